Context: an optimization exercise on an open-source flow, tuned for small area. The choices shown serve that exercise and are no tape-out recipe.
The RTL was checked by simulation tests, not by an equivalence proof against the original design.
Order is by start time. A run may have started before the one above it ended, and the first run may already hold edits.
Some runs may be left out. An edit can pass the tests and still lose a function that they never use.

==> design.v <==
module KeyPress(
	CLK,
	nRST,
	KEY_IN,
	KEY_FLAG,
	KEY_STATE
);
	input CLK;
	input nRST;
	input KEY_IN;
	output reg KEY_FLAG;			 
	output reg KEY_STATE;		 
	reg key_a, key_b;
	reg en_cnt, cnt_full;
	reg [3:0]state;
	reg [19:0]cnt;
	wire flag_H2L, flag_L2H;
	localparam
		Key_up			=	4'b0001,
		Filter_Up2Down	=	4'b0010,
		Key_down			=	4'b0100,
		Filter_Down2Up	=	4'b1000;
	always @(posedge CLK or negedge nRST)
		if(!nRST)
			begin
				key_a <= 1'b0;
				key_b <= 1'b0;
			end
		else
			begin
				key_a <= KEY_IN;
				key_b <= key_a;
			end
	assign flag_H2L = key_b && (!key_a);
	assign flag_L2H = (!key_b) && key_a;
	always @(posedge CLK or negedge nRST)
		if(!nRST)
			cnt <= 1'b0;
		else if(en_cnt)
			cnt <= cnt + 1'b1;
		else
			cnt <= 1'b0;
	always @(posedge CLK or negedge nRST)
		if(!nRST)
			cnt_full <= 1'b0;
		else if(cnt == 20'd39)
			cnt_full <= 1'b1;
		else
			cnt_full <= 1'b0;
	always @(posedge CLK or negedge nRST)
		if(!nRST)
			begin
				en_cnt <= 1'b0;
				state <= Key_up;
				KEY_FLAG <= 1'b0;
				KEY_STATE <= 1'b1;
			end
		else
			case(state)
				Key_up: begin
					KEY_FLAG <= 1'b0;
					if(flag_H2L) begin
						state <= Filter_Up2Down;
						en_cnt <= 1'b1;
					end
					else
						state <= Key_up;
				end
				Filter_Up2Down: begin
					if(cnt_full) begin
						en_cnt <= 1'b0;
						state <= Key_down;
						KEY_STATE <= 1'b0;
						KEY_FLAG <= 1'b1;
					end
					else if(flag_L2H) begin
						en_cnt <= 1'b0;
						state <= Key_up;
					end
					else
						state <= Filter_Up2Down;
				end
				Key_down: begin
					KEY_FLAG <= 1'b0;
					if(flag_L2H) begin
						state <= Filter_Down2Up;
						en_cnt <= 1'b1;
					end
					else
						state <= Key_down;
				end
				Filter_Down2Up: begin
					if(cnt_full) begin
						en_cnt <= 1'b0;
						state <= Key_up;
						KEY_FLAG <= 1'b1;
						KEY_STATE <= 1'b1;
					end
					else if(flag_H2L) begin
						en_cnt <= 1'b0;
						state <= Key_down;
					end
					else
						state <= Filter_Down2Up;
				end
				default: begin
					en_cnt <= 1'b0;
					state <= Key_up;
					KEY_FLAG <= 1'b0;
					KEY_STATE <= 1'b1;
				end
			endcase
endmodule
module KeyValue(
	CLK,
	nRST,
	KEY_ROW,
	KEY_COL,
	KEY_Value,
    KEY_Value1,
	Value_en
);
	input CLK;
	input nRST;
	input [3:0]KEY_COL;				 
	output reg Value_en;
	output reg [3:0]KEY_ROW;		 
	output reg [3:0]KEY_Value;		 
    output reg [3:0]KEY_Value1;		 
	wire [3:0]key_flag;
	wire [3:0]key_state;
	reg [4:0]state;
	reg row_flag;						 
	reg [1:0]rowIndex;
	reg [1:0]colIndex;
	wire [3:0]key_index;
	localparam
		NO_KEY		=	5'b00001,
		ROW_ONE		=	5'b00010,
		ROW_TWO		=	5'b00100,
		ROW_THREE	=	5'b01000,
		ROW_FOUR	=	5'b10000;
	KeyPress u0(
		.CLK(CLK),
		.nRST(nRST),
		.KEY_IN(KEY_COL[0]),
		.KEY_FLAG(key_flag[0]),
		.KEY_STATE(key_state[0])
	);
	KeyPress u1(
		.CLK(CLK),
		.nRST(nRST),
		.KEY_IN(KEY_COL[1]),
		.KEY_FLAG(key_flag[1]),
		.KEY_STATE(key_state[1])
	);
	KeyPress u2(
		.CLK(CLK),
		.nRST(nRST),
		.KEY_IN(KEY_COL[2]),
		.KEY_FLAG(key_flag[2]),
		.KEY_STATE(key_state[2])
	);
	KeyPress u3(
		.CLK(CLK),
		.nRST(nRST),
		.KEY_IN(KEY_COL[3]),
		.KEY_FLAG(key_flag[3]),
		.KEY_STATE(key_state[3])
	);
	always @(posedge CLK or negedge nRST)
		if(!nRST)
			begin
				state <= NO_KEY;
				row_flag <= 1'b0;
				KEY_ROW <= 4'b0000;
				rowIndex <= 2'd0;
			end
		else
			case(state)
				NO_KEY: begin
					row_flag <= 1'b0;
					KEY_ROW <= 4'b0000;
					if(key_flag != 4'b0000) begin
						state <= ROW_ONE;
						KEY_ROW <= 4'b1110;
					end
					else
						state <= NO_KEY;
				end
				ROW_ONE: begin
					if(KEY_COL != 4'b1111) begin
						state <= NO_KEY;
						rowIndex <= 2'd0;
						row_flag <= 1'b1;
					end
					else begin
						state <= ROW_TWO;
						KEY_ROW <= 4'b1101;
					end
				end
				ROW_TWO: begin
					if(KEY_COL != 4'b1111) begin
						state <= NO_KEY;
						rowIndex <= 2'd1;
						row_flag <= 1'b1;
					end
					else begin
						state <= ROW_THREE;
						KEY_ROW <= 4'b1011;
					end
				end
				ROW_THREE: begin
					if(KEY_COL != 4'b1111) begin
						state <= NO_KEY;
						rowIndex <= 2'd2;
						row_flag <= 1'b1;
					end
					else begin
						state <= ROW_FOUR;
						KEY_ROW <= 4'b0111;
					end
				end
				ROW_FOUR: begin
					if(KEY_COL != 4'b1111) begin
						rowIndex <= 2'd3;
						row_flag <= 1'b1;
					end
					state <= NO_KEY;
				end
			endcase
	always @(posedge CLK or negedge nRST)
		if(!nRST)
			colIndex <= 2'd0;
		else if(key_state != 4'b1111)
			case(key_state)
				4'b1110: colIndex <= 2'd0;
				4'b1101: colIndex <= 2'd1;
				4'b1011: colIndex <= 2'd2;
				4'b0111: colIndex <= 2'd3;
			endcase
	assign key_index = {rowIndex, colIndex};
	always @(posedge CLK or negedge nRST)
		if(!nRST)
			begin
				Value_en <= 1'b0;
				KEY_Value <= 4'h0;
				KEY_Value1 <= 4'h0;
			end
		else if(row_flag)
			begin
				Value_en <= 1'b1;
				KEY_Value1 <= key_index;
				case(key_index)
					4'd0:  KEY_Value <= 4'h1;
					4'd1:  KEY_Value <= 4'h2;
					4'd2:  KEY_Value <= 4'h3;
					4'd3:  KEY_Value <= 4'ha;
					4'd4:  KEY_Value <= 4'h4;
					4'd5:  KEY_Value <= 4'h5;
					4'd6:  KEY_Value <= 4'h6;
					4'd7:  KEY_Value <= 4'hb;
					4'd8:  KEY_Value <= 4'h7;
					4'd9:  KEY_Value <= 4'h8;
					4'd10: KEY_Value <= 4'h9;
					4'd11: KEY_Value <= 4'hc;
					4'd12: KEY_Value <= 4'he;
					4'd13: KEY_Value <= 4'h0;
					4'd14: KEY_Value <= 4'hf;
					default: KEY_Value <= 4'hd;
				endcase
			end
		else
			Value_en <= 1'b0;
endmodule
module smg_display(
    input wire clk,            
    input wire rst_n,          
    input wire [31:0] number,  
    output reg [7:0] seg,      
    output reg [2:0] sel       
);
reg [7:0] div_cnt;
wire scan_tick;
reg [3:0] display_data [7:0];
reg [2:0] scan_cnt;
always @(posedge clk or negedge rst_n) begin
    if (!rst_n)
        div_cnt <= 8'd0;
    else
        div_cnt <= div_cnt + 8'd1;
end
assign scan_tick = (div_cnt[4:0] == 5'b01111);
always @(posedge clk or negedge rst_n) begin
    if (!rst_n)
        scan_cnt <= 3'd0;
    else if (scan_tick)
        scan_cnt <= scan_cnt + 3'd1;
end
always @(posedge clk or negedge rst_n) begin
    if (!rst_n)
        sel <= 3'd1;
    else if (scan_tick)
        sel <= 3'd1 + scan_cnt;
end
always @(posedge clk or negedge rst_n) begin
    if (!rst_n) begin
        display_data[0] <= 4'hf;
        display_data[1] <= 4'hf;
        display_data[2] <= 4'hf;
        display_data[3] <= 4'hf;
        display_data[4] <= 4'hf;
        display_data[5] <= 4'hf;
        display_data[6] <= 4'hf;
        display_data[7] <= 4'hf;
    end else begin
        if (number == 32'hFFFFFFFF) begin
            display_data[0] <= 4'hf;
            display_data[1] <= 4'hf;
            display_data[2] <= 4'hf;
            display_data[3] <= 4'hf;
            display_data[4] <= 4'hf;
            display_data[5] <= 4'hf;
            display_data[6] <= 4'hf;
            display_data[7] <= 4'hf;
        end else begin
            display_data[0] <= number[31:28];
            display_data[1] <= number[27:24];
            display_data[2] <= number[23:20];
            display_data[3] <= number[19:16];
            display_data[4] <= number[15:12];
            display_data[5] <= number[11:8];
            display_data[6] <= number[7:4];
            display_data[7] <= number[3:0];
        end
    end
end
always @(*) begin
    case(display_data[scan_cnt])
        4'h0: seg = 8'b00111111;   
        4'h1: seg = 8'b00000110;   
        4'h2: seg = 8'b01011011;   
        4'h3: seg = 8'b01001111;   
        4'h4: seg = 8'b01100110;   
        4'h5: seg = 8'b01101101;   
        4'h6: seg = 8'b01111101;   
        4'h7: seg = 8'b00000111;   
        4'h8: seg = 8'b01111111;   
        4'h9: seg = 8'b01101111;   
        4'hf: seg = 8'b01000000;   
        default: seg = 8'b00000000;
    endcase
end
endmodule
module mm_lock(
    input wire clk,            
    input wire rst_n,          
    input wire [3:0] key_value,   
    input wire key_valid,      
    output reg [31:0] display_num,     
    output wire led1,          
    output wire led2,          
    output reg led3,           
    output reg [31:0] error_count,    
    output wire start_count4,  
    output wire start_count5   
);
    reg [3:0] input_count;           
    reg current_state;
    localparam LOCKED = 1'b0;
    localparam UNLOCKED = 1'b1;
    reg count5__begin;               
    reg [31:0] password;
    reg change_password_mode;
    reg [31:0] temp_password;        
    reg password_success;
    reg [24:0] flash_counter;
    wire led3_flash;
    reg [26:0] success_timer;
    reg [28:0] idle_timer;
    wire idle_timeout;
    localparam IDLE_TIMEOUT = 20_000 - 1;
    always @(posedge clk or negedge rst_n) begin
        if(!rst_n) begin
            display_num <= 32'hFFFFFFFF;
            input_count <= 0;
            current_state <= LOCKED;
            change_password_mode <= 0;
            error_count <= 0;
            temp_password <= 0;
            password_success <= 0;
            success_timer <= 0;
            idle_timer <= 0;
            count5__begin <= 0;
            password <= 32'h12345678;
        end else begin
            if(!key_valid) begin
                if(current_state == UNLOCKED) begin
                    idle_timer <= (idle_timer >= IDLE_TIMEOUT) ? 0 : idle_timer + 1;
                end else begin
                    idle_timer <= 0;
                end
                if(idle_timeout) begin
                    current_state <= LOCKED;
                    display_num <= 32'hFFFFFFFF;
                    input_count <= 0;
                    change_password_mode <= 0;
                    temp_password <= 0;
                    count5__begin <= 0;
                end
                if(password_success) begin
                    if(success_timer < 27'd2_000) begin
                        success_timer <= success_timer + 1;
                    end else begin
                        password_success <= 0;
                        success_timer <= 0;
                    end
                end
            end
            if(key_valid) begin
                idle_timer <= 0;
                case(key_value)
                    4'h0, 4'h1, 4'h2, 4'h3, 4'h4, 4'h5, 4'h6, 4'h7, 4'h8, 4'h9: begin
                        count5__begin <= 1;
                        if(input_count < 8) begin
                            display_num <= {display_num[27:0], key_value};
                            input_count <= input_count + 1;
                        end
                    end
                    4'hA: begin  
                        if(current_state == LOCKED) begin
                            if(display_num == password) begin
                                current_state <= UNLOCKED;
                                display_num <= 32'hFFFFFFFF;
                                error_count <= 0;
                            end else begin  
                                input_count <= 0;
                                error_count <= error_count + 1;
                                display_num <= error_count + 1;
                            end
                        end else if(change_password_mode) begin
                            if(temp_password == 0) begin  
                                temp_password <= display_num;
                                display_num <= 32'hFFFFFFFF;
                                input_count <= 0;
                            end else begin  
                                if(display_num == temp_password) begin
                                    password <= display_num;
                                    password_success <= 1;
                                end
                                change_password_mode <= 0;
                                temp_password <= 0;
                                display_num <= 32'hFFFFFFFF;
                                input_count <= 0;
                            end
                        end
                    end
                    4'hB: begin  
                        current_state <= LOCKED;
                        display_num <= 32'hFFFFFFFF;
                        input_count <= 0;
                        change_password_mode <= 0;
                        temp_password <= 0;
                        count5__begin <= 0;
                    end
                    4'hC: begin  
                        display_num <= 32'hFFFFFFFF;
                        input_count <= 0;
                    end
                    4'hD: begin  
                        if(current_state == UNLOCKED) begin
                            change_password_mode <= ~change_password_mode;
                            input_count <= 0;
                            display_num <= 32'hFFFFFFFF;
                            temp_password <= 0;
                        end
                    end
                    4'hE: begin  
                        if(current_state == UNLOCKED) begin
                            input_count <= 0;
                            display_num <= password;
                        end
                    end
                    default: ;
                endcase
            end
        end
    end
    always @(posedge clk or negedge rst_n) begin
        if(!rst_n) begin
            flash_counter <= 0;
        end else begin
            flash_counter <= (flash_counter == 25'd250) ? 0 : flash_counter + 1;
        end
    end
    assign led3_flash = (flash_counter < 25'd125);
    always @(*) begin
        if(password_success) begin
            led3 = led3_flash;
        end else begin
            led3 = change_password_mode;
        end
    end
    assign start_count4 = (current_state == LOCKED) && (error_count >= 1);
    assign start_count5 = (current_state == LOCKED) && (count5__begin > 0);
    assign led1 = (current_state == UNLOCKED);
    assign led2 = (current_state == LOCKED);
    assign idle_timeout = (idle_timer == IDLE_TIMEOUT);
endmodule
module warning(
    input wire clk,
    input wire rst_n,
    input wire [31:0] error_count,
    input wire start_count4,
    input wire start_count5,
    output reg led4,
    output reg led5
);
    parameter COUNT_1S = 2_000 - 1;
    parameter COUNT_5S = 5 * (COUNT_1S + 1) - 1;
    parameter COUNT_30S = 30 * (COUNT_1S + 1) - 1;
    parameter FLASH_PERIOD = (COUNT_1S + 1) / 8 -1;
    reg [31:0] counter4;
    reg [31:0] prev_error_count;
    reg counter4_reset_flag;
     always @(posedge clk or negedge rst_n) begin
        if (!rst_n) begin
            counter4 <= 0;
            led4 <= 0;
            prev_error_count <= 0;
            counter4_reset_flag <= 0;
        end else begin
            if (error_count != prev_error_count) begin
                counter4 <= 0;
                prev_error_count <= error_count;
                counter4_reset_flag <= 1;
            end else begin
                counter4_reset_flag <= 0;
            end
            if (start_count4) begin
                if (counter4_reset_flag) begin
                    counter4 <= 0;
                end
                case (error_count)
                    32'h1, 32'h2: begin
                        if (counter4 < COUNT_5S) begin
                            counter4 <= counter4 + 1;
                            led4 <= (counter4 % FLASH_PERIOD < FLASH_PERIOD/2);
                        end else begin
                            led4 <= 0;
                        end
                    end
                    32'h3: begin
                        if (counter4 < COUNT_30S) begin
                            counter4 <= counter4 + 1;
                            led4 <= (counter4 % FLASH_PERIOD < FLASH_PERIOD/2);
                        end else begin
                            led4 <= 0;
                        end
                    end
                    default: begin
                        if (error_count > 32'h3) begin
                            led4 <= 1;
                            counter4 <= 0;
                        end
                    end
                endcase
            end else begin
                counter4 <= 0;
                led4 <= 0;
            end
        end
    end
    reg [31:0] counter5;
    always @(posedge clk or negedge rst_n) begin
        if (!rst_n) begin
            counter5 <= 0;
            led5 <= 0;
        end else if (start_count5) begin
            counter5 <= counter5 + 1;
            if (counter5 < COUNT_30S) begin
                led5 <= 0;
            end else if (counter5 >= COUNT_30S && counter5 < 2 * COUNT_30S) begin
                led5 <= (counter5 % FLASH_PERIOD < FLASH_PERIOD/2);
            end else begin
                counter5 <= 0;
                led5 <= 0;
            end
        end else begin
            counter5 <= 0;
            led5 <= 0;
        end
    end
endmodule
module exp81(
    input wire clk,           
    input wire rst_n,         
    input wire [3:0] key_in,  
    output wire [3:0] key_out,  
    output wire [7:0] seg,    
    output wire [2:0] sel,    
    output wire led1,         
    output wire led2,         
    output wire led3,         
    output wire led4,         
    output wire led5          
);
    wire [3:0] key_value;
    wire key_valid;
    wire [31:0] display_num;
    wire [31:0] error_count;
    wire start_count4, start_count5;
    KeyValue key_inst(
       .CLK(clk),
       .nRST(rst_n),
       .KEY_COL(key_in),
       .KEY_ROW(key_out),
       .KEY_Value(key_value),
       .KEY_Value1(),
       .Value_en(key_valid)
    );
    smg_display smg_inst(
       .clk(clk),
       .rst_n(rst_n),
       .number(display_num),
       .seg(seg),
       .sel(sel)
    );
    mm_lock mm_lock_inst (
       .clk(clk),
       .rst_n(rst_n),
       .key_value(key_value),
       .key_valid(key_valid),
       .display_num(display_num),
       .led1(led1),
       .led2(led2),
       .led3(led3),
       .error_count(error_count),
       .start_count4(start_count4),
       .start_count5(start_count5)
    );
    warning warning_inst(
        .clk(clk),
        .rst_n(rst_n),
        .error_count(error_count),
        .start_count4(start_count4),
        .start_count5(start_count5),
        .led4(led4),
        .led5(led5)
    );
endmodule
==> run.sh <==
#!/bin/bash
# synth_recipe.tcl (not shown) runs the flow's synth.tcl, then flattens the netlist and writes it again
# the make line also repeats each setting of config.mk as NAME=value (left out here)
make -C /OpenROAD-flow-scripts/flow DESIGN_CONFIG=/design/flow/config.mk WORK_HOME=/design/flow/orfs CLKGATE_MAP_FILE= SYNTH_SCRIPT=/design/flow/synth_recipe.tcl finish
==> config.mk <==
export PLATFORM = sky130hd
export DESIGN_NAME = exp81
export DESIGN_NICKNAME = exp81
export VERILOG_FILES = /design/flow/design.v
export SDC_FILE = /design/flow/constraint.sdc
export NUM_CORES = 4
export LEC_CHECK = 0
export CAP_MARGIN = 20
export CORE_MARGIN = 2
export CORE_UTILIZATION = 40
export SLEW_MARGIN = 20
==> constraint.sdc <==
create_clock -name core_clock -period 30.0 [get_ports {clk}]
set_input_delay 6.0000 -clock core_clock [delete_from_list [all_inputs] [get_ports {clk}]]
set_output_delay 6.0000 -clock core_clock [all_outputs]
set_load 0.01 [all_outputs]
==> flow_summary.toml, run 1 <==
[outcome]
outcome = "finished clean"

[timing]
fin_tns_setup_ns = 0
finalSetupViolCount = 0
slew_headroom = 0.2693
finalCriticalPeriod_ns = 21.00
max_freq_mhz = 47.62
clock_skew_ns = 0.02382
rsz0062_at_grt = "no"
post-route-period-util = 0.7000
hold_viol = 0
worstMarginPinSlew_ns = 1.082
report.final.slew_viol_count = 0

[clocking]
cts_tree = "done"
h-tree-depth = 2
cts_buffers = 53
cts_sinks = 496
postCtsResizedCells = 0
cts_hold_buffers = 0
root_buffer = "clkbuf_16"
clkTransAtPathRegs_ns = 0.07
clock_latency_ns = 0.63
clockBufferDepth = 3
cts_setup_buffers = 0

[setup_path]
worstPathRequired_ns = 30.50
cp-end-kind = "register"
rr_endpoint = "warning_inst.led4"
crit_top_cell = "nor2_1"
r2r_setup_slack_ns = 9.00
max_stage_delay_ns = 0.82
start_kind = "register"
reg2reg_from = "warning_inst.counter4[24]"
worstPathMaxFanout = 19
path_class = "register to register"
arrival_ns = 21.50
cp_slowest_cell = "o41ai_1"
worstRegToRegCells = 64

[route]
post_drt_wl_per_cell_um = 17.21
firstDrtPassIters = 6
vias = 36870
drtAntennaViolNets = 0
vias_per_cell = 5.971
drtIter0Drc = 2867
drc = 0
wirelength_um = 106200

[synth]
ys.flop_type = "dfrtp_1"
seq_area_frac_synth = 0.3042
synthCells = 4996
synth_edf_count = 0
ys_ff_latch = 496
yosys-top-cells-count = "453 x nor2_1, 409 x dfrtp_1, 362 x nand2_1"
syn_area_um2 = 41160
yosysMostFrequentCell = "nor2_1"
syn-mean-instance-area_um2 = 8.238
synth_top_area_share = 0.2487
yosys.area.top_type = "dfrtp_1"
synth_area_leaders = "dfrtp_1 25%, dfstp_2 5.6%, xnor2_1 5.3%, nor2_1 4.1%, a21oi_1 3.8%"
async_flop_share = 1.000
synth_cell_types = 167
yosysWarnings = 6

[grt]
grt-ovfl-total = 0
antenna_found_initial = 0
grt_pass1_wl_um = 177500
track_usage = 0.1936
grt_pass1_vias = 34630
grt_max_degree = 110

[layout]
area_growth_syn_to_layout_pct = 6.250
drive_above_1_share = 0.1051
final_nets = 4815
antenna_cells = 0
stdcell_count = 6174

[floorplanning]
rows = 117
ioPinCount = 26
start_util = 0.4040
die_width_um = 324.8
coreArea_um2 = 101900
dieArea_um2 = 105500
dieHeight_um = 324.8

[placed_design]
gp_congestion = 0.8957
port_buffers = 24
dp_hpwl_um = 75290
dp.cells = 6079

[min_path]
min_path_type = "register to register"
whs_path_depth = 0
worstHoldStart = "mm_lock_inst.display_num[28]"
hold-path-endpoint = "smg_inst.display_data[0][0]"

[flow_run]
maxCapViolations = 0
sequential cells by signal (all words and copies together), names as in the netlist, 5 cells and up:
name and count:
mm_lock_inst.password 32, warning_inst.prev_error_count 32, mm_lock_inst.display_num 32, mm_lock_inst.flash_counter 25
key_inst.u2.cnt 20, warning_inst.counter5 32, mm_lock_inst.success_timer 27, key_inst.u0.cnt 20
mm_lock_inst.error_count 32, mm_lock_inst.idle_timer 29, key_inst.u3.cnt 20, warning_inst.counter4 32
key_inst.state 5, smg_inst.display_data 32, smg_inst.div_cnt 5, key_inst.u1.cnt 20
mm_lock_inst.temp_password 32
per-stage QoR:
stage | hold WS, ns | util | worst slack [ns] | instance area, um^2
6_report | 0.4184 | 0.4292 | 9.001 | 43730
5_1_grt | 0.4240 | 0.4292 | 6.937 | 43730
4_1_cts | 0.4258 | 0.4291 | 9.036 | 43720
3_5_place_dp | 0.4178 | 0.4112 | 9.160 | 41900
3_3_place_gp | 0.4145 | 0.4112 | 9.606 | 41900
2_1_floorplan | 0.3520 | - | 12.35 | 41270
placed cells by master (no fill, tap or decap), drive strengths merged, types with 90 or more instances in the layout:
cell   count
o21ai    372
and2     114
and3     113
nand3    169
inv      113
xnor2    258
nor4      92
a21oi    326
nor2     459
nor3     168
xor2      98
nand4     90
dfrtp    409
nand2    365
cells by family after synthesis:
| group | count (synthesis) | share of synthesized area |
|---|---|---|
| buffers and inverters | 489 | 0.05007 |
| xor gates and xnor gates | 356 | 0.07804 |
| DFF | 496 | 0.3042 |
| adders and majority gates | 66 | 0.01879 |
| other | 1 | 0.00009111 |
| AOI/OAI and AO/OA | 1609 | 0.2837 |
| muxes | 113 | 0.03067 |
| and+or+nand+nor | 1866 | 0.2344 |
worst max-delay path, delay by kind of cell, from the launching register on:
kind / cells / cell delay (ns)
flops: 1 / 0.57
simple gates: 19 / 5.88
compound gates: 35 / 11.34
buf+inv: 2 / 0.20
xor+xnor: 4 / 1.12
mux: 2 / 1.14
fa+ha+maj: 2 / 0.58
metal layers:
layer / track usage / wire length (um) / vias to the layer above
met5: 0 / 0 / -
met4: 0.04851 / 2111 / 0
met3: 0.01850 / 4316 / 141
met2: 0.3140 / 48640 / 869
met1: 0.2761 / 51160 / 17700
li1: - / - / 18150
how the worst max path moves through the flow:
| stage | from | end | slack (ns) | depth (start not counted) |
|---|---|---|---|---|
| final | warning_inst.counter4[24] | warning_inst.led4 | 9.00 | 64 |
| after global routing | warning_inst.counter4[24] | warning_inst.led4 | 6.94 | 61 |
| after CTS | warning_inst.counter4[24] | warning_inst.led4 | 9.04 | 61 |
| after detailed placement | warning_inst.counter4[24] | warning_inst.led4 | 9.16 | 61 |
| after global placement | warning_inst.counter4[23] | warning_inst.led4 | 9.61 | 62 |
| after floorplan | warning_inst.counter5[24] | warning_inst.led5 | 12.35 | 69 |
layout make-up:
type	instances	area, um^2
Clock inverter	24	335.3
Clock buffer	71	1484
Timing Repair Buffer	53	466.7
Inverter	122	457.9
Sequential cell	496	12520
Multi-Input combinational cell	4040	26750
Tap cell	1368	1712
Fill cell	10150	58160
Power of run 1 is left out: the tool's default activity adds up to more than one toggle a clock period on the data nets, which glitch-free logic cannot reach.
==> run 2, diff against run 1 <==
==> design.v (replaced) <==
module KeyPress(
	input  CLK,
	input  nRST,
	input  KEY_IN,
	output reg KEY_FLAG,	 
	output KEY_STATE	 
);
	reg key_a, key_b;
	reg lvl;		 
	reg filt;		 
	reg [5:0] cnt;		 
	wire flag_H2L = key_b & ~key_a;
	wire flag_L2H = ~key_b & key_a;
	wire full = (cnt == 6'd40);
	wire toward = lvl ? flag_H2L : flag_L2H;	 
	wire back   = lvl ? flag_L2H : flag_H2L;	 
	assign KEY_STATE = lvl;
	always @(posedge CLK or negedge nRST)
		if (!nRST) begin
			key_a <= 1'b0;
			key_b <= 1'b0;
		end else begin
			key_a <= KEY_IN;
			key_b <= key_a;
		end
	always @(posedge CLK)
		if (filt)
			cnt <= cnt + 6'd1;
		else
			cnt <= (cnt == 6'd39) ? 6'd40 : 6'd0;
	always @(posedge CLK or negedge nRST)
		if (!nRST) begin
			lvl <= 1'b1;
			filt <= 1'b0;
			KEY_FLAG <= 1'b0;
		end else begin
			KEY_FLAG <= filt & full;
			if (!filt) begin
				if (toward) filt <= 1'b1;
			end else if (full) begin
				filt <= 1'b0;
				lvl <= ~lvl;
			end else if (back)
				filt <= 1'b0;
		end
endmodule
module KeyValue(
	input  CLK,
	input  nRST,
	input  [3:0] KEY_COL,
	output [3:0] KEY_ROW,
	output reg [3:0] KEY_Value,	 
	output reg Value_en
);
	wire [3:0] key_flag;
	wire [3:0] key_state;
	reg [1:0] m;
	reg [1:0] r;
	reg [1:0] colIndex;
	KeyPress u0(.CLK(CLK), .nRST(nRST), .KEY_IN(KEY_COL[0]), .KEY_FLAG(key_flag[0]), .KEY_STATE(key_state[0]));
	KeyPress u1(.CLK(CLK), .nRST(nRST), .KEY_IN(KEY_COL[1]), .KEY_FLAG(key_flag[1]), .KEY_STATE(key_state[1]));
	KeyPress u2(.CLK(CLK), .nRST(nRST), .KEY_IN(KEY_COL[2]), .KEY_FLAG(key_flag[2]), .KEY_STATE(key_state[2]));
	KeyPress u3(.CLK(CLK), .nRST(nRST), .KEY_IN(KEY_COL[3]), .KEY_FLAG(key_flag[3]), .KEY_STATE(key_state[3]));
	assign KEY_ROW = (m == 2'd0) ? 4'b0000 : ~(4'b0001 << r);
	always @(posedge CLK or negedge nRST)
		if (!nRST) begin
			m <= 2'd0;
			r <= 2'd0;
		end else if (m != 2'd1) begin
			m <= (key_flag != 4'b0000) ? 2'd1 : 2'd0;
			r <= 2'd0;
		end else if (KEY_COL != 4'b1111)
			m <= 2'd2;
		else if (r == 2'd3)
			m <= 2'd3;
		else
			r <= r + 2'd1;
	always @(posedge CLK or negedge nRST)
		if (!nRST)
			colIndex <= 2'd0;
		else
			case (key_state)
				4'b1110: colIndex <= 2'd0;
				4'b1101: colIndex <= 2'd1;
				4'b1011: colIndex <= 2'd2;
				4'b0111: colIndex <= 2'd3;
				default: ;
			endcase
	always @(posedge CLK or negedge nRST)
		if (!nRST)
			Value_en <= 1'b0;
		else
			Value_en <= (m == 2'd2);
	always @(posedge CLK)
		if (m == 2'd2)
			case ({r, colIndex})
				4'd0:  KEY_Value <= 4'h1;
				4'd1:  KEY_Value <= 4'h2;
				4'd2:  KEY_Value <= 4'h3;
				4'd3:  KEY_Value <= 4'ha;
				4'd4:  KEY_Value <= 4'h4;
				4'd5:  KEY_Value <= 4'h5;
				4'd6:  KEY_Value <= 4'h6;
				4'd7:  KEY_Value <= 4'hb;
				4'd8:  KEY_Value <= 4'h7;
				4'd9:  KEY_Value <= 4'h8;
				4'd10: KEY_Value <= 4'h9;
				4'd11: KEY_Value <= 4'hc;
				4'd12: KEY_Value <= 4'he;
				4'd13: KEY_Value <= 4'h0;
				4'd14: KEY_Value <= 4'hf;
				default: KEY_Value <= 4'hd;
			endcase
endmodule
module smg_display(
    input  wire clk,
    input  wire rst_n,
    input  wire [31:0] number,
    output reg  [7:0] seg,
    output wire [2:0] sel
);
    reg [7:0] pos;
    reg started;
    wire [2:0] scan_cnt = pos[7:5];
    always @(posedge clk or negedge rst_n)
        if (!rst_n) begin
            pos <= 8'd16;
            started <= 1'b0;
        end else begin
            pos <= pos + 8'd1;
            if (pos[4:0] == 5'd31)
                started <= 1'b1;
        end
    assign sel = {scan_cnt[2:1], scan_cnt[0] | ~started};
    reg [3:0] digit;
    always @(*) begin
        case (scan_cnt)
            3'd0: digit = number[31:28];
            3'd1: digit = number[27:24];
            3'd2: digit = number[23:20];
            3'd3: digit = number[19:16];
            3'd4: digit = number[15:12];
            3'd5: digit = number[11:8];
            3'd6: digit = number[7:4];
            default: digit = number[3:0];
        endcase
        case (digit)
            4'h0: seg = 8'b00111111;
            4'h1: seg = 8'b00000110;
            4'h2: seg = 8'b01011011;
            4'h3: seg = 8'b01001111;
            4'h4: seg = 8'b01100110;
            4'h5: seg = 8'b01101101;
            4'h6: seg = 8'b01111101;
            4'h7: seg = 8'b00000111;
            4'h8: seg = 8'b01111111;
            4'h9: seg = 8'b01101111;
            4'hf: seg = 8'b01000000;
            default: seg = 8'b00000000;
        endcase
    end
endmodule
module mm_lock(
    input  wire clk,
    input  wire rst_n,
    input  wire [3:0] key_value,    
    input  wire key_valid,          
    input  wire led3_flash,         
    output reg  [31:0] display_num,  
    output wire led1,
    output wire led2,
    output wire led3,
    output reg  [31:0] n_error_count,  
    output wire error_changed,      
    output wire start_count4,
    output wire start_count5
);
    localparam IDLE_TIMEOUT = 15'd19_999;
    reg        ev;                  
    reg [3:0]  input_count;
    reg        unlocked;
    reg        count5__begin;
    reg [31:0] password;
    reg        change_password_mode;
    reg [31:0] temp_password;       
    reg        password_success;
    reg [10:0] success_timer;
    reg [14:0] idle_timer;
    reg [31:0] error_count;
    reg [31:0] n_display_num;
    reg [3:0]  n_input_count;
    reg        n_unlocked;
    reg        n_count5__begin;
    reg [31:0] n_password;
    reg        n_change_password_mode;
    reg [31:0] n_temp_password;
    reg        n_password_success;
    reg [10:0] n_success_timer;
    reg [14:0] n_idle_timer;
    wire [31:0] error_inc = error_count + 32'd1;
    wire idle_timeout = (idle_timer == IDLE_TIMEOUT);
    always @(*) begin
        n_display_num = display_num;
        n_input_count = input_count;
        n_unlocked = unlocked;
        n_count5__begin = count5__begin;
        n_password = password;
        n_change_password_mode = change_password_mode;
        n_temp_password = temp_password;
        n_password_success = password_success;
        n_success_timer = success_timer;
        n_idle_timer = idle_timer;
        n_error_count = error_count;
        if (!ev) begin
            if (unlocked)
                n_idle_timer = (idle_timer >= IDLE_TIMEOUT) ? 15'd0 : idle_timer + 15'd1;
            else
                n_idle_timer = 15'd0;
            if (idle_timeout) begin
                n_unlocked = 1'b0;
                n_display_num = 32'hFFFFFFFF;
                n_input_count = 4'd0;
                n_change_password_mode = 1'b0;
                n_count5__begin = 1'b0;
            end
            if (password_success) begin
                if (success_timer < 11'd2_000)
                    n_success_timer = success_timer + 11'd1;
                else begin
                    n_password_success = 1'b0;
                    n_success_timer = 11'd0;
                end
            end
        end else begin
            n_idle_timer = 15'd0;
            case (key_value)
                4'h0, 4'h1, 4'h2, 4'h3, 4'h4, 4'h5, 4'h6, 4'h7, 4'h8, 4'h9: begin
                    n_count5__begin = 1'b1;
                    if (input_count < 4'd8) begin
                        n_display_num = {display_num[27:0], key_value};
                        n_input_count = input_count + 4'd1;
                    end
                end
                4'hA: begin
                    if (!unlocked) begin
                        if (display_num == password) begin
                            n_unlocked = 1'b1;
                            n_display_num = 32'hFFFFFFFF;
                            n_error_count = 32'd0;
                        end else begin
                            n_input_count = 4'd0;
                            n_error_count = error_inc;
                            n_display_num = error_inc;
                        end
                    end else if (change_password_mode) begin
                        if (temp_password == 32'd0) begin
                            n_temp_password = display_num;
                            n_display_num = 32'hFFFFFFFF;
                            n_input_count = 4'd0;
                        end else begin
                            if (display_num == temp_password) begin
                                n_password = display_num;
                                n_password_success = 1'b1;
                            end
                            n_change_password_mode = 1'b0;
                            n_display_num = 32'hFFFFFFFF;
                            n_input_count = 4'd0;
                        end
                    end
                end
                4'hB: begin
                    n_unlocked = 1'b0;
                    n_display_num = 32'hFFFFFFFF;
                    n_input_count = 4'd0;
                    n_change_password_mode = 1'b0;
                    n_count5__begin = 1'b0;
                end
                4'hC: begin
                    n_display_num = 32'hFFFFFFFF;
                    n_input_count = 4'd0;
                end
                4'hD: begin
                    if (unlocked) begin
                        n_change_password_mode = ~change_password_mode;
                        n_input_count = 4'd0;
                        n_display_num = 32'hFFFFFFFF;
                        n_temp_password = 32'd0;
                    end
                end
                4'hE: begin
                    if (unlocked) begin
                        n_input_count = 4'd0;
                        n_display_num = password;
                    end
                end
                default: ;
            endcase
        end
    end
    always @(posedge clk or negedge rst_n) begin
        if (!rst_n) begin
            ev <= 1'b0;
            display_num <= 32'hFFFFFFFF;
            input_count <= 4'd0;
            unlocked <= 1'b0;
            change_password_mode <= 1'b0;
            error_count <= 32'd0;
            password_success <= 1'b0;
            success_timer <= 11'd0;
            idle_timer <= 15'd0;
            count5__begin <= 1'b0;
            password <= 32'h12345678;
        end else begin
            ev <= key_valid;
            display_num <= n_display_num;
            input_count <= n_input_count;
            unlocked <= n_unlocked;
            change_password_mode <= n_change_password_mode;
            error_count <= n_error_count;
            password_success <= n_password_success;
            success_timer <= n_success_timer;
            idle_timer <= n_idle_timer;
            count5__begin <= n_count5__begin;
            password <= n_password;
        end
    end
    always @(posedge clk)
        temp_password <= n_temp_password;
    assign error_changed = ev & (key_value == 4'hA) & ~unlocked &
                           ((display_num != password) | (error_count != 32'd0));
    assign led1 = n_unlocked;
    assign led2 = ~n_unlocked;
    assign led3 = n_password_success ? led3_flash : n_change_password_mode;
    assign start_count4 = ~n_unlocked & (n_error_count != 32'd0);
    assign start_count5 = ~n_unlocked & n_count5__begin;
endmodule
module warning(
    input  wire clk,
    input  wire rst_n,
    input  wire [31:0] error_count,
    input  wire error_changed,
    input  wire start_count4,
    input  wire start_count5,
    output reg  led4,
    output reg  led5
);
    reg [7:0] q4, r4;
    reg [8:0] q5;
    reg [7:0] r5;
    reg counter4_reset_flag;
    wire r4_wrap = (r4 == 8'd248);
    wire [7:0] q4_inc = r4_wrap ? q4 + 8'd1 : q4;
    wire [7:0] r4_inc = r4_wrap ? 8'd0 : r4 + 8'd1;
    wire lt_5s  = (q4 < 8'd40)  | ((q4 == 8'd40)  & (r4 < 8'd39));    
    wire lt_30s = (q4 < 8'd240) | ((q4 == 8'd240) & (r4 < 8'd239));   
    wire is12 = (error_count == 32'd1) | (error_count == 32'd2);
    wire is3  = (error_count == 32'd3);
    wire run4 = (is12 & lt_5s) | (is3 & lt_30s);
    always @(posedge clk or negedge rst_n)
        if (!rst_n)
            counter4_reset_flag <= 1'b0;
        else
            counter4_reset_flag <= error_changed;
    always @(posedge clk or negedge rst_n)
        if (!rst_n)
            led4 <= 1'b0;
        else if (!start_count4)
            led4 <= 1'b0;
        else if (is12 | is3)
            led4 <= run4 & (r4 < 8'd124);
        else
            led4 <= 1'b1;    
    always @(posedge clk)
        if (!start_count4 | !(is12 | is3) | (!run4 & (error_changed | counter4_reset_flag))) begin
            q4 <= 8'd0;
            r4 <= 8'd0;
        end else if (run4) begin
            q4 <= q4_inc;
            r4 <= r4_inc;
        end
    wire r5_wrap = (r5 == 8'd248);
    wire lt_a = (q5 < 9'd240) | ((q5 == 9'd240) & (r5 < 8'd239));    
    wire lt_b = (q5 < 9'd481) | ((q5 == 9'd481) & (r5 < 8'd229));    
    always @(posedge clk or negedge rst_n)
        if (!rst_n)
            led5 <= 1'b0;
        else
            led5 <= start_count5 & ~lt_a & lt_b & (r5 < 8'd124);
    always @(posedge clk)
        if (!start_count5 | !lt_b) begin
            q5 <= 9'd0;
            r5 <= 8'd0;
        end else begin
            q5 <= r5_wrap ? q5 + 9'd1 : q5;
            r5 <= r5_wrap ? 8'd0 : r5 + 8'd1;
        end
endmodule
module exp81(
    input wire clk,           
    input wire rst_n,         
    input wire [3:0] key_in,  
    output wire [3:0] key_out,  
    output wire [7:0] seg,    
    output wire [2:0] sel,    
    output wire led1,         
    output wire led2,         
    output wire led3,         
    output wire led4,         
    output wire led5          
);
    wire [3:0] key_value;
    wire key_valid;
    wire [31:0] display_num;
    wire [31:0] error_count;
    wire error_changed;
    wire start_count4, start_count5;
    reg [7:0] flash_counter;
    always @(posedge clk or negedge rst_n)
        if (!rst_n)
            flash_counter <= 8'd0;
        else
            flash_counter <= (flash_counter == 8'd250) ? 8'd0 : flash_counter + 8'd1;
    KeyValue key_inst(
       .CLK(clk),
       .nRST(rst_n),
       .KEY_COL(key_in),
       .KEY_ROW(key_out),
       .KEY_Value(key_value),
       .Value_en(key_valid)
    );
    mm_lock mm_lock_inst (
       .clk(clk),
       .rst_n(rst_n),
       .key_value(key_value),
       .key_valid(key_valid),
       .led3_flash(flash_counter < 8'd125),
       .display_num(display_num),
       .led1(led1),
       .led2(led2),
       .led3(led3),
       .n_error_count(error_count),
       .error_changed(error_changed),
       .start_count4(start_count4),
       .start_count5(start_count5)
    );
    smg_display smg_inst(
       .clk(clk),
       .rst_n(rst_n),
       .number(display_num),
       .seg(seg),
       .sel(sel)
    );
    warning warning_inst(
        .clk(clk),
        .rst_n(rst_n),
        .error_count(error_count),
        .error_changed(error_changed),
        .start_count4(start_count4),
        .start_count5(start_count5),
        .led4(led4),
        .led5(led5)
    );
endmodule
==> run 2 against run 1 <==
  * Hold slack lost 0.066 ns
  * Flip-flop and latch count shrank 225
  * Maximum frequency is 110% higher
  * Critical endpoint is now led1
  * Non-clock buffer count fell by 20
  * Highest routed layer unchanged
  * Final cell count fell by 67%
  * Final area down 62%
  * Critical path type is now register to output pin
  * Worst setup slack gained 11 ns
  * Still clean on timing, DRC and antenna
  * Critical path depth is 56 lower
==> flow_summary.toml, run 2 <==
[route]
drtIter0Drc = 1024
dr_wl_met2_um = 17080
post_drt_wl_per_cell_um = 18.66
firstDrtPassIters = 5
drtAntennaViolNets = 0
m1WireLength_um = 17360
vias_per_cell = 5.746
vias = 11590
top_layer_used = "met4"
drc = 0
dr_wl_met3_um = 2186
wirelength_um = 37640

[synth]
async_flop_share = 0.6568
yosysMostFrequentCell = "nand2_1"
synthCells = 1570
synth_cell_types = 90
yosys.area.top_type = "dfrtp_1"
yosysWarnings = 6
syn_area_um2 = 15020
ys.flop_type = "dfrtp_1"
synth_area_leaders = "dfrtp_1 21%, dfstp_2 8.7%, dfxtp_1 7.6%, edfxtp_1 7.2%, xor2_1 5.8%"
synth_edf_count = 36
yosys-top-cells-count = "135 x nand2_1, 128 x dfrtp_1, 112 x nor2_1"
ys_ff_latch = 271
synth_top_area_share = 0.2133
syn-mean-instance-area_um2 = 9.566
seq_area_frac_synth = 0.4487

[setup_path]
max_stage_delay_ns = 0.64
cp_slowest_cell = "dfstp_2"
cp-end-kind = "output pin"
reg2reg_from = "mm_lock_inst.error_count[0]"
crit_start = "mm_lock_inst.display_num[24]"
start_kind = "register"
crit_chain = "xor2_1 > nor4_1 > and4_1 > nand2_1 > o21ai_0 > a21oi_1 > inv_1 > clkdlybuf4s50_1"
path_class = "register to output pin"
worstPathMaxFanout = 10
r2r_setup_slack_ns = 25.74
arrival_ns = 3.88
crit_buf_inv = 2
worstPathRequired_ns = 24.00
cp_top_family = "simple AND/OR/NAND/NOR gates"

[clocking]
cts_setup_buffers = 0
cts_hold_buffers = 0
clock_latency_ns = 0.55
clkTransAtPathRegs_ns = 0.06
clockBufferDepth = 3
postCtsResizedCells = 0
h-tree-depth = 1
root_buffer = "clkbuf_16"
cts_buffers = 30
cts_sinks = 271
cts_tree = "done"

[timing]
max_freq_mhz = 101.2
hold_viol = 0
report.final.slew_viol_count = 0
finalSetupViolCount = 0
worstMarginPinSlew_ns = 1.100
rsz0062_at_grt = "no"
post-route-period-util = 0.3294
fin_tns_setup_ns = 0
finalCriticalPeriod_ns = 9.883
clock_skew_ns = 0.01324
slew_headroom = 0.2649

[grt]
grt_pass1_wl_um = 61240
grt-ovfl-total = 0
grt_max_degree = 107
grt_pass1_vias = 11020
antenna_found_initial = 0
track_usage = 0.1941

[placed_design]
port_buffers = 24
dp_hpwl_um = 25800
dp.cells = 1961
gp_congestion = 0.9385

[layout]
final_common_cell = "nand2_1"
finish.utilization = 0.4459
antenna_cells = 0
area_growth_syn_to_layout_pct = 9.206
final_nets = 1574
drive_above_1_share = 0.1104
final_cell_mix = "135 x nand2_1, 128 x dfrtp_1, 112 x nor2_1, 99 x xor2_1, 81 x o21ai_0"
stdcell_count = 2017

[floorplanning]
die_width_um = 197.8
start_util = 0.4083
rows = 70
coreArea_um2 = 36790
dieArea_um2 = 39110
ioPinCount = 26
dieHeight_um = 197.8

[min_path]
worstHoldStart = "key_inst.Value_en"
min_path_type = "register to register"

[flow_run]
maxCapViolations = 0

[outcome]
outcome = "finished clean"
[run 2: changes by cell type after synthesis, sizes merged, moves of 57 or more]
cell    delta
o21ai    -290
and2      -69
and3      -88
xnor2    -212
dfxtp     +57
a21oi    -258
nor2     -346
nand3    -113
a211oi    -65
nor3     -134
nand2    -229
dfrtp    -281
clkbuf   -220
[run 2: per-layer routing]
metal  vias to the layer above  GRT usage
met3                        60    0.02810
met4                         0    0.05430
met2                       326     0.3112
li1                       5489          -
met5                         -          0
met1                      5714     0.2736
[run 2: through the flow]
stage	worst slack, ns	hold slack, ns	cell area (um^2)
floorplan	21.51	0.3312	15020
global route	19.92	0.3567	16400
finish	20.12	0.3521	16400
detailed placement	20.77	0.3404	15410
CTS	20.18	0.3546	16400
global placement	20.84	0.3373	15410
[run 2: kinds of logic after synthesis]
logic type      Yosys count  share of synthesized area
compound gates          332                     0.1483
xor+xnor                145                    0.08456
fa+ha+maj                43                    0.03582
buf+inv                 168                    0.04957
flops                   271                     0.4487
mux                      48                    0.03649
other cells               1                  0.0002497
simple gates            562                     0.1963
[run 2: final cells by class]
type                            instances  area, um^2
Sequential cell                       271        6739
Fill cell                            3546       20380
Clock buffer                           47       918.4
Tap cell                              468       585.6
Inverter                               58       217.7
Timing Repair Buffer                   33       311.5
Clock inverter                          9       70.07
Multi-Input combinational cell       1131        7559
[run 2: worst reg2reg max path: cells and delay by family, from the launching register on]
family	cells	cell delay, ns
compound gates	2	0.70
xor+xnor	1	0.36
fa+ha+maj	1	0.57
flops	1	0.62
simple gates	5	1.93
[run 2: final timing paths]
kind,end,depth (start not counted)
min reg2reg,mm_lock_inst.ev,0
max in group asynchronous,mm_lock_inst.password[0],2
min,mm_lock_inst.ev,0
max,led1,8
min in group asynchronous,mm_lock_inst.error_count[22],1
max reg2reg,warning_inst.r4[3],9
Power of run 2 is not shown: the default activity estimate is doubtful for this run.
==> run 3, diff against run 2 <==
--- a/design.v
+++ b/design.v
@@ -11,7 +11,9 @@
 	reg [5:0] cnt;		 
 	wire flag_H2L = key_b & ~key_a;
 	wire flag_L2H = ~key_b & key_a;
-	wire full = (cnt == 6'd40);
+	localparam [5:0] C39 = 6'd45, C40 = 6'd26;
+	wire [5:0] cnt_step = {cnt[4:0], ~(cnt[5] ^ cnt[4])};
+	wire full = (cnt == C40);
 	wire toward = lvl ? flag_H2L : flag_L2H;	 
 	wire back   = lvl ? flag_L2H : flag_H2L;	 
 	assign KEY_STATE = lvl;
@@ -25,9 +27,9 @@
 		end
 	always @(posedge CLK)
 		if (filt)
-			cnt <= cnt + 6'd1;
+			cnt <= cnt_step;
 		else
-			cnt <= (cnt == 6'd39) ? 6'd40 : 6'd0;
+			cnt <= (cnt == C39) ? C40 : 6'd0;
 	always @(posedge CLK or negedge nRST)
 		if (!nRST) begin
 			lvl <= 1'b1;
@@ -175,7 +177,8 @@
     output wire start_count4,
     output wire start_count5
 );
-    localparam IDLE_TIMEOUT = 15'd19_999;
+    localparam [14:0] IDLE_TIMEOUT = 15'd8947;
+    localparam [10:0] SUCCESS_END = 11'd935;
     reg        ev;                  
     reg [3:0]  input_count;
     reg        unlocked;
@@ -183,6 +186,7 @@
     reg [31:0] password;
     reg        change_password_mode;
     reg [31:0] temp_password;       
+    reg        temp_valid;          
     reg        password_success;
     reg [10:0] success_timer;
     reg [14:0] idle_timer;
@@ -194,6 +198,7 @@
     reg [31:0] n_password;
     reg        n_change_password_mode;
     reg [31:0] n_temp_password;
+    reg        n_temp_valid;
     reg        n_password_success;
     reg [10:0] n_success_timer;
     reg [14:0] n_idle_timer;
@@ -207,13 +212,14 @@
         n_password = password;
         n_change_password_mode = change_password_mode;
         n_temp_password = temp_password;
+        n_temp_valid = temp_valid;
         n_password_success = password_success;
         n_success_timer = success_timer;
         n_idle_timer = idle_timer;
         n_error_count = error_count;
         if (!ev) begin
             if (unlocked)
-                n_idle_timer = (idle_timer >= IDLE_TIMEOUT) ? 15'd0 : idle_timer + 15'd1;
+                n_idle_timer = idle_timeout ? 15'd0 : {idle_timer[13:0], ~(idle_timer[14] ^ idle_timer[13])};
             else
                 n_idle_timer = 15'd0;
             if (idle_timeout) begin
@@ -224,8 +230,8 @@
                 n_count5__begin = 1'b0;
             end
             if (password_success) begin
-                if (success_timer < 11'd2_000)
-                    n_success_timer = success_timer + 11'd1;
+                if (success_timer != SUCCESS_END)
+                    n_success_timer = {success_timer[9:0], ~(success_timer[10] ^ success_timer[8])};
                 else begin
                     n_password_success = 1'b0;
                     n_success_timer = 11'd0;
@@ -253,8 +259,9 @@
                             n_display_num = error_inc;
                         end
                     end else if (change_password_mode) begin
-                        if (temp_password == 32'd0) begin
+                        if (!temp_valid) begin  
                             n_temp_password = display_num;
+                            n_temp_valid = (display_num != 32'd0);
                             n_display_num = 32'hFFFFFFFF;
                             n_input_count = 4'd0;
                         end else begin
@@ -284,7 +291,7 @@
                         n_change_password_mode = ~change_password_mode;
                         n_input_count = 4'd0;
                         n_display_num = 32'hFFFFFFFF;
-                        n_temp_password = 32'd0;
+                        n_temp_valid = 1'b0;
                     end
                 end
                 4'hE: begin
@@ -324,8 +331,10 @@
             password <= n_password;
         end
     end
-    always @(posedge clk)
+    always @(posedge clk) begin
         temp_password <= n_temp_password;
+        temp_valid <= n_temp_valid;
+    end
     assign error_changed = ev & (key_value == 4'hA) & ~unlocked &
                            ((display_num != password) | (error_count != 32'd0));
     assign led1 = n_unlocked;
@@ -344,18 +353,27 @@
     output reg  led4,
     output reg  led5
 );
-    reg [7:0] q4, r4;
-    reg [8:0] q5;
-    reg [7:0] r5;
+    localparam [6:0] S39 = 7'd105, S105 = 7'd81, S114 = 7'd51, S115 = 7'd102,
+                     S123 = 7'd40, S124 = 7'd80;
+    localparam [7:0] Q40 = 8'd218, Q240 = 8'd26, Q241 = 8'd53;
+    reg [7:0] q4;
+    reg       p4;
+    reg [6:0] s4;
+    reg [7:0] q5;
+    reg       h5, p5;
+    reg [6:0] s5;
     reg counter4_reset_flag;
-    wire r4_wrap = (r4 == 8'd248);
-    wire [7:0] q4_inc = r4_wrap ? q4 + 8'd1 : q4;
-    wire [7:0] r4_inc = r4_wrap ? 8'd0 : r4 + 8'd1;
-    wire lt_5s  = (q4 < 8'd40)  | ((q4 == 8'd40)  & (r4 < 8'd39));    
-    wire lt_30s = (q4 < 8'd240) | ((q4 == 8'd240) & (r4 < 8'd239));   
+    wire [6:0] s4_step = {s4[5:0], ~(s4[6] ^ s4[5])};
+    wire [7:0] q4_step = {q4[6:0], ~(q4[7] ^ q4[5] ^ q4[4] ^ q4[3])};
+    wire [6:0] s5_step = {s5[5:0], ~(s5[6] ^ s5[5])};
+    wire [7:0] q5_step = {q5[6:0], ~(q5[7] ^ q5[5] ^ q5[4] ^ q5[3])};
+    wire s4_end = (s4 == (p4 ? S124 : S123));
+    wire s5_end = (s5 == (p5 ? S124 : S123));
+    wire at_5s  = (q4 == Q40)  & ~p4 & (s4 == S39);     
+    wire at_30s = (q4 == Q240) &  p4 & (s4 == S115);    
     wire is12 = (error_count == 32'd1) | (error_count == 32'd2);
     wire is3  = (error_count == 32'd3);
-    wire run4 = (is12 & lt_5s) | (is3 & lt_30s);
+    wire run4 = (is12 & ~at_5s) | (is3 & ~at_30s);
     always @(posedge clk or negedge rst_n)
         if (!rst_n)
             counter4_reset_flag <= 1'b0;
@@ -367,32 +385,48 @@
         else if (!start_count4)
             led4 <= 1'b0;
         else if (is12 | is3)
-            led4 <= run4 & (r4 < 8'd124);
+            led4 <= run4 & ~p4;
         else
             led4 <= 1'b1;    
     always @(posedge clk)
         if (!start_count4 | !(is12 | is3) | (!run4 & (error_changed | counter4_reset_flag))) begin
             q4 <= 8'd0;
-            r4 <= 8'd0;
+            p4 <= 1'b0;
+            s4 <= 7'd0;
         end else if (run4) begin
-            q4 <= q4_inc;
-            r4 <= r4_inc;
+            if (s4_end) begin
+                s4 <= 7'd0;
+                p4 <= ~p4;
+                if (p4)
+                    q4 <= q4_step;
+            end else
+                s4 <= s4_step;
         end
-    wire r5_wrap = (r5 == 8'd248);
-    wire lt_a = (q5 < 9'd240) | ((q5 == 9'd240) & (r5 < 8'd239));    
-    wire lt_b = (q5 < 9'd481) | ((q5 == 9'd481) & (r5 < 8'd229));    
+    wire at_mid = ~h5 & (q5 == Q240) & p5 & (s5 == S114);    
+    wire at_end =  h5 & (q5 == Q241) & p5 & (s5 == S105);    
     always @(posedge clk or negedge rst_n)
         if (!rst_n)
             led5 <= 1'b0;
         else
-            led5 <= start_count5 & ~lt_a & lt_b & (r5 < 8'd124);
+            led5 <= start_count5 & h5 & ~at_end & ~p5;
     always @(posedge clk)
-        if (!start_count5 | !lt_b) begin
-            q5 <= 9'd0;
-            r5 <= 8'd0;
+        if (!start_count5 | at_end) begin
+            q5 <= 8'd0;
+            h5 <= 1'b0;
+            p5 <= 1'b0;
+            s5 <= 7'd0;
         end else begin
-            q5 <= r5_wrap ? q5 + 9'd1 : q5;
-            r5 <= r5_wrap ? 8'd0 : r5 + 8'd1;
+            if (s5_end) begin
+                s5 <= 7'd0;
+                p5 <= ~p5;
+                if (p5)
+                    q5 <= q5_step;
+            end else
+                s5 <= s5_step;
+            if (at_mid) begin
+                h5 <= 1'b1;
+                q5 <= 8'd0;
+            end
         end
 endmodule
 module exp81(
@@ -414,12 +448,17 @@
     wire [31:0] error_count;
     wire error_changed;
     wire start_count4, start_count5;
-    reg [7:0] flash_counter;
+    reg flash_off;
+    reg [6:0] flash_pos;
     always @(posedge clk or negedge rst_n)
-        if (!rst_n)
-            flash_counter <= 8'd0;
-        else
-            flash_counter <= (flash_counter == 8'd250) ? 8'd0 : flash_counter + 8'd1;
+        if (!rst_n) begin
+            flash_off <= 1'b0;
+            flash_pos <= 7'd0;
+        end else if (flash_pos == (flash_off ? 7'd32 : 7'd80)) begin
+            flash_off <= ~flash_off;
+            flash_pos <= 7'd0;
+        end else
+            flash_pos <= {flash_pos[5:0], ~(flash_pos[6] ^ flash_pos[5])};
     KeyValue key_inst(
        .CLK(clk),
        .nRST(rst_n),
@@ -433,7 +472,7 @@
        .rst_n(rst_n),
        .key_value(key_value),
        .key_valid(key_valid),
-       .led3_flash(flash_counter < 8'd125),
+       .led3_flash(~flash_off),
        .display_num(display_num),
        .led1(led1),
        .led2(led2),
--- a/config.mk
+++ b/config.mk
@@ -5,6 +5,7 @@
 export SDC_FILE = /design/flow/constraint.sdc
 export NUM_CORES = 4
 export LEC_CHECK = 0
+export ABC_AREA = 1
 export CAP_MARGIN = 20
 export CORE_MARGIN = 2
 export CORE_UTILIZATION = 40
==> run 3 against run 2 <==
  * Still clean
  * Sequential share of layout area increased by 1.6 points
  * Clock skew increased by 0.014 ns
  * Final cell count increased by 11%
  * Utilization increased by 0.31 points
  * Die area decreased by 5.0%
  * Wire length decreased by 3.9%
  * Critical path type unchanged
==> flow_summary.toml, run 3 <==
[floorplanning]
coreArea_um2 = 35310
dieArea_um2 = 37160
rows = 69
dieHeight_um = 192.8
start_util = 0.4036
ioPinCount = 26
die_width_um = 192.8

[synth]
synth.area.mux_share = 0
synth_top_family_by_area = "simple AND/OR/NAND/NOR gates"
syn-mean-instance-area_um2 = 8.121
ys.flop_type = "dfrtp_1"
seq_area_frac_synth = 0.4749
synth_adder_area_share = 0.02634
yosysMostFrequentCell = "nand2_1"
synth_area_leaders = "dfrtp_1 22%, nand2_1 9.6%, dfstp_2 9.2%, dfxtp_1 8.0%, edfxtp_1 7.8%"
synth-simple-area-share = 0.2444
synth-xor-area-share = 0.04486
yosys-top-cells-count = "364 x nand2_1, 229 x inv_1, 155 x nor2_1"
yosys.area.top_type = "dfrtp_1"
syn_area_um2 = 14250
synth_compound_area_frac = 0.1233
ys_ff_latch = 272
synth_cell_types = 56
synth_top_area_share = 0.2247
async_flop_share = 0.6544
synthCells = 1755
synth_edf_count = 37
yosysWarnings = 6

[timing]
slew_headroom = 0.2783
fin_tns_setup_ns = 0
clock_skew_ns = 0.02730
rsz0062_at_grt = "no"
max_freq_mhz = 98.22
report.final.slew_viol_count = 0
worstMarginPinSlew_ns = 1.073
post-route-period-util = 0.3394
finalCriticalPeriod_ns = 10.18
finalSetupViolCount = 0
hold_viol = 0

[clocking]
clockBufferDepth = 3
cts_sinks = 272
root_buffer = "clkbuf_16"
clock_latency_ns = 0.58
cts_tree = "done"
cts_setup_buffers = 0
h-tree-depth = 1
postCtsResizedCells = 0
clkTransAtPathRegs_ns = 0.06
cts_hold_buffers = 0
cts_buffers = 30

[grt]
antenna_found_initial = 0
grt-ovfl-total = 0
grt_pass1_wl_um = 59030
grt_pass1_vias = 11200
grt_max_degree = 66
track_usage = 0.1988

[layout]
finish.utilization = 0.4489
final_cell_mix = "364 x nand2_1, 229 x inv_1, 154 x nor2_1, 147 x o21ai_0, 128 x dfrtp_1"
final_common_cell = "nand2_1"
antenna_cells = 0
area_growth_syn_to_layout_pct = 11.22
final_nets = 1797
drive_above_1_share = 0.1087

[outcome]
outcome = "finished clean"

[setup_path]
path_class = "register to output pin"
cp-end-kind = "output pin"
arrival_ns = 4.18
worstPathMaxFanout = 35
reg2reg_from = "mm_lock_inst.display_num[6]"
crit_start = "mm_lock_inst.display_num[6]"
worstPathRequired_ns = 24.00
start_kind = "register"

[route]
firstDrtPassIters = 6
vias = 11560
drtAntennaViolNets = 0
wirelength_um = 36180
vias_per_cell = 5.145
drc = 0
drtIter0Drc = 938
post_drt_wl_per_cell_um = 16.11

[min_path]
min_path_type = "register to register"
worstHoldStart = "key_inst.Value_en"

[placed_design]
gp_congestion = 0.9368
dp_hpwl_um = 25860
port_buffers = 24

[flow_run]
maxCapViolations = 0
==> run 3: changes by cell type after synthesis, sizes merged, moves of 34 or more <==
cell,delta
nand2,+254
and2,-44
mux2,-34
nand3,+45
nor2,+65
inv,+189
o21ai,+70
xor2,-57
==> run 3: final cells by class <==
cell class | count | area [um^2]
clock buffers | 43 | 862.1
clock inverters | 13 | 110.1
fillers | 3505 | 19460
inverters | 249 | 939.7
multi-input cells | 1174 | 6275
flip-flops and latches | 272 | 6769
well taps | 461 | 576.8
repair buffers | 34 | 319.1
==> run 3: kinds of logic (layout without fill, tap and decap cells) <==
kind of cell | count (synthesis) | after routing
compound gates | 301 | 301
xor+xnor | 73 | 73
fa+ha+maj | 30 | 30
buf+inv | 309 | 339
flops | 272 | 272
other cells | 1 | 1
simple gates | 769 | 769
==> run 3: critical path, cell delays in order, from the launching register on <==
cell	delay, ns
dfstp_2	0.58
xnor2_1	0.13
nand2_1	0.08
nor2_1	0.08
nand2_1	0.09
nor2_1	0.22
nand2_2	0.46
inv_1	0.16
nor2_1	0.05
inv_1	0.54
o21ai_0	0.43
inv_1	0.19
clkdlybuf4s50_1	0.59
==> run 3: per-stage QoR <==
| step | worst slack, ns | instance area, um^2 | hold WS, ns | cells |
|---|---|---|---|---|
| 6_report | 19.82 | 15850 | 0.3545 | 2246 |
| 5_1_grt | 19.36 | 15850 | 0.3749 | 2246 |
| 4_1_cts | 19.74 | 15850 | 0.3535 | 2246 |
| 3_5_place_dp | 20.40 | 14880 | 0.3362 | 2190 |
| 3_3_place_gp | 20.52 | 14880 | 0.3351 | 2190 |
| 2_1_floorplan | 21.80 | 14250 | 0.3312 | 1755 |
==> run 3: per-layer routing <==
metal	vias to the layer above	share of wire	global-route usage
met5	-	0	0
met4	0	0.021	0.04991
met3	53	0.054	0.03019
met2	297	0.46	0.3245
met1	5447	0.46	0.2759
li1	5758	-	-
==> run 3: worst paths after layout <==
check	to	slack [ns]	depth (start not counted)
worst max-delay path	led1	19.82	12
worst min-delay path	mm_lock_inst.ev	0.35	0
worst max register to register	warning_inst.q4[0]	26.20	16
worst min register to register	mm_lock_inst.ev	0.35	0
max in group asynchronous	mm_lock_inst.password[0]	22.63	3
min in group asynchronous	mm_lock_inst.error_count[17]	5.42	1
Power of run 3 is not shown: the default activity estimate is doubtful for this run.
==> run 4, diff against run 3 <==
--- a/config.mk
+++ b/config.mk
@@ -8,5 +8,7 @@
 export ABC_AREA = 1
 export CAP_MARGIN = 20
 export CORE_MARGIN = 2
-export CORE_UTILIZATION = 40
+export CORE_UTILIZATION = 70
+export CTS_BUF_LIST = sky130_fd_sc_hd__clkbuf_4
+export PLACE_DENSITY = 0.8
 export SLEW_MARGIN = 20
==> run 4 against run 3 <==
  * Still clean on timing, DRC and antenna
  * Wire length shrank 3.3%
  * Worst setup slack lost 0.12 ns
  * Register-to-register slack worse by 0.05 ns
  * Clock skew grew 0.0093 ns
  * Final cell count is 5.1% lower
  * Die area down 42%
  * Final area shrank 1.6%
  * First-iteration DRC count rose by 5.5%
  * Hold slack got worse by 0.0088 ns
  * Highest routed layer unchanged
==> flow_summary.toml, run 4 <==
[route]
drtIter0Drc = 990
vias_per_cell = 5.744
post_drt_wl_per_cell_um = 16.42
firstDrtPassIters = 6
wirelength_um = 34990
drtAntennaViolNets = 0
vias = 12240
drc = 0

[layout]
final_cell_mix = "364 x nand2_1, 229 x inv_1, 154 x nor2_1, 147 x o21ai_0, 128 x dfrtp_1"
final_nets = 1836
area_growth_syn_to_layout_pct = 9.428
area.sequential_um2 = 6769
final_common_cell = "nand2_1"
multi_input_area_um2 = 6275
fillerInstances = 1444
drive_above_1_share = 0.1430

[setup_path]
arrival_ns = 4.30
rr_endpoint = "warning_inst.q4[7]"
start_kind = "register"
worstPathMaxFanout = 35
cp-end-kind = "output pin"
path_class = "register to output pin"
r2r_setup_slack_ns = 26.15
worstPathRequired_ns = 24.00
worstRegToRegCells = 17
reg2reg_from = "mm_lock_inst.display_num[15]"

[clocking]
cts_buffers = 72
clockBufferDepth = 3
postCtsResizedCells = 0
cts_setup_buffers = 0
cts_sinks = 272
clock_latency_ns = 0.70
cts_tree = "done"
cts_hold_buffers = 0
root_buffer = "clkbuf_4"
clkTransAtPathRegs_ns = 0.07
h-tree-depth = 3

[timing]
hold_viol = 0
post-route-period-util = 0.3433
slew_headroom = 0.3317
clock_skew_ns = 0.03665
max_freq_mhz = 97.10
report.final.slew_viol_count = 0
fin_tns_setup_ns = 0
worstMarginPinSlew_ns = 0.9933
rsz0062_at_grt = "no"
finalSetupViolCount = 0
holdWs_ns = 0.3457
finalCriticalPeriod_ns = 10.30

[synth]
yosysMostFrequentCell = "nand2_1"
seq_area_frac_synth = 0.4749
syn_area_um2 = 14250
synth_edf_count = 37
synth_cell_types = 56
ys.flop_type = "dfrtp_1"
synthCells = 1755
synth_top_area_share = 0.2247
async_flop_share = 0.6544
synth_area_leaders = "dfrtp_1 22%, nand2_1 9.6%, dfstp_2 9.2%, dfxtp_1 8.0%, edfxtp_1 7.8%"
ys_ff_latch = 272
yosys.area.top_type = "dfrtp_1"
yosysWarnings = 6
syn-mean-instance-area_um2 = 8.121
yosys-top-cells-count = "364 x nand2_1, 229 x inv_1, 155 x nor2_1"

[grt]
antenna_found_initial = 1
grt_pass1_vias = 12080
grt_pass1_wl_um = 58070
track_usage = 0.3371
grt_max_degree = 92
grt-ovfl-total = 0

[outcome]
outcome = "finished clean"

[floorplanning]
dieArea_um2 = 21520
die_width_um = 146.7
ioPinCount = 26
dieHeight_um = 146.7
rows = 52
coreArea_um2 = 20100
start_util = 0.7089

[min_path]
min_path_type = "register to register"
hold-path-endpoint = "mm_lock_inst.ev"
whs_path_depth = 0
worstHoldStart = "key_inst.Value_en"

[placed_design]
gp_congestion = 0.9957
port_buffers = 24
dp_hpwl_um = 24270

[flow_run]
maxCapViolations = 0
## run 4: cell types whose count changed in the layout (fill, tap and decap cells not counted), moves of 2 or more
cell	before	now
buf_4	10	6
clkinv_1	10	22
clkbuf_1	9	0
clkbuf_16	32	0
buf_6	0	2
clkbuf_8	3	0
clkbuf_4	0	107
## run 4: cells by family after synthesis
family / Yosys count / share of synthesized area
DFF: 272 / 0.4749
AOI/OAI and AO/OA: 301 / 0.1233
other: 1 / 0.0002631
adders and majority gates: 30 / 0.02634
and+or+nand+nor: 769 / 0.2444
buffers and inverters: 309 / 0.08586
xor gates and xnor gates: 73 / 0.04486
## run 4: cell type report
cell class | count | area share
Antenna cell | 1 | 0.0001604
Clock inverter | 27 | 0.01099
Tap cell | 270 | 0.02166
Multi-Input combinational cell | 1174 | 0.4023
Clock buffer | 107 | 0.05150
Inverter | 249 | 0.06025
Sequential cell | 272 | 0.4340
Timing Repair Buffer | 31 | 0.01909
## run 4: worst max path at each step
stage / from / endpoint / cells after the start
finish: mm_lock_inst.display_num[15] / led1 / 13
global route: mm_lock_inst.display_num[14] / led1 / 13
CTS: mm_lock_inst.display_num[6] / led1 / 12
detailed placement: mm_lock_inst.display_num[6] / led1 / 12
global placement: mm_lock_inst.display_num[14] / led1 / 13
floorplan: smg_inst.pos[5] / seg[3] / 9
## run 4: critical path: stages (launching register included)
cell	delay, ns
dfstp_2	0.58
inv_2	0.08
nand2_1	0.07
nand4_1	0.10
nor2_1	0.12
nand2_1	0.08
nor2_1	0.16
nand2_2	0.46
inv_1	0.16
nor2_1	0.05
inv_1	0.53
o21ai_0	0.46
inv_1	0.20
clkdlybuf4s50_1	0.55
## run 4: stage by stage
stage	std cells	setup slack (ns)	cell area, um^2	utilization
final	2131	19.70	15600	0.7758
after global routing	2131	19.32	15600	0.7758
after CTS	2130	19.78	15590	0.7755
after detailed placement	1996	20.53	14620	0.7270
after global placement	1996	20.68	14620	0.7270
after floorplan	1755	21.80	14250	-
## run 4: layer usage
layer  global-route usage  up-vias  wire [um]
met5                    0        -          0
met4               0.1942        0       1799
met3              0.07484      129       2561
met2               0.5444      506      16550
met1               0.4218     5709      14080
li1                     -     5896          -
Power of run 4 is not shown: the default activity estimate is doubtful for this run.
==> run 5, diff against run 4 <==
--- a/design.v
+++ b/design.v
@@ -168,6 +168,9 @@
     input  wire [3:0] key_value,    
     input  wire key_valid,          
     input  wire led3_flash,         
+    input  wire idle_timeout,       
+    output reg  ev,                 
+    output reg  unlocked,           
     output reg  [31:0] display_num,  
     output wire led1,
     output wire led2,
@@ -177,33 +180,28 @@
     output wire start_count4,
     output wire start_count5
 );
-    localparam [14:0] IDLE_TIMEOUT = 15'd8947;
     localparam [10:0] SUCCESS_END = 11'd935;
-    reg        ev;                  
     reg [3:0]  input_count;
-    reg        unlocked;
     reg        count5__begin;
     reg [31:0] password;
     reg        change_password_mode;
-    reg [31:0] temp_password;       
+    reg [31:0] ec_temp;             
     reg        temp_valid;          
     reg        password_success;
     reg [10:0] success_timer;
-    reg [14:0] idle_timer;
-    reg [31:0] error_count;
     reg [31:0] n_display_num;
     reg [3:0]  n_input_count;
     reg        n_unlocked;
     reg        n_count5__begin;
     reg [31:0] n_password;
     reg        n_change_password_mode;
-    reg [31:0] n_temp_password;
+    reg [31:0] n_ec_temp;
     reg        n_temp_valid;
     reg        n_password_success;
     reg [10:0] n_success_timer;
-    reg [14:0] n_idle_timer;
+    wire [31:0] error_count = ec_temp;      
+    wire [31:0] temp_password = ec_temp;    
     wire [31:0] error_inc = error_count + 32'd1;
-    wire idle_timeout = (idle_timer == IDLE_TIMEOUT);
     always @(*) begin
         n_display_num = display_num;
         n_input_count = input_count;
@@ -211,17 +209,12 @@
         n_count5__begin = count5__begin;
         n_password = password;
         n_change_password_mode = change_password_mode;
-        n_temp_password = temp_password;
         n_temp_valid = temp_valid;
         n_password_success = password_success;
         n_success_timer = success_timer;
-        n_idle_timer = idle_timer;
         n_error_count = error_count;
+        n_ec_temp = ec_temp;
         if (!ev) begin
-            if (unlocked)
-                n_idle_timer = idle_timeout ? 15'd0 : {idle_timer[13:0], ~(idle_timer[14] ^ idle_timer[13])};
-            else
-                n_idle_timer = 15'd0;
             if (idle_timeout) begin
                 n_unlocked = 1'b0;
                 n_display_num = 32'hFFFFFFFF;
@@ -238,7 +231,6 @@
                 end
             end
         end else begin
-            n_idle_timer = 15'd0;
             case (key_value)
                 4'h0, 4'h1, 4'h2, 4'h3, 4'h4, 4'h5, 4'h6, 4'h7, 4'h8, 4'h9: begin
                     n_count5__begin = 1'b1;
@@ -260,7 +252,7 @@
                         end
                     end else if (change_password_mode) begin
                         if (!temp_valid) begin  
-                            n_temp_password = display_num;
+                            n_ec_temp = display_num;
                             n_temp_valid = (display_num != 32'd0);
                             n_display_num = 32'hFFFFFFFF;
                             n_input_count = 4'd0;
@@ -303,6 +295,10 @@
                 default: ;
             endcase
         end
+        if (!unlocked)
+            n_ec_temp = n_error_count;
+        else if (!n_unlocked)
+            n_ec_temp = 32'd0;       
     end
     always @(posedge clk or negedge rst_n) begin
         if (!rst_n) begin
@@ -311,10 +307,9 @@
             input_count <= 4'd0;
             unlocked <= 1'b0;
             change_password_mode <= 1'b0;
-            error_count <= 32'd0;
+            ec_temp <= 32'd0;
             password_success <= 1'b0;
             success_timer <= 11'd0;
-            idle_timer <= 15'd0;
             count5__begin <= 1'b0;
             password <= 32'h12345678;
         end else begin
@@ -323,24 +318,21 @@
             input_count <= n_input_count;
             unlocked <= n_unlocked;
             change_password_mode <= n_change_password_mode;
-            error_count <= n_error_count;
+            ec_temp <= n_ec_temp;
             password_success <= n_password_success;
             success_timer <= n_success_timer;
-            idle_timer <= n_idle_timer;
             count5__begin <= n_count5__begin;
             password <= n_password;
         end
     end
-    always @(posedge clk) begin
-        temp_password <= n_temp_password;
+    always @(posedge clk)
         temp_valid <= n_temp_valid;
-    end
     assign error_changed = ev & (key_value == 4'hA) & ~unlocked &
                            ((display_num != password) | (error_count != 32'd0));
     assign led1 = n_unlocked;
     assign led2 = ~n_unlocked;
     assign led3 = n_password_success ? led3_flash : n_change_password_mode;
-    assign start_count4 = ~n_unlocked & (n_error_count != 32'd0);
+    assign start_count4 = ~n_unlocked & ~unlocked & (n_error_count != 32'd0);
     assign start_count5 = ~n_unlocked & n_count5__begin;
 endmodule
 module warning(
@@ -350,6 +342,9 @@
     input  wire error_changed,
     input  wire start_count4,
     input  wire start_count5,
+    input  wire unlocked_lag,       
+    input  wire key_lag,            
+    output wire idle_timeout,       
     output reg  led4,
     output reg  led5
 );
@@ -359,9 +354,13 @@
     reg [7:0] q4;
     reg       p4;
     reg [6:0] s4;
-    reg [7:0] q5;
-    reg       h5, p5;
-    reg [6:0] s5;
+    localparam [14:0] IDLE_TIMEOUT = 15'd8947;
+    reg [16:0] x;
+    wire [7:0] q5 = x[16:9];
+    wire       h5 = x[8];
+    wire       p5 = x[7];
+    wire [6:0] s5 = x[6:0];
+    wire [14:0] idle_timer = x[14:0];
     reg counter4_reset_flag;
     wire [6:0] s4_step = {s4[5:0], ~(s4[6] ^ s4[5])};
     wire [7:0] q4_step = {q4[6:0], ~(q4[7] ^ q4[5] ^ q4[4] ^ q4[3])};
@@ -409,25 +408,35 @@
             led5 <= 1'b0;
         else
             led5 <= start_count5 & h5 & ~at_end & ~p5;
-    always @(posedge clk)
-        if (!start_count5 | at_end) begin
-            q5 <= 8'd0;
-            h5 <= 1'b0;
-            p5 <= 1'b0;
-            s5 <= 7'd0;
-        end else begin
-            if (s5_end) begin
-                s5 <= 7'd0;
-                p5 <= ~p5;
-                if (p5)
-                    q5 <= q5_step;
-            end else
-                s5 <= s5_step;
-            if (at_mid) begin
-                h5 <= 1'b1;
-                q5 <= 8'd0;
-            end
+    assign idle_timeout = unlocked_lag & (idle_timer == IDLE_TIMEOUT);
+    wire idle_run = unlocked_lag & ~key_lag & ~idle_timeout;
+    wire c5_run = start_count5 & ~at_end;
+    reg [7:0] nq5;
+    reg       nh5, np5;
+    reg [6:0] ns5;
+    always @(*) begin
+        nq5 = q5;
+        nh5 = h5;
+        np5 = p5;
+        ns5 = s5_step;
+        if (s5_end) begin
+            ns5 = 7'd0;
+            np5 = ~p5;
+            if (p5)
+                nq5 = q5_step;
+        end
+        if (at_mid) begin
+            nh5 = 1'b1;
+            nq5 = 8'd0;
         end
+    end
+    always @(posedge clk)
+        if (idle_run)
+            x <= {2'b00, idle_timer[13:0], ~(idle_timer[14] ^ idle_timer[13])};
+        else if (c5_run)
+            x <= {nq5, nh5, np5, ns5};
+        else
+            x <= 17'd0;
 endmodule
 module exp81(
     input wire clk,           
@@ -448,6 +457,7 @@
     wire [31:0] error_count;
     wire error_changed;
     wire start_count4, start_count5;
+    wire unlocked_lag, key_lag, idle_timeout;
     reg flash_off;
     reg [6:0] flash_pos;
     always @(posedge clk or negedge rst_n)
@@ -473,6 +483,9 @@
        .key_value(key_value),
        .key_valid(key_valid),
        .led3_flash(~flash_off),
+       .idle_timeout(idle_timeout),
+       .ev(key_lag),
+       .unlocked(unlocked_lag),
        .display_num(display_num),
        .led1(led1),
        .led2(led2),
@@ -496,6 +509,9 @@
         .error_changed(error_changed),
         .start_count4(start_count4),
         .start_count5(start_count5),
+        .unlocked_lag(unlocked_lag),
+        .key_lag(key_lag),
+        .idle_timeout(idle_timeout),
         .led4(led4),
         .led5(led5)
     );
--- a/config.mk
+++ b/config.mk
@@ -9,6 +9,8 @@
 export CAP_MARGIN = 20
 export CORE_MARGIN = 2
 export CORE_UTILIZATION = 70
-export CTS_BUF_LIST = sky130_fd_sc_hd__clkbuf_4
+export CTS_BUF_LIST = sky130_fd_sc_hd__clkbuf_8
+export CTS_CLUSTER_DIAMETER = 60
+export CTS_CLUSTER_SIZE = 15
 export PLACE_DENSITY = 0.8
 export SLEW_MARGIN = 20
==> run 5 against run 4 <==
  * Still clean on timing, DRC and antenna
  * Maximum frequency is 1.9% higher
  * Count of clock-buffer cells in the layout is 84 lower
  * Area after synthesis is 7.1% lower
  * Flip-flop and latch count is 47 lower
  * Via count is 2.7% higher
  * Wire length is 12% higher
  * Sequential share of layout area is 4.0 points lower
  * Critical path depth is 1 lower
  * Final cell count is 5.5% lower
  * Final area is 10% lower
  * Register-to-register slack worse by 0.14 ns
  * Clock skew is 0.012 ns lower
  * Critical path type unchanged
  * Critical endpoint is now led3
  * Largest cell class is now multi-input combinational cells
==> flow_summary.toml, run 5 <==
[outcome]
outcome = "finished clean"

[setup_path]
r2r_setup_slack_ns = 26.01
rr_endpoint = "warning_inst.s4[5]"
worstPathMaxFanout = 65
crit_chain = "inv_2 > nor3_4 > buf_4 > inv_1 > nor3_1 > nand2_1 > nor2_1 > nand2_2 > nand2_1 > nor2_1 > a21oi_1 > clkdlybuf4s50_1"
path_class = "register to output pin"
start_kind = "register"
crit_buf_inv = 4
worstPathRequired_ns = 24.00
max_stage_delay_ns = 0.63
arrival_ns = 4.11
cp_top_family = "simple AND/OR/NAND/NOR gates"
cp-end-kind = "output pin"
cp_slowest_cell = "nand2_2"
worstRegToRegCells = 19
reg2reg_from = "key_inst.KEY_Value[1]"

[placed_design]
port_buffers = 24
gp_congestion = 1.055
place_area_um2 = 13520
dp_hpwl_um = 28550
dp.cells = 1975

[timing]
fin_tns_setup_ns = 0
clock_skew_ns = 0.02507
finalCriticalPeriod_ns = 10.11
report.final.slew_viol_count = 0
hold_viol = 0
rsz0062_at_grt = "no"
worstMarginPinSlew_ns = 1.095
max_freq_mhz = 98.91
post-route-period-util = 0.3370
finalSetupViolCount = 0
slew_headroom = 0.2671
holdWs_ns = 0.3691

[synth]
yosys.area.top_type = "dfrtp_1"
ys_ff_latch = 225
synth_top_area_share = 0.2136
async_flop_share = 0.7244
seq_area_frac_synth = 0.4165
synth_edf_count = 13
ys.flop_type = "dfrtp_1"
yosys-top-cells-count = "387 x nand2_1, 258 x inv_1, 195 x o21ai_0"
syn-mean-instance-area_um2 = 7.415
syn_area_um2 = 13240
synth_cell_types = 53
synthCells = 1785
yosysWarnings = 6
yosysMostFrequentCell = "nand2_1"
synth_area_leaders = "dfrtp_1 21%, nand2_1 11%, dfstp_2 9.9%, dfxtp_1 7.4%, o21ai_0 7.4%"

[min_path]
hold-path-endpoint = "mm_lock_inst.ev"
worstHoldStart = "key_inst.Value_en"
whs_path_depth = 0
min_path_type = "register to register"

[layout]
reg_top3 = "mm_lock_inst.display_num: 32 flops, mm_lock_inst.ec_temp: 32 flops, mm_lock_inst.password: 32 flops"
drive_above_1_share = 0.07697
stdcell_count = 2014
final_common_cell = "nand2_1"
final_nets = 1803
area_growth_syn_to_layout_pct = 5.700
final_cell_mix = "385 x nand2_1, 264 x inv_1, 195 x o21ai_0, 127 x nor2_1, 113 x dfrtp_1"
stdcell_area_um2 = 13990
antenna_cells = 0
fillerInstances = 1409

[grt]
grt-ovfl-total = 0
track_usage = 0.3952
grt_pass1_vias = 11930
grt.met3_usage = 0.07762
antenna_found_initial = 0
use_met2 = 0.6395
grt_max_degree = 89
use_met1 = 0.4927
busiest_layer = "met2"
grt_pass1_wl_um = 62310

[clocking]
root_buffer = "clkbuf_8"
h-tree-depth = 1
postCtsResizedCells = 0
clock_latency_ns = 0.57
clkTransAtPathRegs_ns = 0.10
cts_sinks = 225
cts_tree = "done"
cts_buffers = 21
cts_setup_buffers = 0
cts_hold_buffers = 0
clockBufferDepth = 3

[route]
firstDrtPassIters = 9
vias = 12570
drc = 0
wirelength_um = 39330
drtAntennaViolNets = 0
drtIter0Drc = 1459
vias_per_cell = 6.241
post_drt_wl_per_cell_um = 19.53

[floorplanning]
rows = 50
dieHeight_um = 141.5
coreArea_um2 = 18640
dieArea_um2 = 20030
start_util = 0.7100
ioPinCount = 26
die_width_um = 141.5

[flow_run]
maxCapViolations = 0
## run 5: changes by cell type after synthesis, sizes merged, moves of 9 or more
cell	before	now
nand3	101	85
a21oi	53	64
o21ai	152	204
edfxtp	37	13
nor2	178	137
o211ai	33	19
o2111ai	12	3
inv	245	270
o22ai	18	57
clkbuf	46	57
dfrtp	128	113
## run 5: worst max path at each step
| stage | to | start | cells after the start |
|---|---|---|---|
| finish | led3 | key_inst.KEY_Value[1] | 12 |
| global route | led3 | mm_lock_inst.ev | 11 |
| CTS | led3 | key_inst.KEY_Value[1] | 12 |
| detailed placement | led3 | key_inst.KEY_Value[1] | 12 |
| global placement | led3 | key_inst.KEY_Value[1] | 12 |
| floorplan | led3 | mm_lock_inst.ev | 12 |
## run 5: cell type report
class                      instances  area, um^2  share of cell area
sequential                       225        5513              0.3940
multi-input combinational       1210        6381              0.4561
clock buffer                      23       316.6             0.02263
clock inverter                    15       133.9            0.009569
tap                              234       292.8             0.02093
timing repair buffer              34       329.1             0.02352
inverter                         273        1025             0.07324
## run 5: cells by family (layout without fill, tap and decap cells)
| group | after synthesis | after routing | share of synthesized area |
|---|---|---|---|
| buf+inv | 350 | 345 | 0.1035 |
| other cells | 1 | 1 | 0.0002833 |
| flops | 225 | 225 | 0.4165 |
| simple gates | 711 | 711 | 0.2318 |
| fa+ha+maj | 32 | 32 | 0.03025 |
| xor+xnor | 77 | 77 | 0.05095 |
| mux | 1 | 1 | 0.0008507 |
| compound gates | 388 | 388 | 0.1659 |
## run 5: metrics by stage
| stage | utilization | setup WS, ns |
|---|---|---|
| after floorplan | - | 21.95 |
| after global placement | 0.7251 | 20.68 |
| after detailed placement | 0.7251 | 20.60 |
| after CTS | 0.7493 | 19.98 |
| after global routing | 0.7505 | 19.63 |
| final | 0.7505 | 19.89 |
## run 5: routing by layer
metal | wire length (um) | up-vias | share of wire
met5 | 0 | - | 0
met4 | 2917 | 0 | 0.074
met3 | 3660 | 208 | 0.093
met2 | 17960 | 743 | 0.46
met1 | 14790 | 5807 | 0.38
li1 | - | 5812 | -
Power of run 5 is not shown: the default activity estimate is doubtful for this run.
==> run 6, diff against run 5 <==
--- a/config.mk
+++ b/config.mk
@@ -9,8 +9,8 @@
 export CAP_MARGIN = 20
 export CORE_MARGIN = 2
 export CORE_UTILIZATION = 70
-export CTS_BUF_LIST = sky130_fd_sc_hd__clkbuf_8
-export CTS_CLUSTER_DIAMETER = 60
-export CTS_CLUSTER_SIZE = 15
+export CTS_BUF_LIST = sky130_fd_sc_hd__clkbuf_16
+export CTS_CLUSTER_DIAMETER = 80
+export CTS_CLUSTER_SIZE = 30
 export PLACE_DENSITY = 0.8
 export SLEW_MARGIN = 20
==> run 6 against run 5 <==
  * Still clean on timing, DRC and antenna
  * Count of clock-buffer cells in the layout is 10 lower
  * Maximum frequency is 0.48% higher
  * Die area unchanged
  * Non-clock buffer count unchanged
  * Clock skew shrank 0.0049 ns
==> flow_summary.toml, run 6 <==
[outcome]
outcome = "finished clean"

[route]
drtIter0Drc = 1370
vias = 12640
vias_per_cell = 6.328
drc = 0
drtAntennaViolNets = 0
wirelength_um = 39600
post_drt_wl_per_cell_um = 19.83
firstDrtPassIters = 7

[clocking]
cts_sinks = 225
h-tree-depth = 1
cts_tree = "done"
cts_setup_buffers = 0
cts_hold_buffers = 0
clock_latency_ns = 0.49
root_buffer = "clkbuf_16"
clkTransAtPathRegs_ns = 0.11
cts_buffers = 13
clockBufferDepth = 3
postCtsResizedCells = 0

[grt]
antenna_found_initial = 0
grt_pass1_vias = 11980
grt_max_degree = 89
grt-ovfl-total = 0
track_usage = 0.3965
grt_pass1_wl_um = 62730

[flow_run]
maxCapViolations = 0

[timing]
rsz0062_at_grt = "no"
finalSetupViolCount = 0
fin_tns_setup_ns = 0
max_freq_mhz = 99.38
hold_viol = 0
finalCriticalPeriod_ns = 10.06
holdWs_ns = 0.3663
slew_headroom = 0.2686
clock_skew_ns = 0.02013
report.final.slew_viol_count = 0
worstMarginPinSlew_ns = 1.093
post-route-period-util = 0.3354

[floorplanning]
dieHeight_um = 141.5
start_util = 0.7100
rows = 50
dieArea_um2 = 20030
coreArea_um2 = 18640
die_width_um = 141.5
ioPinCount = 26

[synth]
yosysWarnings = 6
seq_area_frac_synth = 0.4165
synth_area_leaders = "dfrtp_1 21%, nand2_1 11%, dfstp_2 9.9%, dfxtp_1 7.4%, o21ai_0 7.4%"
synthCells = 1785
ys.flop_type = "dfrtp_1"
ys_ff_latch = 225
synth_cell_types = 53
syn_area_um2 = 13240
synth_edf_count = 13
yosys.area.top_type = "dfrtp_1"
synth_top_area_share = 0.2136
async_flop_share = 0.7244
yosysMostFrequentCell = "nand2_1"
syn-mean-instance-area_um2 = 7.415
yosys-top-cells-count = "387 x nand2_1, 258 x inv_1, 195 x o21ai_0"

[setup_path]
worstPathMaxFanout = 65
worstRegToRegCells = 19
r2r_setup_slack_ns = 26.01
path_class = "register to output pin"
start_kind = "register"
worstPathRequired_ns = 24.00
arrival_ns = 4.06
cp-end-kind = "output pin"

[min_path]
whs_path_depth = 0
min_path_type = "register to register"

[layout]
multi_input_area_um2 = 6381
area.sequential_um2 = 5513
reg_top3 = "mm_lock_inst.display_num: 32 flops, mm_lock_inst.ec_temp: 32 flops, mm_lock_inst.password: 32 flops"
final_cell_mix = "385 x nand2_1, 259 x inv_1, 195 x o21ai_0, 127 x nor2_1, 113 x dfrtp_1"
antenna_cells = 0
final_common_cell = "nand2_1"
stdcell_area_um2 = 13950
area_growth_syn_to_layout_pct = 5.379
final_nets = 1795
drive_above_1_share = 0.07090
fillerInstances = 1411

[placed_design]
place_area_um2 = 13520
gp_congestion = 1.055
port_buffers = 24
dp_hpwl_um = 28550
## run 6: cell counts after synthesis
No cell type changed its count.
## run 6: cells by family after synthesis
logic type | synth area share
multiplexers | 0.0008507
adder cells (fa/ha/maj) | 0.03025
other | 0.0002833
XOR/XNOR | 0.05095
AND/OR/NAND/NOR | 0.2318
AO/OA/AOI/OAI | 0.1659
buffers and inverters | 0.1035
flip-flops | 0.4165
## run 6: per-stage QoR
| step | cells | util | worst slack (ns) |
|---|---|---|---|
| 2_1_floorplan | 1785 | - | 21.95 |
| 3_3_place_gp | 1975 | 0.7251 | 20.68 |
| 3_5_place_dp | 1975 | 0.7251 | 20.60 |
| 4_1_cts | 1996 | 0.7470 | 20.04 |
| 5_1_grt | 1997 | 0.7482 | 19.70 |
| 6_report | 1997 | 0.7482 | 19.94 |
## run 6: area by class of cell
class                           count  share of cell area
Sequential cell                   225              0.3952
Clock inverter                      8            0.005920
Tap cell                          234             0.02099
Inverter                          273             0.07347
Multi-Input combinational cell   1210              0.4575
Timing Repair Buffer               34             0.02359
Clock buffer                       13             0.02332
## run 6: critical path, stage by stage (launching register included)
cell and delay (ns):
edfxtp_1 0.51, inv_2 0.10, nor3_4 0.18, buf_4 0.36, inv_1 0.15, nor3_1 0.30, nand2_1 0.08, nor2_1 0.13
nand2_2 0.61, nand2_1 0.34, nor2_1 0.07, a21oi_1 0.15, clkdlybuf4s50_1 0.55
## run 6: worst paths after layout
path	end	startpoint
setup / recovery	led3	key_inst.KEY_Value[1]
setup reg to reg	warning_inst.s4[5]	key_inst.KEY_Value[1]
hold reg to reg	mm_lock_inst.ev	key_inst.Value_en
max in group asynchronous	mm_lock_inst.display_num[30]	rst_n
hold / removal	mm_lock_inst.ev	key_inst.Value_en
min in group asynchronous	smg_inst.pos[2]	rst_n
## run 6: routing by layer
metal  global-route usage  up-vias  share of wire
met5                    0        -              0
met4               0.2232        0          0.068
met3              0.06716      208          0.095
met2               0.6574      775           0.46
met1               0.4957     5857           0.37
li1                     -     5797              -
Power of run 6 is not shown: the default activity estimate is doubtful for this run.

[afterwards: timing with drivers on the ports]
The flow's constraints put no driver on any port. The routed layouts listed below were extracted and timed again, unchanged, in two steps. Step 1, drivers: a clkbuf_16 drives clk and a buf_2 each remaining input, both assumed. Step 2, shift: input delay + t, output delay - t, t = (earliest + latest rising clock arrival at the registers) / 2. This alone moves slack from input paths to output paths. Three values: ideal ports, drivers, drivers and shift; two values: the first two.
run	shift t [ns]	setup WS [ns]	pins driven straight from the clock port
run 1	0.681	9.001 / 9.001 / 9.001	1
run 2	0.601	20.117 / 20.065 / 20.665	1
run 3	0.616	19.819 / 19.770 / 20.386	1
run 4	0.722	19.701 / 19.655 / 20.378	1
run 5	0.599	19.890 / 19.845 / 20.444	1
run 6	0.532	19.938 / 19.889 / 20.421	1
After both steps setup and hold are still met in every run listed.
